Context: an optimization exercise on an open-source flow, tuned for a short achievable clock period and few clock cycles. The choices shown serve that exercise and are no tape-out recipe.
Only simulation tests tie the RTL to the original design; equivalence was not proved.
The runs stand in the order in which they began. Some may have run side by side, so a run need not build on the results above it, and the first need not be the original design.
Not every run is shown, and edits may drop behaviour that the tests do not exercise.
Power figures rest on the tool's default switching activity, not on a simulated workload.

==> design.v <==
`timescale 1ns / 1ps
module ALU(
    input signed [31:0] op1, op2,
    input [3:0] ALUOp,
    output reg [31:0] ALUResult,
    output reg zero
);
always @(*) begin
    case (ALUOp)
        0: ALUResult = op1 + op2;   
        1: ALUResult = op1 - op2;   
        2: ALUResult = op1 << op2[4:0];   
        3: ALUResult = op1 >> op2[4:0];   
        4: ALUResult = op1 >>> op2[4:0];   
        5: ALUResult = op1 ^ op2;   
        6: ALUResult = op1 | op2;   
        7: ALUResult = op1 & op2;   
        8: ALUResult = (op1 == op2) ? 1 : 0;   
        9: ALUResult = (op1 != op2) ? 1 : 0;   
        10: ALUResult = (op1 < op2) ? 1 : 0;   
        11: ALUResult = (op1 >= op2) ? 1 : 0;   
        12: ALUResult = ($unsigned(op1) < $unsigned(op2)) ? 1 : 0;   
        13: ALUResult = ($unsigned(op1) >= $unsigned(op2)) ? 1 : 0;   
        default: ALUResult = 0;
    endcase
    zero = (ALUResult) ? 0 : 1;
end
endmodule
module ALUControl(
    input [2:0] ALUSrc,
    input [31:0] rs1Data, rs2Data, imm32, pc,
    output reg [31:0] op1, op2
);
always @(*) begin
    case (ALUSrc)
        0: begin   
            op1 = rs1Data;
            op2 = rs2Data;
        end
        1 : begin   
            op1 = rs1Data;
            op2 = imm32;
        end
        2: begin   
            op1 = pc;
            op2 = 4;
        end
        3: begin   
            op1 = 0;
            op2 = imm32;
        end
        4: begin   
            op1 = pc;
            op2 = imm32;
        end
        5: begin   
            op1 = rs1Data;
            op2 = {27'b0, imm32[4:0]};
        end
        default: begin
            op1 = 0;
            op2 = 0;
        end
    endcase
end
endmodule
module Controller(
    input [31:0] inst, addr,
    output reg [3:0] ALUOp,
    output reg [2:0] ALUSrc,
    output reg Branch, MemRead, MemWrite, MemtoReg, RegWrite, ioRead, ioWrite, is_signed
);
parameter R = 7'b0110011, I = 7'b0010011, L = 7'b0000011, S = 7'b0100011, B = 7'b1100011;
parameter J = 7'b1101111, I_jalr = 7'b1100111, U_lui = 7'b0110111, U_auipc = 7'b0010111, I_sys = 7'b1110011;
always @(*) begin   
    case (inst[6:0])
        L, S, I_jalr, J, U_lui, U_auipc: ALUOp = 0;
        B: begin
            case (inst[14:12])
                0: ALUOp = 8;   
                1: ALUOp = 9;   
                4: ALUOp = 10;   
                5: ALUOp = 11;   
                6: ALUOp = 12;   
                7: ALUOp = 13;   
                default: ALUOp = 0;
            endcase
        end
        R, I: begin
            case (inst[14:12])
                0: begin
                    if (inst[6:0] == R && inst[31:25] == 7'h20) ALUOp = 1;   
                    else ALUOp = 0;   
                end
                1: ALUOp = 2;   
                2: ALUOp = 10;   
                3: ALUOp = 12;   
                4: ALUOp = 5;   
                5: begin
                    if (inst[31:25] == 7'h20) ALUOp = 4;   
                    else ALUOp = 3;   
                end
                6: ALUOp = 6;   
                7: ALUOp = 7;   
                default: ALUOp = 0;
            endcase
        end
        default: ALUOp = 0;
    endcase
end
always @(*) begin   
    case (inst[6:0])
        B, J, I_jalr: Branch = 1;
        default: Branch = 0;
    endcase
end
always @(*) begin   
    case (inst[6:0])
        I: begin
            if (inst[14:12] == 1 || inst[14:12] == 5) ALUSrc = 5;   
            else ALUSrc = 1;   
        end
        L, S: ALUSrc = 1;
        J, I_jalr: ALUSrc = 2;
        U_lui: ALUSrc = 3;
        U_auipc: ALUSrc = 4;
        default: ALUSrc = 0;
    endcase
end
always @(*) begin   
    case (inst[6:0])
        L: begin
            MemtoReg = 1;
            if (addr[31:16] == 16'hFFFF) begin
                MemRead = 0;
                ioRead = 1;
            end
            else begin
                MemRead = 1;
                ioRead = 0;
            end
            is_signed = inst[14:12] == 0 || inst[14:12] == 1;   
        end
        default: begin
            MemtoReg = 0;
            MemRead = 0;
            ioRead = 0;
            is_signed = 0;
        end
    endcase
end
always @(*) begin   
    case (inst[6:0])
        R, I, L, J, I_jalr, U_lui, U_auipc: begin
            RegWrite = 1;
            MemWrite = 0;
            ioWrite = 0;
        end
        S: begin
            RegWrite = 0;
            if (addr[31:16] == 16'hFFFF) begin
                MemWrite = 0;
                ioWrite = 1;
            end
            else begin
                MemWrite = 1;
                ioWrite = 0;
            end
        end
        default: begin
            RegWrite = 0;
            MemWrite = 0;
            ioWrite = 0;
        end
    endcase
end
endmodule
module Decoder(
    input clk,
    input rst,
    input regWrite,     
    input [31:0] inst,         
    input [31:0] writeData,    
    output wire [31:0] rs1Data,     
    output wire [31:0] rs2Data,     
    output [31:0] imm32        
);
parameter R = 7'b0110011, I = 7'b0010011, L = 7'b0000011, S = 7'b0100011, B = 7'b1100011;
parameter J = 7'b1101111, I_jalr = 7'b1100111, U_lui = 7'b0110111, U_auipc = 7'b0010111, I_sys = 7'b1110011;
reg [31:0] registers [0:31];   
wire rs1;
assign rs1 = registers[1];  
immGen ig(inst, imm32);
assign rs1Data = registers[inst[19:15]];   
assign rs2Data = registers[inst[24:20]];
integer i;
always @(posedge clk or negedge rst) begin
    if (!rst) begin
        for (i = 0; i < 32; i = i + 1) begin
            registers[i] <= 32'b0;   
        end
    end
    else if (regWrite && (inst[11:7] != 5'b0)) begin
        registers[inst[11:7]] <= writeData;
    end
end
endmodule
module immGen(
    input [31:0] inst,
    output reg [31:0] imm
);
parameter R = 7'b0110011, I = 7'b0010011, L = 7'b0000011, S = 7'b0100011, B = 7'b1100011;
parameter J = 7'b1101111, I_jalr = 7'b1100111, U_lui = 7'b0110111, U_auipc = 7'b0010111, I_sys = 7'b1110011;
always @(*) begin
    case (inst[6:0])
        R: imm = 32'b0;
        I, L, I_jalr, I_sys: imm = { {20{inst[31]}}, inst[31:20] };
        S: imm = { {20{inst[31]}}, inst[31:25], inst[11:7] };
        B: imm = { {20{inst[31]}}, inst[7], inst[30:25], inst[11:8], 1'b0 };
        J: imm = { {12{inst[31]}}, inst[19:12], inst[20], inst[30:21], 1'b0 };
        U_lui, U_auipc: imm = { inst[31:12], 12'b0 };
        default: imm = 32'b0;
    endcase
end
endmodule
module WriteMux(
    input MemtoReg,
    input [31:0] ALUResult,
    input [31:0] dout,
    output reg [31:0] writeData
    );
    always @(*) begin
        if (MemtoReg) begin
            writeData = dout;
        end else begin
            writeData = ALUResult;
        end
    end
endmodule
module IFetch(
    input clk, rst, branch, zero,
    input [31:0] rs1Data, 
    input[31:0] imm32,
    output [13:0] imem_addr,   
    input [31:0] imem_data,    
    output[31:0] inst,
    output reg [31:0] pc,
    output reg [31:0] pcOld
    );
    assign imem_addr = pc[15:2];
    assign inst = imem_data;
    always@ (posedge clk or negedge rst) begin
        if(!rst) begin 
            pcOld <= 32'b0;
            pc<= 32'b0;
        end
        else if(branch & ~zero) begin 
            pcOld <= pc;
            if (inst[6:0] != 7'b1100111) begin  
                pc<=pc+imm32;
            end else begin  
                pc<=rs1Data+imm32;
            end
        end
        else begin  
            pc<=pc+4;
            pcOld <= pc;
        end
    end
endmodule
module MemOrIO(
    input clk, rst,
    input MemRead,   
    input MemWrite,   
    input ioRead,   
    input ioWrite,   
    input is_signed,   
    input [31:0] addr_in,   
    input [7:0] switch_little,   
    input [7:0] switch_big,   
    input button0, button1, button2, button3,
    input [31:0] din,   
    output reg [31:0] dout,   
    output [13:0] dmem_addr,   
    output [31:0] dmem_wdata,   
    output dmem_we,   
    input [31:0] dmem_rdata,   
    output reg [7:0] led_big,   
    output reg [7:0] led_little,   
    output reg [31:0] seg   
);
wire [31:0] MemData;
assign dmem_addr = addr_in[13:0];
assign dmem_wdata = din;
assign dmem_we = MemWrite;
assign MemData = dmem_rdata;
reg [31:0] ioData;   
wire LEDCtrl, SwitchCtrl, ButtonCtrl, SegCtrl;
assign SwitchCtrl = (ioRead && (addr_in == 32'hFFFF0008 || addr_in == 32'hFFFF000C)) ? 1 : 0;
assign LEDCtrl = (ioWrite && (addr_in == 32'hFFFF0000 || addr_in == 32'hFFFF0004)) ? 1 : 0;
assign ButtonCtrl = (ioRead && (addr_in == 32'hFFFF0010 || addr_in == 32'hFFFF0014 || addr_in == 32'hFFFF0018 || addr_in == 32'hFFFF001C)) ? 1 : 0;
assign SegCtrl = (ioWrite && addr_in == 32'hFFFF0020) ? 1 : 0;
always @* begin
    if (MemRead || ioRead)
        dout = (MemRead) ? MemData : ioData;
    else
        dout = 32'h0;
end
always @(*) begin
    case (addr_in)
        32'hFFFF0008:   
            ioData = SwitchCtrl ? is_signed ? {{24{switch_big[7]}}, switch_big} : {24'h0, switch_big} : 32'h0;
        32'hFFFF000C:   
            ioData = SwitchCtrl ? is_signed ? {{24{switch_little[7]}}, switch_little} : {24'h0, switch_little} : 32'h0;
        32'hFFFF0010:   
            ioData = ButtonCtrl ? {31'h0, button0} : 32'h0;
        32'hFFFF0014:   
            ioData = ButtonCtrl ? {31'h0, button1} : 32'h0;
        32'hFFFF0018:   
            ioData = ButtonCtrl ? {31'h0, button2} : 32'h0;
        32'hFFFF001C:   
            ioData = ButtonCtrl ? {31'h0, button3} : 32'h0;
        default: ioData = 32'h0;
    endcase
end
always @(posedge clk or negedge rst) begin
    if (!rst) begin
        led_big <= 8'h0;
        led_little <= 8'h0;
        seg <= 32'h0;
    end
    else begin
        case (addr_in)
            32'hFFFF0000: begin   
                led_big <= LEDCtrl ? din[7:0] : led_big;
                led_little <= led_little;
                seg <= seg;
            end
            32'hFFFF0004: begin   
                led_big <= led_big;
                led_little <= LEDCtrl ? din[7:0] : led_little;
                seg <= seg;
            end
            32'hFFFF0020: begin   
                led_big <= led_big;
                led_little <= led_little;
                seg <= SegCtrl ? din : seg;
            end
            default: begin
                led_big <= led_big;
                led_little <= led_little;
                seg <= seg;
            end
        endcase
    end
end
endmodule
module CPU(
    input clk, rst,
    input [7:0] switch_little,   
    input [7:0] switch_big,   
    input button0, button1, button2, button3,   
    output [13:0] imem_addr,
    input  [31:0] imem_data,
    output [13:0] dmem_addr,
    output [31:0] dmem_wdata,
    output dmem_we,
    input  [31:0] dmem_rdata,
    output [7:0] led_big,   
    output [7:0] led_little,   
    output [31:0] seg   
);
wire [31:0] pc;  
wire [31:0] pcOld;  
wire [31:0] inst;  
wire branch;  
wire [3:0] ALUOp;  
wire [2:0] ALUSrc;  
wire MemRead;  
wire MemWrite;  
wire MemtoReg;  
wire RegWrite;  
wire ioRead;   
wire ioWrite;   
wire is_signed;   
wire [31:0] rs1Data; 
wire [31:0] rs2Data;  
wire [31:0] imm32;  
wire [31:0] op1, op2;  
wire [31:0] ALUResult;  
wire zero;  
wire [31:0] dout;  
wire [31:0] writeData;  
IFetch ife(.clk(clk), .rst(rst), .branch(branch), .zero(zero), .imm32(imm32), .imem_addr(imem_addr), .imem_data(imem_data), .inst(inst), .pc(pc),.pcOld(pcOld),.rs1Data(rs1Data)); 
Controller ctrl(.inst(inst), .addr(ALUResult), .ALUOp(ALUOp), .ALUSrc(ALUSrc), .Branch(branch), .MemRead(MemRead), .MemWrite(MemWrite), .MemtoReg(MemtoReg), .RegWrite(RegWrite), .ioRead(ioRead), .ioWrite(ioWrite), .is_signed(is_signed));
Decoder dc (.clk(clk), .rst(rst), .regWrite(RegWrite), .inst(inst), .writeData(writeData), .imm32(imm32), .rs1Data(rs1Data), .rs2Data(rs2Data)); 
ALUControl ac(.ALUSrc(ALUSrc), .rs1Data(rs1Data), .rs2Data(rs2Data), .imm32(imm32), .pc(pc), .op1(op1), .op2(op2));
ALU alu(.op1(op1), .op2(op2), .ALUOp(ALUOp), .ALUResult(ALUResult), .zero(zero));
MemOrIO m(.clk(clk), .rst(rst), .MemRead(MemRead), .MemWrite(MemWrite), .ioRead(ioRead), .ioWrite(ioWrite), .is_signed(is_signed), .addr_in(ALUResult), .din(rs2Data), .dout(dout), .dmem_addr(dmem_addr), .dmem_wdata(dmem_wdata), .dmem_we(dmem_we), .dmem_rdata(dmem_rdata), .led_big(led_big), .led_little(led_little), .seg(seg), .switch_little(switch_little), .switch_big(switch_big), .button0(button0), .button1(button1), .button2(button2), .button3(button3));
WriteMux wc(.MemtoReg(MemtoReg), .ALUResult(ALUResult), .dout(dout), .writeData(writeData));
endmodule
==> run.sh <==
#!/bin/bash
# synth_recipe.tcl (not shown) runs the flow's synth.tcl, then flattens the netlist and writes it again
# the make line also repeats each setting of config.mk as NAME=value (left out here)
make -C /OpenROAD-flow-scripts/flow DESIGN_CONFIG=/design/flow/config.mk WORK_HOME=/design/flow/orfs CLKGATE_MAP_FILE= SYNTH_SCRIPT=/design/flow/synth_recipe.tcl finish
==> config.mk <==
export PLATFORM = sky130hd
export DESIGN_NAME = CPU
export DESIGN_NICKNAME = CPU
export VERILOG_FILES = /design/flow/design.v
export SDC_FILE = /design/flow/constraint.sdc
export NUM_CORES = 4
export LEC_CHECK = 0
export CAP_MARGIN = 20
export CORE_MARGIN = 2
export CORE_UTILIZATION = 25
export SLEW_MARGIN = 20
==> constraint.sdc <==
create_clock -name core_clock -period 12.5 [get_ports {clk}]
set_input_delay 2.5000 -clock core_clock [delete_from_list [all_inputs] [get_ports {clk}]]
set_output_delay 2.5000 -clock core_clock [all_outputs]
set_load 0.01 [all_outputs]
==> summary.md, run 1 <==
| Metric | Value |
|---|---|
| Max VDD drop | 147.0 uV |
| Final setup vio count | 0 |
| Via Count | 82,293 |
| Setup crit end kind | output pin |
| Mapped Area | 69,130 um^2 |
| Asr flop ratio synth | 100.0% |
| Met1 global-route usage | 42.01% |
| First-pass GRT wire length | 668.3 mm |
| #FFs+latches synth | 1,104 |
| Synth unique cells | 100 |
| Leak Pwr | 40.26 nW |
| Main synth FF type | dfrtp_1 |
| Die Y | 529.9 um |
| TritonCTS clock tree | done |
| DR WL/cell | 39.36 um |
| Met2 Usage GRT | 48.21% |
| EDFF count, synth | 0 |
| Number of DRC markers after the initial detailed-route iteration | 14,354 |
| Crit path top cell by count | buf_4 |
| CP arrival | 9.81 ns |
| Largest net degree at the start of global routing | 162 |
| Post-synthesis xor/xnor area fraction | 1.052% |
| Worst Setup Start Kind | input pin |
| CORE AREA | 275,800 um^2 |
| DP Area | 84,610 um^2 |
| Largest family of logic cells by synthesized area | compound AO/OA/AOI/OAI gates |
| Clock tree buffer depth | 3 |
| Sink Count | 1,104 |
| Post-synthesis simple-gate area fraction | 19.28% |
| Min-Delay Path Class | register to register |
| Root Driver | clkbuf_16 |
| CP peak stage delay | 0.72 ns |
| Unrepaired setup endpoints after global routing | no |
| Final-report hold violation count | 0 |
| Routing usage on met3 | 13.48% |
| Grt ovf | 0 |
| Nets@finish | 9,122 |
| Tcrit/Tclk final | 98.49% |
| Post-synthesis compound-gate area fraction | 27.91% |
| Reg2reg start | dc.registers[6][1] |
| DR vias/cell | 6.442 |
| Synth top area cells | dfrtp_1 40%, a22oi_1 9.0%, nor2_1 5.3% |
| Yosys warning total | 9 |
| Worst skew pair latency | 0.89 ns |
| Num ports | 195 |
| FMAX | 0.08123 GHz |
| Grt peak-use layer | met2 |
| CTS Buf Count | 135 |
| Vias in the first global route | 75,614 |
| Die Area | 280,800 um^2 |
| Dpl cells | 12,454 |
| Drt pass-1 iters | 14 |
| Mapped Cells | 8,129 |
| Adder-cell share of the synthesized area | 2.422% |
| Crit-path max FO | 24 |
| H-tree Lvls | 4 |
| Final HPWL DP | 363.7 mm |
| Min Tclk post-route | 12.31 ns |
| Finished Cell Area | 90,080 um^2 |
| CTS Hold Buffers Added | 0 |
| Yosys top cell area share | 39.96% |
| Worst setup path start | imem_data[16] |
| Final Instance Count excl. Fillers | 12,774 |
| Post-synthesis sequential area ratio | 39.96% |
| Initial antenna violation count | 65 |
| Clock transition at the registers of the reported paths | 0.05 ns |
| Post-synthesis mux area share | 3.994% |
| Min-delay src | dc.registers[0][1] |
| Routed Antenna Nets | 0 |
| Fill cells | 28,722 |
| Slowest-stage cell, CP | a2111oi_0 |
| Port bufs | 194 |
| Critical Path RT | 10.00 ns |
| GRT Total Usage | 34.50% |
| # rows | 193 |
| Final estimated routing congestion in global placement | 1.079 |
| Total power draw | 0.01137 W |
| Final wirelength | 502.7 mm |
| Max_cap viols | 0 |
| Syn_area_per_cell | 8.505 um^2 |
| Final Slew Violations | 0 |
| Worst slew margin | 12.18% |
| Largest area contributor in the netlist | dfrtp_1 |
| DR DRC count | 0 |
| Worst hold slack | 0.3955 ns |
| Share of cells above drive strength 1 | 20.72% |
| Initial Util | 25.07% |
| P&R area growth vs syn | 30.30% |
| FF-to-FF setup slack | 3.71 ns |
| Status | no timing/DRC/antenna violations |
| Type of the worst setup path | input pin to output pin |
| Die width | 529.9 um |
| Pwr/cell area | 126.2 nW/um^2 |
| Slew @ Worst Pin | 1.312 ns |
| Clk_skew | 0.05946 ns |
path summary, 6_finish.rpt:
kind | end | cells past startpoint
max in group asynchronous | dc.registers[6][11] | 3
max | dmem_we | 29
min reg2reg | dc.registers[0][1] | 0
min | dc.registers[0][1] | 0
min in group asynchronous | dc.registers[11][14] | 1
max reg2reg | dc.registers[28][18] | 34
critical path: cells and delay by family:
kind / cells / cell delay (ns)
adder cells (fa/ha/maj): 1 / 0.37
AO/OA/AOI/OAI: 9 / 2.68
buffers and inverters: 8 / 1.84
AND/OR/NAND/NOR: 10 / 2.12
XOR/XNOR: 1 / 0.18
Yosys cell counts (all sizes together) (169+ instances only):
library cell  number
a41oi            191
o21ai            510
a21oi            568
dfrtp           1104
buf              224
a22oi            834
nor2             980
clkbuf           587
and3             388
mux2i            169
nand2            614
nand3            272
layer usage:
metal / part of all wire, % / vias up
met5: 0.053 / -
met4: 9.8 / 40
met3: 14 / 2164
met2: 40 / 7498
met1: 37 / 40413
li1: - / 32178
cells by family after synthesis:
kind of cell,count (synthesis)
AOI/OAI and AO/OA,2831
xor gates and xnor gates,83
adders and majority gates,132
buffers and inverters,914
DFF,1104
muxes,261
and+or+nand+nor,2804
timing repair:
item	CTS	global route
gates resized for setup	30	63
pin swaps	3	12
buffers inserted	13	6
setup endpoints to repair	2	2
sequential cells by signal, indices dropped and copies added (netlist names):
register / cells
m.led_little: 8
dc.registers: 1024
ife.pc: 32
m.led_big: 8
m.seg: 32
metrics by stage:
step	setup slack [ns]	utilization, %	TNS (ns)
2_1_floorplan	1.121	-	0
3_3_place_gp	-0.8206	30.67	-0.9189
3_5_place_dp	-0.7547	30.68	-0.9541
4_1_cts	0.001734	32.49	0
5_1_grt	0.1343	32.62	0
6_report	0.1888	32.66	0
layout by cell type (no fill, tap or decap), types with 86 or more instances in the layout:
master / instances
a21oi_1: 556
dfrtp_1: 1104
buf_4: 1097
o21ai_1: 147
a2111oi_0: 94
ha_1: 127
a22oi_1: 826
o21ai_0: 360
mux2i_1: 163
nand2_1: 601
clkdlybuf4s50_1: 183
buf_12: 154
mux2_2: 88
clkbuf_16: 135
and3_1: 387
nand4_1: 117
nor2_1: 892
a31oi_1: 100
nand3_1: 270
inv_1: 86
a41oi_1: 190
nor3_1: 93
power by group:
group          total [W]  internal (W)  switching, W
logic            0.00294       0.00107       0.00187
clock network    0.00431       0.00244       0.00187
registers        0.00412       0.00381      0.000311
final cells by class:
| class | count | area, um^2 | share of cell area, % |
|---|---|---|---|
| antenna | 57 | 142.6 | 0.1583 |
| multi-input combinational | 6111 | 39190 | 43.51 |
| inverter | 103 | 387.9 | 0.4306 |
| timing repair buffer | 1449 | 13300 | 14.76 |
| sequential | 1104 | 27630 | 30.67 |
| clock inverter | 69 | 1041 | 1.156 |
| tap | 3705 | 4636 | 5.146 |
| clock buffer | 176 | 3752 | 4.166 |
Testbench counts, summed over its fixed seeds: cycles 32,817.
==> run 2, diff against run 1 <==
==> design.v (replaced) <==
module CPU(
    input clk, rst,
    input [7:0] switch_little,
    input [7:0] switch_big,
    input button0, button1, button2, button3,
    output [13:0] imem_addr,
    input  [31:0] imem_data,
    output [13:0] dmem_addr,
    output [31:0] dmem_wdata,
    output dmem_we,
    input  [31:0] dmem_rdata,
    output reg [7:0] led_big,
    output reg [7:0] led_little,
    output reg [31:0] seg
);
localparam OP_R = 7'b0110011, OP_I = 7'b0010011, OP_L = 7'b0000011, OP_S = 7'b0100011, OP_B = 7'b1100011;
localparam OP_JAL = 7'b1101111, OP_JALR = 7'b1100111, OP_LUI = 7'b0110111, OP_AUIPC = 7'b0010111;
reg [31:0] pc_f;
reg [15:2] ia_q;            
reg        valid_x;
reg [31:0] pc_x;
reg [31:0] ir_x;
reg        pred_x;          
reg [31:0] ptgt_x;
reg [31:0] pchk_x;          
reg        pjr_x;           
reg [31:0] opa_x, opb_x;    
reg [31:0] imm_x;           
reg        am_x, awl_x, awr_x, ar_x;
reg        bm_x, bwl_x, bwr_x, br_x, bi_x;    
reg        sm_x, swl_x, swr_x, sr_x;          
reg        wen_x;           
reg        isld_x, isst_x, isbr_x, isjal_x, isjalr_x;
reg        isr_x, isi_x, isfix_x, iscti_x;
reg        sub_x;
reg [4:0]  rd_x_q;
reg [2:0]  f3_x;
reg        wen_m;
reg [4:0]  rd_m;
reg        load_m;
reg        st_io_m;
reg        ld_io_m;
reg        ld_sext_m;
reg [31:0] res_m;
reg [13:0] daddr_m;      
reg [31:0] wdata_m;
reg        we_m;
reg        wen_w;
reg [4:0]  rd_w;
reg        ldmem_w;
reg [31:0] res_w;
reg [31:0] rdata_w;
reg [31:0] rf [1:31];
localparam BI = 4;
localparam BN = 1 << BI;
reg             btb_v   [0:BN-1];
reg [15:BI+2]   btb_tag [0:BN-1];
reg [15:0]      btb_tgt [0:BN-1];
reg [31:0]      btb_chk [0:BN-1];
reg             btb_jr  [0:BN-1];
reg             upd;
reg             upd_set;
reg [BI+1:2]    upd_idx;
reg [15:BI+2]   upd_tag;
reg [31:0]      upd_tgt;
reg [31:0]      upd_chk;
reg             upd_jr;
assign imem_addr  = ia_q;
assign dmem_addr  = daddr_m;
assign dmem_wdata = wdata_m;
assign dmem_we    = we_m;
wire [31:0] wb_w = ldmem_w ? rdata_w : res_w;
wire ldmem_m = load_m & ~ld_io_m;    
wire [31:0] ir = imem_data;
wire [6:0] opc = ir[6:0];
wire [4:0] rs1 = ir[19:15];
wire [4:0] rs2 = ir[24:20];
wire [4:0] rd  = ir[11:7];
wire f_r     = opc == OP_R;
wire f_i     = opc == OP_I;
wire f_ld    = opc == OP_L;
wire f_st    = opc == OP_S;
wire f_br    = opc == OP_B;
wire f_jal   = opc == OP_JAL;
wire f_jalr  = opc == OP_JALR;
wire f_lui   = opc == OP_LUI;
wire f_auipc = opc == OP_AUIPC;
wire [32*32-1:0] rf_flat;
genvar q;
generate
    for (q = 0; q < 32; q = q + 1) begin : rfl
        if (q == 0) begin : z
            assign rf_flat[31:0] = 32'd0;
        end else begin : r
            assign rf_flat[q*32 +: 32] = rf[q];
        end
    end
endgenerate
wire [31:0] rv1, rv2;
rfread rp1 (.regs(rf_flat), .rs(rs1), .byp(wen_w & (rd_w == rs1)), .bval(wb_w), .v(rv1));
rfread rp2 (.regs(rf_flat), .rs(rs2), .byp(wen_w & (rd_w == rs2)), .bval(wb_w), .v(rv2));
wire m1 = wen_x & (rd_x_q == rs1);
wire w1 = wen_m & (rd_m == rs1) & ~m1;
wire m2 = wen_x & (rd_x_q == rs2);
wire w2 = wen_m & (rd_m == rs2) & ~m2;
wire f_imm2 = ~(f_r | f_br);
wire stall_f;
wire [BI+1:2] idx_f = pc_f[BI+1:2];
wire hit_f = btb_v[idx_f] & (btb_tag[idx_f] == pc_f[15:BI+2]) &
             (pc_f[31:16] == 16'd0) & (pc_f[1:0] == 2'd0);
wire [31:0] btgt_f = {16'd0, btb_tgt[idx_f]};
wire [31:0] a  = ({32{am_x}} & res_m) | ({32{awl_x}} & rdata_w) | ({32{awr_x}} & res_w) | ({32{ar_x}} & opa_x);
wire [31:0] op2 = ({32{bm_x}} & res_m) | ({32{bwl_x}} & rdata_w) | ({32{bwr_x}} & res_w) | ({32{br_x}} & opb_x) | ({32{bi_x}} & imm_x);
wire [31:0] sd  = ({32{sm_x}} & res_m) | ({32{swl_x}} & rdata_w) | ({32{swr_x}} & res_w) | ({32{sr_x}} & opb_x);
wire [31:0] sum  = a + (sub_x ? ~op2 : op2) + {31'd0, sub_x};
wire        eq   = a == op2;
wire        ltu  = a < op2;
wire        lt   = (a[31] ^ op2[31]) ? a[31] : ltu;
wire [4:0]  sh   = op2[4:0];
wire [31:0] shl  = a << sh;
wire [63:0] shx  = {{32{ir_x[30] & a[31]}}, a} >> sh;
wire [31:0] shr  = shx[31:0];
reg [31:0] alu;
always @(*) begin
    case (f3_x)
        3'd0: alu = sum;
        3'd1: alu = shl;
        3'd2: alu = {31'd0, lt};
        3'd3: alu = {31'd0, ltu};
        3'd4: alu = a ^ op2;
        3'd5: alu = shr;
        3'd6: alu = a | op2;
        default: alu = a & op2;
    endcase
end
wire [31:0] immu_x = {ir_x[31:12], 12'b0};
wire [31:0] immb_x = {{20{ir_x[31]}}, ir_x[7], ir_x[30:25], ir_x[11:8], 1'b0};
wire [31:0] immj_x = {{12{ir_x[31]}}, ir_x[19:12], ir_x[20], ir_x[30:21], 1'b0};
wire [31:0] pc4_x  = pc_x + 32'd4;
wire [31:0] fix_x  = (ir_x[6:0] == OP_LUI) ? immu_x : (ir_x[6:0] == OP_AUIPC) ? pc_x + immu_x : pc4_x;
wire [31:0] tgt_x  = pc_x + (isjal_x ? immj_x : immb_x);
wire [31:0] res_x = isfix_x ? fix_x : (isr_x | isi_x) ? alu : sum;
reg cond;
always @(*) begin
    case (f3_x)
        3'd0: cond = eq;
        3'd1: cond = ~eq;
        3'd4: cond = lt;
        3'd5: cond = ~lt;
        3'd6: cond = ltu;
        3'd7: cond = ~ltu;
        default: cond = 1'b0;    
    endcase
end
wire tgt_ok = pred_x & ~pjr_x & (pchk_x == (isjal_x ? immj_x : immb_x));    
wire jr_ok  = pred_x & pjr_x & (a == pchk_x);                              
wire taken  = isjal_x | isjalr_x | (isbr_x & cond);
wire        rd_t  = isjalr_x ? ~jr_ok : ~tgt_ok;                  
wire [31:0] jsum  = a + imm_x;      
wire [31:0] np_t  = isjalr_x ? jsum : tgt_x;
wire        rd_n  = pred_x;                                      
wire        redir_x = valid_x & (taken ? rd_t : rd_n);
wire [31:0] pc_next;
wire [15:2] ia_next;
nextpc npc (.rs1(rs1), .rs2(rs2), .isld_x(isld_x), .wen_x(wen_x), .rd_x(rd_x_q),
            .hit_f(hit_f), .btgt_f(btgt_f), .pc_f(pc_f),
            .valid_x(valid_x), .taken(taken), .rd_t(rd_t), .np_t(np_t), .rd_n(rd_n), .pc4_x(pc4_x),
            .ia_q(ia_q), .stall_f(stall_f), .pc_next(pc_next), .ia_next(ia_next));
wire [16:0] lo_sum = {1'b0, a[15:0]} + {1'b0, op2[15:0]};
wire [31:16] io_need = ~(a[31:16] ^ op2[31:16]);
wire io_addr = (io_need[16] == lo_sum[16]) &
               (io_need[31:17] == (a[30:16] & op2[30:16]));
wire go_f = ~redir_x & ~stall_f;
always @(posedge clk or negedge rst) begin
    if (!rst) begin
        pc_f <= 32'd0;
        ia_q <= 14'd0;
        valid_x <= 1'b0;
        wen_x <= 1'b0;
        isld_x <= 1'b0;
        isst_x <= 1'b0;
        isbr_x <= 1'b0;
        isjal_x <= 1'b0;
        isjalr_x <= 1'b0;
    end else begin
        pc_f     <= pc_next;
        ia_q     <= ia_next;
        valid_x  <= go_f;
        wen_x    <= go_f & (f_r | f_i | f_ld | f_jal | f_jalr | f_lui | f_auipc) & (rd != 5'd0);
        isld_x   <= go_f & f_ld;
        isst_x   <= go_f & f_st;
        isbr_x   <= go_f & f_br;
        isjal_x  <= go_f & f_jal;
        isjalr_x <= go_f & f_jalr;
    end
end
always @(posedge clk) begin
    pc_x <= pc_f;
    ir_x <= ir;
    pred_x <= hit_f;
    ptgt_x <= btgt_f;
    pchk_x <= btb_chk[idx_f];
    pjr_x <= btb_jr[idx_f];
    opa_x <= rv1;
    opb_x <= rv2;
    imm_x <= f_st ? {{20{ir[31]}}, ir[31:25], ir[11:7]} : {{20{ir[31]}}, ir[31:20]};
    am_x  <= m1;
    awl_x <= w1 & ldmem_m;
    awr_x <= w1 & ~ldmem_m;
    ar_x  <= ~m1 & ~w1;
    bm_x  <= m2 & ~f_imm2;
    bwl_x <= w2 & ldmem_m & ~f_imm2;
    bwr_x <= w2 & ~ldmem_m & ~f_imm2;
    br_x  <= ~m2 & ~w2 & ~f_imm2;
    bi_x  <= f_imm2;
    sm_x  <= m2;
    swl_x <= w2 & ldmem_m;
    swr_x <= w2 & ~ldmem_m;
    sr_x  <= ~m2 & ~w2;
    rd_x_q <= rd;
    f3_x <= ir[14:12];
    isr_x <= f_r;
    isi_x <= f_i;
    isfix_x <= f_lui | f_auipc | f_jal | f_jalr;
    iscti_x <= f_br | f_jal | f_jalr;
    sub_x <= f_r & ir[30] & (ir[14:12] == 3'd0);
end
always @(posedge clk or negedge rst) begin
    if (!rst) begin
        wen_m <= 1'b0;
        load_m <= 1'b0;
        st_io_m <= 1'b0;
        ld_io_m <= 1'b0;
        we_m <= 1'b0;
    end else begin
        wen_m   <= wen_x;
        load_m  <= isld_x;
        st_io_m <= isst_x & io_addr;
        ld_io_m <= isld_x & io_addr;
        we_m    <= isst_x & ~io_addr;
    end
end
always @(posedge clk) begin
    rd_m <= rd_x_q;
    ld_sext_m <= (f3_x == 3'd0) | (f3_x == 3'd1);
    res_m <= res_x;
    daddr_m <= sum[13:0];
    wdata_m <= sd;
end
wire upd_ok = upd_set & (upd_tgt[31:16] == 16'd0) & (upd_tgt[1:0] == 2'd0);
integer j;
always @(posedge clk or negedge rst) begin
    if (!rst) begin
        upd <= 1'b0;
        for (j = 0; j < BN; j = j + 1) btb_v[j] <= 1'b0;
    end else begin
        upd <= valid_x & (iscti_x | pred_x);
        if (upd) btb_v[upd_idx] <= upd_ok;
    end
end
always @(posedge clk) begin
    upd_set <= taken & (pc_x[31:16] == 16'd0) & (pc_x[1:0] == 2'd0);    
    upd_jr <= isjalr_x;
    upd_idx <= pc_x[BI+1:2];
    upd_tag <= pc_x[15:BI+2];
    upd_tgt <= isjalr_x ? sum : tgt_x;
    upd_chk <= isjalr_x ? a : isjal_x ? immj_x : immb_x;
    if (upd & upd_ok) begin
        btb_tag[upd_idx] <= upd_tag;
        btb_tgt[upd_idx] <= upd_tgt[15:0];
        btb_chk[upd_idx] <= upd_chk;
        btb_jr[upd_idx] <= upd_jr;
    end
end
reg [31:0] io_rd;
always @(*) begin
    case (res_m[15:0])
        16'h0008: io_rd = ld_sext_m ? {{24{switch_big[7]}}, switch_big} : {24'd0, switch_big};
        16'h000C: io_rd = ld_sext_m ? {{24{switch_little[7]}}, switch_little} : {24'd0, switch_little};
        16'h0010: io_rd = {31'd0, button0};
        16'h0014: io_rd = {31'd0, button1};
        16'h0018: io_rd = {31'd0, button2};
        16'h001C: io_rd = {31'd0, button3};
        default:  io_rd = 32'd0;
    endcase
end
always @(posedge clk or negedge rst) begin
    if (!rst) begin
        led_big <= 8'h0;
        led_little <= 8'h0;
        seg <= 32'h0;
        wen_w <= 1'b0;
    end else begin
        if (st_io_m && res_m[15:0] == 16'h0000) led_big <= wdata_m[7:0];
        if (st_io_m && res_m[15:0] == 16'h0004) led_little <= wdata_m[7:0];
        if (st_io_m && res_m[15:0] == 16'h0020) seg <= wdata_m;
        wen_w <= wen_m;
    end
end
always @(posedge clk) begin
    rd_w <= rd_m;
    ldmem_w <= ldmem_m;
    res_w <= ld_io_m ? io_rd : res_m;
    rdata_w <= dmem_rdata;
end
integer i;
always @(posedge clk or negedge rst) begin
    if (!rst) begin
        for (i = 1; i < 32; i = i + 1) rf[i] <= 32'd0;
    end else if (wen_w) begin
        rf[rd_w] <= wb_w;
    end
end
endmodule
module rfread(
    input  [32*32-1:0] regs,
    input  [4:0]       rs,
    input              byp,
    input  [31:0]      bval,
    output [31:0]      v
);
wire [31:0] sel = 32'd1 << rs;
reg [31:0] r;
integer k;
always @(*) begin
    r = 32'd0;
    for (k = 0; k < 32; k = k + 1) r = r | ({32{sel[k]}} & regs[k*32 +: 32]);
end
assign v = byp ? bval : r;
endmodule
module nextpc(
    input  [4:0]  rs1, rs2,
    input         isld_x, wen_x,
    input  [4:0]  rd_x,
    input         hit_f,
    input  [31:0] btgt_f, pc_f,
    input         valid_x, taken, rd_t, rd_n,
    input  [31:0] np_t, pc4_x,
    input  [15:2] ia_q,
    output        stall_f,
    output [31:0] pc_next,
    output [15:2] ia_next
);
assign stall_f = isld_x & wen_x & ((rd_x == rs1) | (rd_x == rs2));
wire [31:0] pc_seq = stall_f ? pc_f : hit_f ? btgt_f : pc_f + 32'd4;
assign pc_next = ~valid_x ? pc_seq :
                 taken ? (rd_t ? np_t : pc_seq) :
                         (rd_n ? pc4_x : pc_seq);
wire [31:0] pc4_f = pc_f + 32'd4;
wire [15:2] ia_seq = stall_f ? ia_q : hit_f ? btgt_f[15:2] : pc4_f[15:2];
assign ia_next = ~valid_x ? ia_seq :
                 taken ? (rd_t ? np_t[15:2] : ia_seq) :
                         (rd_n ? pc4_x[15:2] : ia_seq);
endmodule
==> flow/run.sh (new file) <==
#!/bin/bash
# Own layout flow: the standard synthesis and layout, with timing repair
# asked to leave MARGIN ns of setup slack at the design's clock period (the
# SDC itself is the design's, unchanged), and all the machine's CPUs for the
# layout tools. Each step logs to its own file.
set -euo pipefail
MARGIN=$(cat flow/margin.txt)
CORES=$(nproc)
bash standard.sh synth > synth.log 2>&1
bash standard.sh SETUP_SLACK_MARGIN=$MARGIN NUM_CORES=$CORES finish > layout.log 2>&1
==> flow/margin.txt (new file) <==
9.0
==> standard.sh (new file) <==
#!/bin/bash
# synth_recipe.tcl (not shown) runs the flow's synth.tcl, then flattens the netlist and writes it again
# the make line also repeats each setting of config.mk as NAME=value (left out here)
make -C /OpenROAD-flow-scripts/flow DESIGN_CONFIG=/design/flow/config.mk WORK_HOME=/design/flow/orfs CLKGATE_MAP_FILE= SYNTH_SCRIPT=/design/flow/synth_recipe.tcl "${@:-finish}"
--- a/config.mk
+++ b/config.mk
@@ -7,5 +7,10 @@
 export LEC_CHECK = 0
+export ABC_CLOCK_PERIOD_IN_PS = 3000
 export CAP_MARGIN = 20
+export CELL_PAD_IN_SITES_DETAIL_PLACEMENT = 1
+export CELL_PAD_IN_SITES_GLOBAL_PLACEMENT = 1
 export CORE_MARGIN = 2
-export CORE_UTILIZATION = 25
+export CORE_UTILIZATION = 30
+export PLACE_DENSITY = 0.45
 export SLEW_MARGIN = 20
+export SYNTH_HIERARCHICAL = 1
removed: run.sh
==> summary.md, run 2 <==
| Metric | Value |
|---|---|
| Status | no timing/DRC/antenna violations |
| Tcrit/Tclk final | 37.18% |
| Min-Delay Path Class | register to register |
| Yosys top cell area share | 23.77% |
| Nets@finish | 12,122 |
| Most frequent cells in the layout | 1,106 x dfrtp_1, 944 x edfxtp_1, 879 x a21oi_1 |
| Reg2reg start | bwl_x |
| P&R area growth vs syn | 34.34% |
| Asr flop ratio synth | 45.02% |
| Clk_skew | 0.09337 ns |
| Total negative slack | 0 ns |
| Initial Util | 30.14% |
| EDFF count, synth | 944 |
| Clock tree buffer depth | 4 |
| Crit-path max FO | 16 |
| Sw Share | 34.98% |
| Unrepaired setup endpoints after global routing | yes |
| Routed Antenna Nets | 0 |
| Final worst slack | 7.852 ns |
| Root Driver | clkbuf_16 |
| Worst hold stages | 0 |
| FMAX | 0.2152 GHz |
| DR DRC count | 0 |
| Internal | 0.01762 W |
| Min Tclk post-route | 4.648 ns |
| Grt ovf | 0 |
| Setup crit end kind | register |
| Max_cap viols | 0 |
| Die width | 634.5 um |
| Clock power share | 35.1% |
| Type of the worst setup path | register to register |
| CP arrival | 5.40 ns |
| Via Count | 107,188 |
| Synth top area cells | edfxtp_1 24%, dfrtp_1 23%, dfxtp_1 7.0% |
| Leak Pwr | 62.74 nW |
| Max VDD drop | 124.3 uV |
| DR vias/cell | 6.175 |
| Yosys warning total | 10 |
| Top-count cell post-synth | dfrtp_1 |
| Logic pwr share | 26.0% |
| Flop pwr share | 38.9% |
| Mapped Cells | 10,747 |
| #FFs+latches synth | 2,479 |
| Final setup vio count | 0 |
| Final wirelength | 739.7 mm |
| # rows | 231 |
| Sink Count | 2,479 |
| Synth unique cells | 119 |
| Post-synthesis sequential area ratio | 54.22% |
| Largest registers | rf (992), btb_chk (512), btb_tgt (256) |
| Dpl ws | 5.897 ns |
| GRT Total Usage | 35.70% |
| Main synth FF type | dfrtp_1 |
| Worst slew margin | 17.61% |
| Number of DRC markers after the initial detailed-route iteration | 14,316 |
| First-pass GRT wire length | 975.3 mm |
| Die Area | 402,600 um^2 |
| Largest net degree at the start of global routing | 135 |
| Initial antenna violation count | 91 |
| Pwr/cell area | 169.1 nW/um^2 |
| Min-delay src | rd_m[3] |
| Fill cells | 41,537 |
| Critical Path RT | 13.25 ns |
| Mapped Area | 119,300 um^2 |
| Worst skew pair latency | 0.98 ns |
| Worst Setup Start Kind | register |
| List of most frequent post-synthesis cells | 1,116 x dfrtp_1, 973 x nor2_1, 950 x a21oi_1 |
| Die Y | 634.5 um |
| Vias in the first global route | 104,919 |
| Syn_area_per_cell | 11.10 um^2 |
| Commonest non-fill, non-tap cell in the layout | dfrtp_1 |
| Clock transition at the registers of the reported paths | 0.06 ns |
| DR WL/cell | 42.62 um |
| Most flops, register | rf |
| Critical R2R Capture | res_m[30] |
| Port bufs | 194 |
| Final Slew Violations | 0 |
| FF-to-FF setup slack | 7.85 ns |
| CTS Buf Count | 305 |
| Num ports | 195 |
| H-tree Lvls | 5 |
| Final HPWL DP | 458.3 mm |
| Worst Hold End | rd_w[3] |
| Drt pass-1 iters | 8 |
| Net switching power | 0.009477 W |
| CORE AREA | 395,700 um^2 |
| Largest area contributor in the netlist | edfxtp_1 |
| Final estimated routing congestion in global placement | 0.9686 |
| Share of cells above drive strength 1 | 29.71% |
| Slew @ Worst Pin | 1.236 ns |
| Final-report hold violation count | 0 |
| TritonCTS clock tree | done |
| Reg2Reg Depth | 15 |
| Largest register FFs | 992 |
[run 2: changes by cell type in the layout (fill, tap and decap cells not counted), sizes merged, moves of 304 or more]
cell	change
mux4	+304
and3	-354
a21oi	+383
nand2	+315
edfxtp	+944
dfxtp	+419
[run 2: timing repair]
action | in CTS | in global routing
hold buffers | 0 | 0
buffers inserted | 694 | 187
endpoints found under the setup margin | 1716 | 940
gates resized for setup | 2111 | 416
gates cloned | 77 | 8
pin swaps | 422 | 315
[run 2: Yosys stat by module (local to each module, per instance)]
module | area, um^2 | flip-flops and latches | copies in the design | cells inside
CPU | 102300 | 2479 | 1 | 8244
nextpc | 2663 | 0 | 1 | 411
rfread | 7157 | 0 | 2 | 1046
[run 2: worst max-delay path: stages (launching register included)]
cell	delay, ns
dfxtp_4	0.38
bufbuf_16	0.31
a22oi_1	0.17
nand3_1	0.29
xor2_1	0.25
ha_1	0.46
a21oi_1	0.36
o21bai_1	0.12
a211o_1	0.34
a21oi_2	0.29
and3_1	0.26
o21ai_4	0.10
a41oi_2	0.21
o21ai_2	0.10
xnor2_2	0.16
o211ai_1	0.65
[run 2: cells by family after synthesis]
| logic type | synth area share (%) |
|---|---|
| AO/OA/AOI/OAI | 18.33 |
| XOR/XNOR | 2.086 |
| adder cells (fa/ha/maj) | 2.260 |
| buffers and inverters | 3.600 |
| flip-flops | 54.22 |
| multiplexers | 9.156 |
| other | 0.003145 |
| AND/OR/NAND/NOR | 10.35 |
[run 2: layer usage]
layer  part of all wire [%]  vias up  global-route usage, %
li1                       -    42675                      -
met1                     43    56343                  49.73
met2                     41     6314                  50.54
met3                    9.8     1818                  8.712
met4                    6.7       38                  19.66
met5                  0.034        -                      0
[run 2: cell type report]
cell class	instances	area [um^2]	share of cell area, %
sequential	2479	64850	40.48
multi-input combinational	7331	58480	36.50
timing repair buffer	1511	18830	11.75
clock buffer	427	8671	5.412
tap	5242	6559	4.094
clock inverter	134	1873	1.169
inverter	195	855.8	0.5342
antenna	38	95.09	0.05936
[run 2: power groups by stage]
stage | registers, W | clock network [W] | logic [W]
3_3_place_gp | 0.0106 | 0 | 0.00580
3_5_place_dp | 0.0107 | 0 | 0.00581
2_1_floorplan | 0.00989 | 0 | 0.00353
5_1_grt | 0.0106 | 0.00994 | 0.00732
4_1_cts | 0.0105 | 0.00965 | 0.00673
6_report | 0.0105 | 0.00952 | 0.00704
[run 2: metrics by stage]
stage / cells / power, W / hold WS (ns) / cell area [um^2] / utilization (%)
finish: 17357 / 0.02709 / 0.3956 / 160200 / 40.49
global placement: 15790 / 0.01645 / 0.3814 / 129500 / 32.72
global route: 17324 / 0.02785 / 0.4047 / 160100 / 40.47
CTS: 17124 / 0.02688 / 0.4023 / 156100 / 39.45
floorplan: 10828 / 0.01342 / 0.3592 / 122100 / -
detailed placement: 15792 / 0.01648 / 0.3871 / 129500 / 32.73
[run 2: worst max-delay path by stage]
stage | startpoint | end | slack (ns)
3_3_place_gp | pc_f[2] | pc_f[24] | 5.91
4_1_cts | am_x | res_m[30] | 8.01
3_5_place_dp | imem_data[20] | opb_x[27] | 5.90
6_report | bwl_x | res_m[30] | 7.85
2_1_floorplan | bwl_x | pc_f[17] | 8.30
5_1_grt | am_x | pc_f[30] | 7.82
Testbench counts for the RTL of run 2, summed over its fixed seeds: cycles 36,721.
==> run 3, diff against run 2 <==
--- a/design.v
+++ b/design.v
@@ -108,4 +108,3 @@
 wire [BI+1:2] idx_f = pc_f[BI+1:2];
-wire hit_f = btb_v[idx_f] & (btb_tag[idx_f] == pc_f[15:BI+2]) &
-             (pc_f[31:16] == 16'd0) & (pc_f[1:0] == 2'd0);
+wire hit_f = 1'b0;    
 wire [31:0] btgt_f = {16'd0, btb_tgt[idx_f]};
==> flow/run.sh (replaced) <==
#!/bin/bash
# Own layout flow: the standard synthesis and layout, with timing repair
# asked to leave MARGIN ns of setup slack at the design's clock period (the
# SDC itself is the design's, unchanged). Each step logs to its own file.
set -euo pipefail
MARGIN=$(cat flow/margin.txt)
bash standard.sh synth > synth.log 2>&1
bash standard.sh SETUP_SLACK_MARGIN=$MARGIN NUM_CORES=3 finish > layout.log 2>&1
==> summary.md, run 3 <==
| Metric | Value |
|---|---|
| Status | failed layout checks |
| SO Faults | slew limit |
| Num ports | 195 |
| List of most frequent post-synthesis cells | 1,100 x dfrtp_1, 977 x nand2_1, 883 x nor2_1 |
| Final wirelength | 646.2 mm |
| EDFF count, synth | 256 |
| Largest registers | rf (992), btb_tgt (256) |
| Clock tree buffer depth | 4 |
| Syn_area_per_cell | 9.495 um^2 |
| Largest net degree at the start of global routing | 151 |
| Most flops, register | rf |
| Most frequent cells in the layout | 1,096 x dfrtp_1, 920 x nand2_1, 801 x nor2_1 |
| FMAX | 0.2189 GHz |
| Synth top area cells | dfrtp_1 30%, edfxtp_1 8.5%, dfxtp_1 7.6% |
| Synth unique cells | 111 |
| CP arrival | 5.38 ns |
| Post-synthesis mux area share | 7.051% |
| Sink Count | 1,698 |
| Mapped Area | 90,530 um^2 |
| TritonCTS clock tree | done |
| Max VDD drop | 112.3 uV |
| Slowest-stage cell, CP | dfxtp_4 |
| Crit path top cell by count | buf_4 |
| Vias in the first global route | 90,589 |
| Largest area contributor in the netlist | dfrtp_1 |
| Type of the worst setup path | register to register |
| Largest family of logic cells by synthesized area | compound AO/OA/AOI/OAI gates |
| Unrepaired setup endpoints after global routing | yes |
| H-tree Lvls | 4 |
| Nets@finish | 10,838 |
| DR WL/cell | 43.91 um |
| Main synth FF type | dfrtp_1 |
| Drt pass-1 iters | 6 |
| Slew @ Worst Pin | 3.222 ns |
| Root Driver | clkbuf_16 |
| Post-synthesis compound-gate area fraction | 23.54% |
| CTS Buf Count | 211 |
| Crit-path cells | buf_12 > buf_4 > a22oi_2 > nand2_1 > buf_12 > ha_4 > nor4_4 > nand3_4 > nor4_4 > xnor2_1 > o21a_1 > nor4_4 > buf_4 > nor2_4 > and2_4 > mux2i_4 > o21ai_4 > buf_4 > buf_12 > buf_4 > o41a_1 > o21ai_1 |
| Finished Cell Area | 125,100 um^2 |
| Critical Path RT | 13.31 ns |
| Die Area | 306,200 um^2 |
| Final estimated routing congestion in global placement | 0.9761 |
| Asr flop ratio synth | 64.78% |
| Routed Antenna Nets | 0 |
| Final setup vio count | 0 |
| Clock transition at the registers of the reported paths | 0.06 ns |
| Worst slew margin | -115.3% |
| Crit-path max FO | 7 |
| Mapped Cells | 9,535 |
| Yosys warning total | 10 |
| Post-synthesis sequential area ratio | 46.46% |
| Top-count cell post-synth | dfrtp_1 |
| Via Count | 92,779 |
| CORE AREA | 300,000 um^2 |
| Commonest non-fill, non-tap cell in the layout | dfrtp_1 |
| Leak Pwr | 52.04 nW |
| Number of DRC markers after the initial detailed-route iteration | 11,686 |
| Die width | 553.3 um |
| Total negative slack | 0 ns |
| Clk_skew | 0.1157 ns |
| Grt ovf | 0 |
| Worst Setup Start Kind | register |
| Post-synthesis xor/xnor area fraction | 2.080% |
| First-pass GRT wire length | 847.7 mm |
| Setup crit end kind | register |
| Port bufs | 194 |
| GRT Total Usage | 40.71% |
| Pwr/cell area | 148.5 nW/um^2 |
| DR vias/cell | 6.305 |
| Fill cells | 32,431 |
| Min Tclk post-route | 4.568 ns |
| Yosys top cell area share | 30.40% |
| CP peak stage delay | 0.40 ns |
| Final-report hold violation count | 0 |
| DP Area | 99,120 um^2 |
| Largest register FFs | 992 |
| Initial Util | 30.17% |
| #FFs+latches synth | 1,698 |
| Post-synthesis simple-gate area fraction | 13.37% |
| Max_cap viols | 0 |
| Min-Delay Path Class | register to register |
| Share of cells above drive strength 1 | 28.71% |
| Tcrit/Tclk final | 36.54% |
| Initial antenna violation count | 68 |
| DR DRC count | 0 |
| Worst skew pair latency | 0.96 ns |
| Final Slew Violations | 28 |
| Final HPWL DP | 400.1 mm |
| # rows | 201 |
| Adder-cell share of the synthesized area | 2.977% |
| Die Y | 553.3 um |
| P&R area growth vs syn | 38.17% |
[run 3: cell families after synthesis]
group	after synthesis
compound gates	3249
simple gates	2686
flops	1698
buf+inv	963
mux	509
xor+xnor	215
fa+ha+maj	213
other cells	2
[run 3: per-module statistics from Yosys (local to each module, per instance)]
module / times used / cell area (um^2) / cells / flip-flops and latches
nextpc: 1 / 2663 / 411 / 0
rfread: 2 / 7157 / 1046 / 0
CPU: 1 / 73560 / 7032 / 1698
[run 3: where the power goes]
| group | total, W | switching (W) | internal, W | leakage (nW) |
|---|---|---|---|---|
| combinational | 0.00485 | 0.00309 | 0.00176 | 28.2 |
| clock | 0.00670 | 0.00274 | 0.00396 | 3.65 |
| sequential | 0.00703 | 0.000837 | 0.00619 | 20.2 |
[run 3: area by class of cell]
| type | instances | area, um^2 | area share [%] |
|---|---|---|---|
| repair buffers | 1458 | 17850 | 14.27 |
| clock buffers | 306 | 6190 | 4.948 |
| repair inverters | 3 | 41.29 | 0.03301 |
| multi-input cells | 6969 | 51690 | 41.32 |
| inverters | 198 | 837.1 | 0.6692 |
| well taps | 3958 | 4952 | 3.959 |
| clock inverters | 87 | 1236 | 0.9882 |
| diodes | 39 | 97.59 | 0.07802 |
| flip-flops and latches | 1698 | 42200 | 33.73 |
[run 3: routing by layer]
metal  GRT usage (%)  vias up  wire length [um]
met5               0        -               336
met4           29.67       46             58350
met2           61.03     5464            275800
met1           50.47    47993            252800
met3           10.66     1904             58840
li1                -    37372                 -
[run 3: final timing paths]
check / depth (start not counted) / slack, ns / to / startpoint
max: 22 / 7.93 / pc_f[16] / awr_x
min: 0 / 0.36 / pc_x[1] / pc_f[1]
max reg2reg: 22 / 7.93 / pc_f[16] / awr_x
min reg2reg: 0 / 0.36 / pc_x[1] / pc_f[1]
max in group asynchronous: 3 / 9.00 / rf[25][25] / rst
min in group asynchronous: 1 / 1.56 / led_little[1] / rst
[run 3: per-stage QoR]
stage | std cells | setup slack (ns) | total power [W] | utilization [%] | hold WS (ns)
finish | 14716 | 7.932 | 0.01858 | 41.69 | 0.3568
global route | 14688 | 7.857 | 0.01908 | 41.67 | 0.3938
CTS | 14501 | 8.010 | 0.01834 | 40.50 | 0.3724
detailed placement | 13350 | 6.099 | 0.01101 | 33.04 | 0.3584
global placement | 13346 | 6.063 | 0.01095 | 33.00 | 0.3575
floorplan | 9626 | 8.328 | 0.008804 | - | 0.3422
[run 3: critical path: cells and delay by family, from the launching register on]
family                     cells  cell delay, ns
muxes                          1            0.23
adders and majority gates      1            0.25
xor gates and xnor gates       1            0.10
and+or+nand+nor                7            1.52
DFF                            1            0.40
buffers and inverters          7            1.06
AOI/OAI and AO/OA              5            0.87
[run 3: repair_timing]
action,4_1_cts,5_1_grt
endpoints found under the hold margin,0,0
resized for setup,1936,367
pin swaps,462,331
gates cloned,74,9
hold buffers,0,0
setup buffers,684,165
setup endpoints to repair,962,829
Testbench counts for the RTL of run 3, summed over its fixed seeds: cycles 38,777.
==> run 4, diff against run 3 <==
--- a/design.v
+++ b/design.v
@@ -108,3 +108,4 @@
 wire [BI+1:2] idx_f = pc_f[BI+1:2];
-wire hit_f = 1'b0;    
+wire hit_f = btb_v[idx_f] & (btb_tag[idx_f] == pc_f[15:BI+2]) &
+             (pc_f[31:16] == 16'd0) & (pc_f[1:0] == 2'd0);
 wire [31:0] btgt_f = {16'd0, btb_tgt[idx_f]};
--- a/flow/run.sh
+++ b/flow/run.sh
@@ -7,2 +7,2 @@
 bash standard.sh synth > synth.log 2>&1
-bash standard.sh SETUP_SLACK_MARGIN=$MARGIN NUM_CORES=3 finish > layout.log 2>&1
+bash standard.sh SETUP_SLACK_MARGIN=$MARGIN NUM_CORES=4 finish > layout.log 2>&1
--- a/config.mk
+++ b/config.mk
@@ -13,3 +13,2 @@
 export CORE_UTILIZATION = 30
-export PLACE_DENSITY = 0.45
 export SLEW_MARGIN = 20
==> summary.md, run 4 <==
| Metric | Value |
|---|---|
| Slowest-stage cell, CP | dfxtp_1 |
| Crit path buffers/inverters | 0 |
| Clock transition at the registers of the reported paths | 0.06 ns |
| Worst setup path start | opb_x[29] |
| TritonCTS clock tree | done |
| CP arrival | 5.71 ns |
| Clock tree buffer depth | 4 |
| Post-synthesis xor/xnor area fraction | 2.086% |
| Most frequent cells in the layout | 1,098 x dfrtp_1, 944 x edfxtp_1, 882 x nor2_1 |
| Min Tclk post-route | 4.793 ns |
| Share of cells above drive strength 1 | 28.99% |
| Yosys warning total | 10 |
| Num ports | 195 |
| Routed Antenna Nets | 0 |
| Adder-cell share of the synthesized area | 2.260% |
| DR WL/cell | 42.46 um |
| Post-synthesis mux area share | 9.156% |
| EDFF count, synth | 944 |
| Total negative slack | 0 ns |
| Layout Utilization | 40.01% |
| DR DRC count | 0 |
| Worst slew margin | -13.99% |
| Vias in the first global route | 107,916 |
| Leak Pwr | 62.10 nW |
| Crit-path max FO | 6 |
| Min-delay src | rd_m[3] |
| Reg2reg start | opb_x[29] |
| Largest registers | rf (992), btb_chk (512), btb_tgt (256) |
| CORE AREA | 395,700 um^2 |
| Mapped Area | 119,300 um^2 |
| Pwr/cell area | 164.6 nW/um^2 |
| Drt pass-1 iters | 9 |
| Mapped Cells | 10,747 |
| Total power draw | 0.02606 W |
| Asr flop ratio synth | 45.02% |
| Syn_area_per_cell | 11.10 um^2 |
| Grt ovf | 0 |
| Unrepaired setup endpoints after global routing | yes |
| Die Y | 634.5 um |
| Post-synthesis sequential area ratio | 54.22% |
| Synth top area cells | edfxtp_1 24%, dfrtp_1 23%, dfxtp_1 7.0% |
| #FFs+latches synth | 2,479 |
| Largest area contributor in the netlist | edfxtp_1 |
| Root Driver | clkbuf_16 |
| Die width | 634.5 um |
| Min-Delay Path Class | register to register |
| Max_cap viols | 1 |
| Main synth FF type | dfrtp_1 |
| Worst Setup Start Kind | register |
| GRT Total Usage | 35.57% |
| SO Faults | capacitance limit, slew limit |
| Reg2Reg Depth | 15 |
| Clk_skew | 0.1224 ns |
| Max VDD drop | 138.3 uV |
| Worst skew pair latency | 1.07 ns |
| H-tree Lvls | 5 |
| Initial Util | 30.14% |
| Port bufs | 194 |
| Largest register FFs | 992 |
| P&R area growth vs syn | 32.75% |
| Top-count cell post-synth | dfrtp_1 |
| Final setup vio count | 0 |
| Worst hold stages | 0 |
| DR vias/cell | 6.433 |
| Commonest non-fill, non-tap cell in the layout | dfrtp_1 |
| Final-report hold violation count | 0 |
| Initial antenna violation count | 103 |
| Type of the worst setup path | register to register |
| Status | failed layout checks |
| Worst path depth | 15 |
| List of most frequent post-synthesis cells | 1,116 x dfrtp_1, 973 x nor2_1, 950 x a21oi_1 |
| Tcrit/Tclk final | 38.34% |
| Largest family of logic cells by synthesized area | compound AO/OA/AOI/OAI gates |
| Final Slew Violations | 11 |
| Post-synthesis simple-gate area fraction | 10.35% |
| Die Area | 402,600 um^2 |
| Nets@finish | 12,090 |
| Synth unique cells | 119 |
| First-pass GRT wire length | 975.8 mm |
| Yosys top cell area share | 23.77% |
| Number of DRC markers after the initial detailed-route iteration | 16,443 |
| Final wirelength | 736.5 mm |
| Cell family with most CP delay | simple AND/OR/NAND/NOR gates |
| Slew @ Worst Pin | 1.708 ns |
| Crit-path cells | a22oi_1 > nand3_4 > ha_4 > nor4_4 > nand4_1 > nor3_2 > xnor2_1 > nand3_1 > o211ai_1 > or2_4 > mux2i_4 > o21ai_4 > or4_1 > o221a_2 > o21ai_1 |
| Via Count | 111,595 |
| Largest net degree at the start of global routing | 156 |
| Setup crit end kind | register |
| Sink Count | 2,479 |
| Final estimated routing congestion in global placement | 1.016 |
| Critical Path RT | 13.41 ns |
| CP peak stage delay | 1.07 ns |
| CTS Hold Buffers Added | 0 |
| Post-synthesis compound-gate area fraction | 18.33% |
| FMAX | 0.2086 GHz |
| # rows | 231 |
| Most flops, register | rf |
| CTS Buf Count | 285 |
| Final HPWL DP | 438.3 mm |
## run 4: cell count changes after synthesis, moves of 47 or more
cell / previous run / this run
edfxtp_1: 256 / 944
mux4_2: 89 / 307
a21oi_1: 854 / 950
nor2_1: 883 / 973
dfxtp_1: 342 / 419
nand2_1: 977 / 924
a22oi_1: 860 / 813
## run 4: path summary, 6_finish.rpt
check	to	slack (ns)
max in group asynchronous	pc_f[3]	9.07
max	pc_f[17]	7.71
min reg2reg	rd_w[3]	0.40
max reg2reg	pc_f[17]	7.71
min in group asynchronous	rf[5][31]	1.42
min	rd_w[3]	0.40
## run 4: metal layers
metal  up-vias  wire length (um)  part of all wire (%)  track usage (%)
li1      42642                 -                     -                -
met1     56908            264900                    36            41.59
met2      8665            303700                    41            50.37
met3      3328             90640                    12            15.70
met4        52             76060                    10            28.29
met5         -              1329                  0.18            1.099
## run 4: cell families (layout without fill, tap and decap cells)
family | after synthesis | in the layout
compound gates | 3329 | 3329
simple gates | 2731 | 2738
flops | 2479 | 2479
buf+inv | 1021 | 2213
mux | 689 | 689
xor+xnor | 284 | 284
fa+ha+maj | 213 | 213
other cells | 1 | 159
## run 4: report_power, final
group	total, W	switching (W)	internal [W]
combinational	0.00680	0.00405	0.00275
clock	0.00872	0.00375	0.00497
sequential	0.0105	0.00131	0.00923
## run 4: per-module statistics from Yosys, one instance, submodules excluded
| module | cell area (um^2) | flops+latches | cells inside | copies in the design |
|---|---|---|---|---|
| CPU | 102300 | 2479 | 8244 | 1 |
| rfread | 7157 | 0 | 1046 | 2 |
| nextpc | 2663 | 0 | 411 | 1 |
## run 4: repair_timing
action                      CTS  global route
pin swaps                   410           292
resized for setup          2030           474
gates cloned                 77            14
buffers inserted            660           193
setup endpoints to repair  1615           720
## run 4: cell type report
type | count | area (um^2)
clock inverter | 117 | 1284
inverter | 195 | 837.1
fill | 41754 | 237400
sequential | 2479 | 64870
multi-input combinational | 7335 | 57900
tap | 5242 | 6559
timing repair buffer | 1495 | 18520
antenna | 77 | 192.7
clock buffer | 406 | 8145
## run 4: worst register-to-register path: stages, from the launching register on
cell and delay (ns):
dfxtp_1 1.07, a22oi_1 0.27, nand3_4 0.31, ha_4 0.28
nor4_4 0.32, nand4_1 0.24, nor3_2 0.24, xnor2_1 0.14
nand3_1 0.10, o211ai_1 0.15, or2_4 0.27, mux2i_4 0.34
o21ai_4 0.11, or4_1 0.42, o221a_2 0.28, o21ai_1 0.07
## run 4: through the flow
stage | hold slack [ns] | setup slack (ns) | cell area, um^2 | cells
6_report | 0.3976 | 7.707 | 158300 | 17346
5_1_grt | 0.3879 | 7.785 | 158200 | 17292
4_1_cts | 0.3901 | 7.955 | 153800 | 17059
3_5_place_dp | 0.3900 | 5.864 | 129400 | 15799
3_3_place_gp | 0.3887 | 5.606 | 129400 | 15798
2_1_floorplan | 0.3592 | 8.297 | 122100 | 10828
Testbench counts for the RTL of run 4, summed over its fixed seeds: cycles 36,721.
==> run 5, diff against run 4 <==
--- a/design.v
+++ b/design.v
@@ -35,2 +35,3 @@
 reg        sub_x;
+reg        rs_sum, rs_shl, rs_shr, rs_xor, rs_or, rs_and, rs_slt, rs_sltu, rs_fix;
 reg [4:0]  rd_x_q;
@@ -114,6 +115,15 @@
 wire [31:0] sd  = ({32{sm_x}} & res_m) | ({32{swl_x}} & rdata_w) | ({32{swr_x}} & res_w) | ({32{sr_x}} & opb_x);
-wire [31:0] sum  = a + (sub_x ? ~op2 : op2) + {31'd0, sub_x};
-wire        eq   = a == op2;
-wire        ltu  = a < op2;
-wire        lt   = (a[31] ^ op2[31]) ? a[31] : ltu;
+wire [31:0] sum, jsum;
+wire eq, lt, ltu, jeq;
+xadd xa (.am(am_x), .awl(awl_x), .awr(awr_x), .ar(ar_x),
+         .bm(bm_x), .bwl(bwl_x), .bwr(bwr_x), .br(br_x), .bi(bi_x),
+         .res_m(res_m), .rdata_w(rdata_w), .res_w(res_w), .ra(opa_x), .rb(opb_x), .imm(imm_x),
+         .sub(sub_x), .sum(sum));
+xcmp xc (.am(am_x), .awl(awl_x), .awr(awr_x), .ar(ar_x),
+         .bm(bm_x), .bwl(bwl_x), .bwr(bwr_x), .br(br_x), .bi(bi_x),
+         .res_m(res_m), .rdata_w(rdata_w), .res_w(res_w), .ra(opa_x), .rb(opb_x), .imm(imm_x),
+         .eq(eq), .lt(lt), .ltu(ltu));
+xjmp xj (.am(am_x), .awl(awl_x), .awr(awr_x), .ar(ar_x),
+         .res_m(res_m), .rdata_w(rdata_w), .res_w(res_w), .ra(opa_x), .imm(imm_x), .chk(pchk_x),
+         .jsum(jsum), .jeq(jeq));
 wire [4:0]  sh   = op2[4:0];
@@ -122,15 +132,2 @@
 wire [31:0] shr  = shx[31:0];
-reg [31:0] alu;
-always @(*) begin
-    case (f3_x)
-        3'd0: alu = sum;
-        3'd1: alu = shl;
-        3'd2: alu = {31'd0, lt};
-        3'd3: alu = {31'd0, ltu};
-        3'd4: alu = a ^ op2;
-        3'd5: alu = shr;
-        3'd6: alu = a | op2;
-        default: alu = a & op2;
-    endcase
-end
 wire [31:0] immu_x = {ir_x[31:12], 12'b0};
@@ -141,3 +138,5 @@
 wire [31:0] tgt_x  = pc_x + (isjal_x ? immj_x : immb_x);
-wire [31:0] res_x = isfix_x ? fix_x : (isr_x | isi_x) ? alu : sum;
+wire [31:0] res_x = ({32{rs_sum}} & sum) | ({32{rs_shl}} & shl) | ({32{rs_shr}} & shr) |
+                    ({32{rs_xor}} & (a ^ op2)) | ({32{rs_or}} & (a | op2)) | ({32{rs_and}} & (a & op2)) |
+                    {31'd0, (rs_slt & lt) | (rs_sltu & ltu)} | ({32{rs_fix}} & fix_x);
 reg cond;
@@ -155,6 +154,5 @@
 wire tgt_ok = pred_x & ~pjr_x & (pchk_x == (isjal_x ? immj_x : immb_x));    
-wire jr_ok  = pred_x & pjr_x & (a == pchk_x);                              
+wire jr_ok  = pred_x & pjr_x & jeq;                                       
 wire taken  = isjal_x | isjalr_x | (isbr_x & cond);
 wire        rd_t  = isjalr_x ? ~jr_ok : ~tgt_ok;                  
-wire [31:0] jsum  = a + imm_x;      
 wire [31:0] np_t  = isjalr_x ? jsum : tgt_x;
@@ -226,2 +224,11 @@
     sub_x <= f_r & ir[30] & (ir[14:12] == 3'd0);
+    rs_fix  <= f_lui | f_auipc | f_jal | f_jalr;
+    rs_sum  <= ~(f_lui | f_auipc | f_jal | f_jalr) & (~(f_r | f_i) | (ir[14:12] == 3'd0));
+    rs_shl  <= (f_r | f_i) & (ir[14:12] == 3'd1);
+    rs_slt  <= (f_r | f_i) & (ir[14:12] == 3'd2);
+    rs_sltu <= (f_r | f_i) & (ir[14:12] == 3'd3);
+    rs_xor  <= (f_r | f_i) & (ir[14:12] == 3'd4);
+    rs_shr  <= (f_r | f_i) & (ir[14:12] == 3'd5);
+    rs_or   <= (f_r | f_i) & (ir[14:12] == 3'd6);
+    rs_and  <= (f_r | f_i) & (ir[14:12] == 3'd7);
 end
@@ -354 +361,44 @@
 endmodule
+module opsel(
+    input m, wl, wr, r,
+    input [31:0] res_m, rdata_w, res_w, rv,
+    output [31:0] v
+);
+assign v = ({32{m}} & res_m) | ({32{wl}} & rdata_w) | ({32{wr}} & res_w) | ({32{r}} & rv);
+endmodule
+module xadd(
+    input am, awl, awr, ar, bm, bwl, bwr, br, bi,
+    input [31:0] res_m, rdata_w, res_w, ra, rb, imm,
+    input sub,
+    output [31:0] sum
+);
+wire [31:0] a, b0;
+opsel sa (.m(am), .wl(awl), .wr(awr), .r(ar), .res_m(res_m), .rdata_w(rdata_w), .res_w(res_w), .rv(ra), .v(a));
+opsel sb (.m(bm), .wl(bwl), .wr(bwr), .r(br), .res_m(res_m), .rdata_w(rdata_w), .res_w(res_w), .rv(rb), .v(b0));
+wire [31:0] b = b0 | ({32{bi}} & imm);
+assign sum = a + (sub ? ~b : b) + {31'd0, sub};
+endmodule
+module xcmp(
+    input am, awl, awr, ar, bm, bwl, bwr, br, bi,
+    input [31:0] res_m, rdata_w, res_w, ra, rb, imm,
+    output eq, lt, ltu
+);
+wire [31:0] a, b0;
+opsel sa (.m(am), .wl(awl), .wr(awr), .r(ar), .res_m(res_m), .rdata_w(rdata_w), .res_w(res_w), .rv(ra), .v(a));
+opsel sb (.m(bm), .wl(bwl), .wr(bwr), .r(br), .res_m(res_m), .rdata_w(rdata_w), .res_w(res_w), .rv(rb), .v(b0));
+wire [31:0] b = b0 | ({32{bi}} & imm);
+assign eq  = a == b;
+assign ltu = a < b;
+assign lt  = (a[31] ^ b[31]) ? a[31] : ltu;
+endmodule
+module xjmp(
+    input am, awl, awr, ar,
+    input [31:0] res_m, rdata_w, res_w, ra, imm, chk,
+    output [31:0] jsum,
+    output jeq
+);
+wire [31:0] a;
+opsel sa (.m(am), .wl(awl), .wr(awr), .r(ar), .res_m(res_m), .rdata_w(rdata_w), .res_w(res_w), .rv(ra), .v(a));
+assign jsum = a + imm;
+assign jeq = a == chk;
+endmodule
--- a/config.mk
+++ b/config.mk
@@ -13,2 +13,3 @@
 export CORE_UTILIZATION = 30
+export PLACE_DENSITY = 0.45
 export SLEW_MARGIN = 20
==> summary.md, run 5 <==
| Metric | Value |
|---|---|
| Pwr/cell area | 167.3 nW/um^2 |
| Min Tclk post-route | 4.935 ns |
| Finished Cell Area | 160,700 um^2 |
| CTS Hold Buffers Added | 0 |
| Via Count | 111,737 |
| Final-report hold violation count | 0 |
| Synth top area cells | edfxtp_1 23%, dfrtp_1 23%, a22oi_1 7.6% |
| H-tree Lvls | 5 |
| Yosys top cell area share | 23.15% |
| # rows | 234 |
| Worst skew pair latency | 0.97 ns |
| Crit-path max FO | 8 |
| First-pass GRT wire length | 1006 mm |
| Fill cells | 43,330 |
| Root Driver | clkbuf_16 |
| List of most frequent post-synthesis cells | 1,277 x nand2_1, 1,247 x a22oi_1, 1,116 x dfrtp_1 |
| Number of DRC markers after the initial detailed-route iteration | 14,578 |
| Final estimated routing congestion in global placement | 0.9491 |
| Max_cap viols | 0 |
| Largest area contributor in the netlist | edfxtp_1 |
| Critical Path RT | 13.31 ns |
| Worst slew margin | 9.450% |
| Final setup vio count | 0 |
| Setup crit end kind | register |
| Tcrit/Tclk final | 39.48% |
| Slew @ Worst Pin | 1.353 ns |
| CP arrival | 5.75 ns |
| Initial antenna violation count | 98 |
| Sink Count | 2,485 |
| Main synth FF type | dfrtp_1 |
| Max VDD drop | 148.7 uV |
| Asr flop ratio synth | 44.91% |
| Commonest non-fill, non-tap cell in the layout | nand2_1 |
| EDFF count, synth | 944 |
| Layout Utilization | 39.53% |
| Port bufs | 194 |
| Final HPWL DP | 463.7 mm |
| FMAX | 0.2026 GHz |
| Top-count cell post-synth | nand2_1 |
| Syn_area_per_cell | 10.83 um^2 |
| Most flops, register | rf |
| Final wirelength | 754.0 mm |
| Nets@finish | 12,556 |
| CTS Buf Count | 305 |
| Routed Antenna Nets | 0 |
| DR WL/cell | 41.93 um |
| Clock transition at the registers of the reported paths | 0.06 ns |
| CP peak stage delay | 0.41 ns |
| Status | no timing/DRC/antenna violations |
| TritonCTS clock tree | done |
| Post-synthesis sequential area ratio | 52.90% |
| Min-Delay Path Class | register to register |
| Vias in the first global route | 110,298 |
| P&R area growth vs syn | 31.18% |
| Die width | 642.9 um |
| Dpl ws | 6.054 ns |
| #FFs+latches synth | 2,485 |
| Slowest-stage cell, CP | dfxtp_4 |
| Clock tree buffer depth | 4 |
| DR DRC count | 0 |
| Total negative slack | 0 ns |
| Largest register FFs | 992 |
| Final Slew Violations | 0 |
| Mapped Area | 122,500 um^2 |
| Leak Pwr | 62.86 nW |
| DR vias/cell | 6.213 |
| Worst Setup Start Kind | register |
| CORE AREA | 406,400 um^2 |
| Crit path buffers/inverters | 6 |
| Crit-path cells | buf_12 > buf_16 > buf_4 > a22oi_2 > nand2_1 > a21oi_2 > ha_1 > a21oi_1 > o21ai_1 > a211oi_1 > o2111ai_1 > o32ai_4 > mux2i_1 > xnor2_1 > a22o_1 > a211o_4 > buf_4 > nand2b_4 > buf_12 > buf_4 > o22ai_2 > and2_1 > a21oi_1 |
| Largest net degree at the start of global routing | 149 |
| Cell family with most CP delay | compound AO/OA/AOI/OAI gates |
| Initial Util | 30.14% |
| Total power draw | 0.02687 W |
| Die Area | 413,300 um^2 |
| Synth unique cells | 128 |
| Type of the worst setup path | register to register |
| Yosys warning total | 10 |
| Most frequent cells in the layout | 1,195 x nand2_1, 1,102 x dfrtp_1, 1,031 x a22oi_1 |
| Mapped Cells | 11,313 |
| Grt ovf | 0 |
| DP Area | 132,500 um^2 |
| Num ports | 195 |
| Share of cells above drive strength 1 | 26.56% |
| Die Y | 642.9 um |
| Drt pass-1 iters | 9 |
| Largest registers | rf (992), btb_chk (512), btb_tgt (256) |
| Crit path top cell by count | buf_4 |
| Clk_skew | 0.08916 ns |
| GRT Total Usage | 35.41% |
| Final worst slack | 7.565 ns |
| Unrepaired setup endpoints after global routing | yes |
[run 5: cell types whose count changed after synthesis, sizes merged, moves of 26 or more]
cell,before,now
a21oi,951,852
a22o,132,74
a22oi,817,1247
buf,271,297
nand2,928,1277
nand3,150,120
nand4,143,226
nor2,997,858
o21ai,636,704
[run 5: area by class of cell]
class,count,area [um^2],share of cell area [%]
well taps,5428,6792,4.227
repair inverters,1,16.27,0.01012
clock buffers,446,8907,5.544
clock inverters,110,1433,0.8917
inverters,193,785.8,0.4891
multi-input cells,7858,59950,37.31
flip-flops and latches,2485,65030,40.48
repair buffers,1410,17610,10.96
diodes,52,130.1,0.08100
[run 5: modules after synthesis, one instance, submodules excluded]
module	area, um^2	cells
nextpc	2630	412
xcmp	900.9	124
xadd	2176	305
xjmp	2092	286
opsel	679.4	108
rfread	6686	996
CPU	97900	7654
[run 5: worst paths after layout]
kind | end | slack [ns] | cells after the start | startpoint
setup / recovery | pc_f[2] | 7.57 | 23 | br_x
hold / removal | rd_w[4] | 0.41 | 0 | rd_m[4]
setup reg to reg | pc_f[2] | 7.57 | 23 | br_x
hold reg to reg | rd_w[4] | 0.41 | 0 | rd_m[4]
max in group asynchronous | rf[31][29] | 9.09 | 3 | rst
min in group asynchronous | rf[20][10] | 1.50 | 1 | rst
[run 5: logic make-up after synthesis]
| logic type | after synthesis | share of synthesized area, % |
|---|---|---|
| AOI/OAI and AO/OA | 3565 | 19.25 |
| and+or+nand+nor | 3042 | 11.29 |
| DFF | 2485 | 52.90 |
| buffers and inverters | 1059 | 3.635 |
| muxes | 665 | 8.691 |
| xor gates and xnor gates | 280 | 2.002 |
| adders and majority gates | 216 | 2.231 |
| other | 1 | 0.003062 |
[run 5: routing by layer]
layer | track usage (%) | wire [um] | up-vias | part of all wire (%)
met2 | 50.83 | 312400 | 6406 | 41
met5 | 0 | 294 | - | 0.039
li1 | - | - | 44777 | -
met1 | 48.09 | 317300 | 58723 | 42
met4 | 17.87 | 45750 | 42 | 6.1
met3 | 10.67 | 78280 | 1789 | 10
[run 5: where the power goes]
part | internal, W | switching [W] | total (W)
Clock | 0.00557 | 0.00380 | 0.00937
Sequential | 0.00925 | 0.00126 | 0.0105
Combinational | 0.00267 | 0.00433 | 0.00699
[run 5: through the flow]
step	hold slack, ns	cells
2_1_floorplan	0.3592	11394
6_report	0.4149	17983
3_5_place_dp	0.3978	16486
3_3_place_gp	0.4058	16483
5_1_grt	0.3905	17936
4_1_cts	0.3823	17813
[run 5: worst reg2reg max path, cell delays in order, from the launching register on]
cell and delay, ns:
dfxtp_4 0.41, buf_12 0.18, buf_16 0.15, buf_4 0.14, a22oi_2 0.13, nand2_1 0.08
a21oi_2 0.12, ha_1 0.27, a21oi_1 0.15, o21ai_1 0.10, a211oi_1 0.30, o2111ai_1 0.24
o32ai_4 0.36, mux2i_1 0.16, xnor2_1 0.16, a22o_1 0.29, a211o_4 0.41, buf_4 0.18
nand2b_4 0.18, buf_12 0.17, buf_4 0.14, o22ai_2 0.26, and2_1 0.22, a21oi_1 0.06
[run 5: what timing repair did]
action / CTS / global route
setup buffers: 691 / 106
setup endpoints to repair: 1846 / 1108
endpoints found under the hold margin: 0 / 0
gates cloned: 80 / 9
pin swaps: 427 / 289
gates resized for setup: 1866 / 314
Testbench counts for the RTL of run 5, summed over its fixed seeds: cycles 36,721.

[port drivers added, routing unchanged]
No port has a modelled driver above. Below, the same layouts with a new extraction and two added sets of constraints. Step 1 assumes that a clkbuf_16 drives the clock port and a buf_2 every other input. Step 2 also shifts input and output timing later by t, the mid clock arrival at the registers, as if the neighbouring blocks saw the same clock. Slacks: no drivers / after step 1 / after step 2; pairs: no drivers / after step 1.
run	shift t [ns]	setup WS [ns]	slew at the worst register clock pin (ns)
run 1	0.952	0.189 / 0.096 / 0.096	0.07 / 0.07
run 2	1.055	7.852 / 7.852 / 7.177	0.08 / 0.08
run 3	1.011	7.932 / 7.932 / 7.283	0.07 / 0.07
run 4	1.126	7.707 / 7.707 / 7.040	0.07 / 0.07
run 5	1.030	7.565 / 7.565 / 7.366	0.07 / 0.07
The setup slack of run 2, which loses most, moves by 0.000 ns with the drivers and by -0.675 ns with both steps.
